From an optimization exercise on the open Yosys and OpenROAD flow, aimed at small area, a short achievable clock period and few clock cycles; shortcuts taken in it are not production practice.
RTL that was checked went through simulation tests only; none was proved equivalent to the original.
The runs stand in the order in which they began. Some may have run side by side, so a run need not build on the results above it, and the first need not be the original design.
Some runs may be left out. An edit can pass the tests and still lose a function that they never use.
For runs 2 to 5, only the layout was checked, not whether the RTL still works.
No activity file was given, so power comes from the tool's default toggle rates.

<file path="config.mk">
export PLATFORM = sky130hd
export DESIGN_NAME = mips_core
export DESIGN_NICKNAME = mips_core
export VERILOG_FILES = /design/flow/design.v
export SDC_FILE = /design/flow/constraint.sdc
export NUM_CORES = 4
export LEC_CHECK = 0
export CAP_MARGIN = 20
export CORE_MARGIN = 2
export CORE_UTILIZATION = 40
export SLEW_MARGIN = 20
</file>
<file path="constraint.sdc">
create_clock -name core_clock -period 6.0 [get_ports {clk}]
set_input_delay 1.2000 -clock core_clock [delete_from_list [all_inputs] [get_ports {clk}]]
set_output_delay 1.2000 -clock core_clock [all_outputs]
set_load 0.01 [all_outputs]
</file>
<file path="design.v">
`timescale 1ns / 1ps
localparam
	PC_NEXT    = 0,
	PC_JUMP    = 1,
	PC_JR      = 2,
	PC_BEQ     = 4,
	PC_BNE     = 5;
localparam
	EXE_A_RS     = 0,
	EXE_A_LINK   = 2,
	EXE_A_BRANCH = 3;
localparam
	EXE_B_RT     = 0,
	EXE_B_IMM    = 1,
	EXE_B_LINK   = 2,
	EXE_B_BRANCH = 3;
localparam
	EXE_ALU_ADD    = 0,
	EXE_ALU_SUB    = 1,
	EXE_ALU_SLT    = 2,
	EXE_ALU_AND    = 4,
	EXE_ALU_OR     = 5;
localparam
	WB_ADDR_RD    = 0,
	WB_ADDR_RT    = 1,
	WB_ADDR_LINK  = 2;
localparam
	WB_DATA_ALU   = 0,
	WB_DATA_MEM   = 1;
localparam
	PC_RESET  = 32'h0000_0000;
localparam   
	INST_R          = 6'b000000,   
	R_FUNC_JR       = 6'b001000,
	R_FUNC_ADD      = 6'b100000,
	R_FUNC_SUB      = 6'b100010,
	R_FUNC_AND      = 6'b100100,
	R_FUNC_OR       = 6'b100101,
	R_FUNC_SLT      = 6'b101010,
	INST_J          = 6'b000010,
	INST_JAL        = 6'b000011,
	INST_BEQ        = 6'b000100,
	INST_BNE        = 6'b000101,
	INST_ADDI       = 6'b001000,
	INST_ANDI       = 6'b001100,
	INST_ORI        = 6'b001101,
	INST_LW         = 6'b100011,
	INST_SW         = 6'b101011;
localparam
	GPR_ZERO = 0,
	GPR_AT = 1,
	GPR_V0 = 2,
	GPR_V1 = 3,
	GPR_A0 = 4,
	GPR_A1 = 5,
	GPR_A2 = 6,
	GPR_A3 = 7,
	GPR_T0 = 8,
	GPR_T1 = 9,
	GPR_T2 = 10,
	GPR_T3 = 11,
	GPR_T4 = 12,
	GPR_T5 = 13,
	GPR_T6 = 14,
	GPR_T7 = 15,
	GPR_S0 = 16,
	GPR_S1 = 17,
	GPR_S2 = 18,
	GPR_S3 = 19,
	GPR_S4 = 20,
	GPR_S5 = 21,
	GPR_S6 = 22,
	GPR_S7 = 23,
	GPR_T8 = 24,
	GPR_T9 = 25,
	GPR_K0 = 26,
	GPR_K1 = 27,
	GPR_GP = 28,
	GPR_SP = 29,
	GPR_FP = 30,
	GPR_RA = 31;
 `timescale 1ns / 1ps
module alu (
	input wire [31:0] a, b,   
	input wire [3:0] oper,   
	output reg [31:0] result   
	);
localparam
	PC_NEXT    = 0,
	PC_JUMP    = 1,
	PC_JR      = 2,
	PC_BEQ     = 4,
	PC_BNE     = 5;
localparam
	EXE_A_RS     = 0,
	EXE_A_LINK   = 2,
	EXE_A_BRANCH = 3;
localparam
	EXE_B_RT     = 0,
	EXE_B_IMM    = 1,
	EXE_B_LINK   = 2,
	EXE_B_BRANCH = 3;
localparam
	EXE_ALU_ADD    = 0,
	EXE_ALU_SUB    = 1,
	EXE_ALU_SLT    = 2,
	EXE_ALU_AND    = 4,
	EXE_ALU_OR     = 5;
localparam
	WB_ADDR_RD    = 0,
	WB_ADDR_RT    = 1,
	WB_ADDR_LINK  = 2;
localparam
	WB_DATA_ALU   = 0,
	WB_DATA_MEM   = 1;
localparam
	PC_RESET  = 32'h0000_0000;
localparam   
	INST_R          = 6'b000000,   
	R_FUNC_JR       = 6'b001000,
	R_FUNC_ADD      = 6'b100000,
	R_FUNC_SUB      = 6'b100010,
	R_FUNC_AND      = 6'b100100,
	R_FUNC_OR       = 6'b100101,
	R_FUNC_SLT      = 6'b101010,
	INST_J          = 6'b000010,
	INST_JAL        = 6'b000011,
	INST_BEQ        = 6'b000100,
	INST_BNE        = 6'b000101,
	INST_ADDI       = 6'b001000,
	INST_ANDI       = 6'b001100,
	INST_ORI        = 6'b001101,
	INST_LW         = 6'b100011,
	INST_SW         = 6'b101011;
localparam
	GPR_ZERO = 0,
	GPR_AT = 1,
	GPR_V0 = 2,
	GPR_V1 = 3,
	GPR_A0 = 4,
	GPR_A1 = 5,
	GPR_A2 = 6,
	GPR_A3 = 7,
	GPR_T0 = 8,
	GPR_T1 = 9,
	GPR_T2 = 10,
	GPR_T3 = 11,
	GPR_T4 = 12,
	GPR_T5 = 13,
	GPR_T6 = 14,
	GPR_T7 = 15,
	GPR_S0 = 16,
	GPR_S1 = 17,
	GPR_S2 = 18,
	GPR_S3 = 19,
	GPR_S4 = 20,
	GPR_S5 = 21,
	GPR_S6 = 22,
	GPR_S7 = 23,
	GPR_T8 = 24,
	GPR_T9 = 25,
	GPR_K0 = 26,
	GPR_K1 = 27,
	GPR_GP = 28,
	GPR_SP = 29,
	GPR_FP = 30,
	GPR_RA = 31;
	always @(*) begin
		result = 0;
		case (oper)
			EXE_ALU_ADD: begin
				result = a + b;
			end
			EXE_ALU_SUB: begin
				result = a - b;
			end
			EXE_ALU_SLT: begin
				result = $signed(a) < $signed(b);
			end
			EXE_ALU_AND: begin
				result = a & b;
			end
			EXE_ALU_OR: begin
				result = a | b;
			end
		endcase
	end
endmodule
 `timescale 1ns / 1ps
module regfile (
	input wire clk,   
	input wire [4:0] addr_a,
	output wire [31:0] data_a,
	input wire [4:0] addr_b,
	output wire [31:0] data_b,
	input wire en_w,
	input wire [4:0] addr_w,
	input wire [31:0] data_w
	);
	reg [31:0] regfile [1:31];   
	always @(posedge clk) begin
		if (en_w && addr_w != 0)
			regfile[addr_w] <= data_w;
	end
	assign data_a = (addr_a == 0) ? 0 : (en_w && addr_w == addr_a) ? data_w : regfile[addr_a];
	assign data_b = (addr_b == 0) ? 0 : (en_w && addr_w == addr_b) ? data_w : regfile[addr_b];
endmodule
 `timescale 1ns / 1ps
module controller ( 
	input wire clk,   
	input wire rst,   
	input wire [31:0] inst,   
	input wire is_branch_exe,   
	input wire [4:0] regw_addr_exe,   
	input wire wb_wen_exe,   
	input wire is_branch_mem,   
	input wire [4:0] regw_addr_mem,   
	input wire wb_wen_mem,   
	output reg [2:0] pc_src,   
	output reg imm_ext,   
	output reg [1:0] exe_a_src,   
	output reg [1:0] exe_b_src,   
	output reg [3:0] exe_alu_oper,   
	output reg mem_ren,   
	output reg mem_wen,   
	output reg [1:0] wb_addr_src,   
	output reg wb_data_src,   
	output reg wb_wen,   
	output reg unrecognized,   
	output reg if_rst,   
	output reg if_en,   
	input wire if_valid,   
	output reg id_rst,
	output reg id_en,
	input wire id_valid,
	output reg exe_rst,
	output reg exe_en,
	input wire exe_valid,
	output reg mem_rst,
	output reg mem_en,
	input wire mem_valid,
	output reg wb_rst,
	output reg wb_en,
	input wire wb_valid
	);
localparam
	PC_NEXT    = 0,
	PC_JUMP    = 1,
	PC_JR      = 2,
	PC_BEQ     = 4,
	PC_BNE     = 5;
localparam
	EXE_A_RS     = 0,
	EXE_A_LINK   = 2,
	EXE_A_BRANCH = 3;
localparam
	EXE_B_RT     = 0,
	EXE_B_IMM    = 1,
	EXE_B_LINK   = 2,
	EXE_B_BRANCH = 3;
localparam
	EXE_ALU_ADD    = 0,
	EXE_ALU_SUB    = 1,
	EXE_ALU_SLT    = 2,
	EXE_ALU_AND    = 4,
	EXE_ALU_OR     = 5;
localparam
	WB_ADDR_RD    = 0,
	WB_ADDR_RT    = 1,
	WB_ADDR_LINK  = 2;
localparam
	WB_DATA_ALU   = 0,
	WB_DATA_MEM   = 1;
localparam
	PC_RESET  = 32'h0000_0000;
localparam   
	INST_R          = 6'b000000,   
	R_FUNC_JR       = 6'b001000,
	R_FUNC_ADD      = 6'b100000,
	R_FUNC_SUB      = 6'b100010,
	R_FUNC_AND      = 6'b100100,
	R_FUNC_OR       = 6'b100101,
	R_FUNC_SLT      = 6'b101010,
	INST_J          = 6'b000010,
	INST_JAL        = 6'b000011,
	INST_BEQ        = 6'b000100,
	INST_BNE        = 6'b000101,
	INST_ADDI       = 6'b001000,
	INST_ANDI       = 6'b001100,
	INST_ORI        = 6'b001101,
	INST_LW         = 6'b100011,
	INST_SW         = 6'b101011;
localparam
	GPR_ZERO = 0,
	GPR_AT = 1,
	GPR_V0 = 2,
	GPR_V1 = 3,
	GPR_A0 = 4,
	GPR_A1 = 5,
	GPR_A2 = 6,
	GPR_A3 = 7,
	GPR_T0 = 8,
	GPR_T1 = 9,
	GPR_T2 = 10,
	GPR_T3 = 11,
	GPR_T4 = 12,
	GPR_T5 = 13,
	GPR_T6 = 14,
	GPR_T7 = 15,
	GPR_S0 = 16,
	GPR_S1 = 17,
	GPR_S2 = 18,
	GPR_S3 = 19,
	GPR_S4 = 20,
	GPR_S5 = 21,
	GPR_S6 = 22,
	GPR_S7 = 23,
	GPR_T8 = 24,
	GPR_T9 = 25,
	GPR_K0 = 26,
	GPR_K1 = 27,
	GPR_GP = 28,
	GPR_SP = 29,
	GPR_FP = 30,
	GPR_RA = 31;
	reg rs_used, rt_used;
	always @(*) begin
		pc_src = PC_NEXT;
		imm_ext = 0;
		exe_a_src = EXE_A_RS;
		exe_b_src = EXE_B_RT;
		exe_alu_oper = EXE_ALU_ADD;
		mem_ren = 0;
		mem_wen = 0;
		wb_addr_src = WB_ADDR_RD;
		wb_data_src = WB_DATA_ALU;
		wb_wen = 0;
		rs_used = 0;
		rt_used = 0;
		unrecognized = 0;
		case (inst[31:26])
			INST_R: begin
				case (inst[5:0])
					R_FUNC_JR: begin
						pc_src = PC_JR;
						rs_used = 1;
					end
					R_FUNC_ADD: begin
						exe_alu_oper = EXE_ALU_ADD;
						wb_addr_src = WB_ADDR_RD;
						wb_data_src = WB_DATA_ALU;
						wb_wen = 1;
						rs_used = 1;
						rt_used = 1;
					end
					R_FUNC_SUB: begin
						exe_alu_oper = EXE_ALU_SUB;
						wb_addr_src = WB_ADDR_RD;
						wb_data_src = WB_DATA_ALU;
						wb_wen = 1;
						rs_used = 1;
						rt_used = 1;
					end
					R_FUNC_AND: begin
						exe_alu_oper = EXE_ALU_AND;
						wb_addr_src = WB_ADDR_RD;
						wb_data_src = WB_DATA_ALU;
						wb_wen = 1;
						rs_used = 1;
						rt_used = 1;
					end
					R_FUNC_OR: begin
						exe_alu_oper = EXE_ALU_OR;
						wb_addr_src = WB_ADDR_RD;
						wb_data_src = WB_DATA_ALU;
						wb_wen = 1;
						rs_used = 1;
						rt_used = 1;
					end
					R_FUNC_SLT: begin
						exe_alu_oper = EXE_ALU_SLT;
						wb_addr_src = WB_ADDR_RD;
						wb_data_src = WB_DATA_ALU;
						wb_wen = 1;
						rs_used = 1;
						rt_used = 1;
					end
					default: begin
						unrecognized = 1;
					end
				endcase
			end
			INST_J: begin
				pc_src = PC_JUMP;
			end
			INST_JAL: begin
				pc_src = PC_JUMP;
				exe_a_src = EXE_A_LINK;
				exe_b_src = EXE_B_LINK;
				exe_alu_oper = EXE_ALU_ADD;
				wb_addr_src = WB_ADDR_LINK;
				wb_data_src = WB_DATA_ALU;
				wb_wen = 1;
			end
			INST_BEQ: begin  
				pc_src = PC_BEQ;
				exe_a_src = EXE_A_BRANCH;
				exe_b_src = EXE_B_BRANCH;
				exe_alu_oper = EXE_ALU_ADD;
				imm_ext = 1;
				rs_used = 1;
				rt_used = 1;
			end
			INST_BNE: begin
				pc_src = PC_BNE;
				exe_a_src = EXE_A_BRANCH;
				exe_b_src = EXE_B_BRANCH;
				exe_alu_oper = EXE_ALU_ADD;
				imm_ext = 1;
				rs_used = 1;
				rt_used = 1;
			end
			INST_ADDI: begin
				imm_ext = 1;
				exe_b_src = EXE_B_IMM;
				exe_alu_oper = EXE_ALU_ADD;
				wb_addr_src = WB_ADDR_RT;
				wb_data_src = WB_DATA_ALU;
				wb_wen = 1;
				rs_used = 1;
			end
			INST_ANDI: begin
				imm_ext = 0;
				exe_b_src = EXE_B_IMM;
				exe_alu_oper = EXE_ALU_AND;
				wb_addr_src = WB_ADDR_RT;
				wb_data_src = WB_DATA_ALU;
				wb_wen = 1;
				rs_used = 1;
			end
			INST_ORI: begin
				imm_ext = 0;
				exe_b_src = EXE_B_IMM;
				exe_alu_oper = EXE_ALU_OR;
				wb_addr_src = WB_ADDR_RT;
				wb_data_src = WB_DATA_ALU;
				wb_wen = 1;
				rs_used = 1;
			end
			INST_LW: begin
				imm_ext = 1;
				exe_b_src = EXE_B_IMM;
				exe_alu_oper = EXE_ALU_ADD;
				mem_ren = 1;
				wb_addr_src = WB_ADDR_RT;
				wb_data_src = WB_DATA_MEM;
				wb_wen = 1;
				rs_used = 1;
			end
			INST_SW: begin
				imm_ext = 1;
				exe_b_src = EXE_B_IMM;
				exe_alu_oper = EXE_ALU_ADD;
				mem_wen = 1;
				rs_used = 1;
				rt_used = 1;
			end
			default: begin
				unrecognized = 1;
			end
		endcase
	end
	reg reg_stall;
	reg branch_stall;
	wire [4:0] addr_rs, addr_rt;
	assign
		addr_rs = inst[25:21],
		addr_rt = inst[20:16];
	always @(*) begin
		reg_stall = 0;
		if (rs_used && addr_rs != 0) begin
			if (regw_addr_exe == addr_rs && wb_wen_exe) begin
				reg_stall = 1;
			end
			else if (regw_addr_mem == addr_rs && wb_wen_mem) begin
				reg_stall = 1;
			end
		end
		if (rt_used && addr_rt != 0) begin
			if (regw_addr_exe == addr_rt && wb_wen_exe) begin
				reg_stall = 1;
			end
			else if (regw_addr_mem == addr_rt && wb_wen_mem) begin
				reg_stall = 1;
			end
		end
	end
	always @(*) begin
		branch_stall = 0;
		if (pc_src != PC_NEXT || is_branch_exe || is_branch_mem)
			branch_stall = 1;
	end
	always @(*) begin
		if_rst = 0;
		if_en = 1;
		id_rst = 0;
		id_en = 1;
		exe_rst = 0;
		exe_en = 1;
		mem_rst = 0;
		mem_en = 1;
		wb_rst = 0;
		wb_en = 1;
		if (rst) begin
			if_rst = 1;
			id_rst = 1;
			exe_rst = 1;
			mem_rst = 1;
			wb_rst = 1;
		end
		else if (reg_stall) begin
			if_en = 0;
			id_en = 0;
			exe_rst = 1;
		end
		else if (branch_stall) begin
			id_rst = 1;
		end
	end
endmodule
 `timescale 1ns / 1ps
module datapath (
	input wire clk,   
	output reg [31:0] inst_data_id,   
	output reg is_branch_exe,   
	output reg [4:0] regw_addr_exe,   
	output reg wb_wen_exe,   
	output reg is_branch_mem,   
	output reg [4:0] regw_addr_mem,   
	output reg wb_wen_mem,   
	input wire [2:0] pc_src_ctrl,   
	input wire imm_ext_ctrl,   
	input wire [1:0] exe_a_src_ctrl,   
	input wire [1:0] exe_b_src_ctrl,   
	input wire [3:0] exe_alu_oper_ctrl,   
	input wire mem_ren_ctrl,   
	input wire mem_wen_ctrl,   
	input wire [1:0] wb_addr_src_ctrl,   
	input wire wb_data_src_ctrl,   
	input wire wb_wen_ctrl,   
	input wire if_rst,   
	input wire if_en,   
	output reg if_valid,   
	output reg inst_ren,   
	output reg [31:0] inst_addr,   
	input wire [31:0] inst_data,   
	input wire id_rst,
	input wire id_en,
	output reg id_valid,
	input wire exe_rst,
	input wire exe_en,
	output reg exe_valid,
	input wire mem_rst,
	input wire mem_en,
	output reg mem_valid,
	output wire mem_ren,   
	output wire mem_wen,   
	output wire [31:0] mem_addr,   
	output wire [31:0] mem_dout,   
	input wire [31:0] mem_din,   
	input wire wb_rst,
	input wire wb_en,
	output reg wb_valid
	);
localparam
	PC_NEXT    = 0,
	PC_JUMP    = 1,
	PC_JR      = 2,
	PC_BEQ     = 4,
	PC_BNE     = 5;
localparam
	EXE_A_RS     = 0,
	EXE_A_LINK   = 2,
	EXE_A_BRANCH = 3;
localparam
	EXE_B_RT     = 0,
	EXE_B_IMM    = 1,
	EXE_B_LINK   = 2,
	EXE_B_BRANCH = 3;
localparam
	EXE_ALU_ADD    = 0,
	EXE_ALU_SUB    = 1,
	EXE_ALU_SLT    = 2,
	EXE_ALU_AND    = 4,
	EXE_ALU_OR     = 5;
localparam
	WB_ADDR_RD    = 0,
	WB_ADDR_RT    = 1,
	WB_ADDR_LINK  = 2;
localparam
	WB_DATA_ALU   = 0,
	WB_DATA_MEM   = 1;
localparam
	PC_RESET  = 32'h0000_0000;
localparam   
	INST_R          = 6'b000000,   
	R_FUNC_JR       = 6'b001000,
	R_FUNC_ADD      = 6'b100000,
	R_FUNC_SUB      = 6'b100010,
	R_FUNC_AND      = 6'b100100,
	R_FUNC_OR       = 6'b100101,
	R_FUNC_SLT      = 6'b101010,
	INST_J          = 6'b000010,
	INST_JAL        = 6'b000011,
	INST_BEQ        = 6'b000100,
	INST_BNE        = 6'b000101,
	INST_ADDI       = 6'b001000,
	INST_ANDI       = 6'b001100,
	INST_ORI        = 6'b001101,
	INST_LW         = 6'b100011,
	INST_SW         = 6'b101011;
localparam
	GPR_ZERO = 0,
	GPR_AT = 1,
	GPR_V0 = 2,
	GPR_V1 = 3,
	GPR_A0 = 4,
	GPR_A1 = 5,
	GPR_A2 = 6,
	GPR_A3 = 7,
	GPR_T0 = 8,
	GPR_T1 = 9,
	GPR_T2 = 10,
	GPR_T3 = 11,
	GPR_T4 = 12,
	GPR_T5 = 13,
	GPR_T6 = 14,
	GPR_T7 = 15,
	GPR_S0 = 16,
	GPR_S1 = 17,
	GPR_S2 = 18,
	GPR_S3 = 19,
	GPR_S4 = 20,
	GPR_S5 = 21,
	GPR_S6 = 22,
	GPR_S7 = 23,
	GPR_T8 = 24,
	GPR_T9 = 25,
	GPR_K0 = 26,
	GPR_K1 = 27,
	GPR_GP = 28,
	GPR_SP = 29,
	GPR_FP = 30,
	GPR_RA = 31;
	reg [2:0] pc_src_exe, pc_src_mem;
	reg [1:0] exe_a_src_exe, exe_b_src_exe;
	reg [3:0] exe_alu_oper_exe;
	reg mem_ren_exe, mem_ren_mem;
	reg mem_wen_exe, mem_wen_mem;
	reg wb_data_src_exe, wb_data_src_mem, wb_data_src_wb;
	wire [31:0] inst_addr_next;
	reg [31:0] inst_addr_id;
	reg [31:0] inst_addr_next_id;
	reg [4:0] regw_addr_id;
	wire [4:0] addr_rs, addr_rt, addr_rd;
	wire [31:0] data_rs, data_rt, data_imm;
	reg [31:0] inst_addr_exe;
	reg [31:0] inst_addr_next_exe;
	reg [31:0] inst_data_exe;
	reg [31:0] data_rs_exe, data_rt_exe, data_imm_exe;
	reg [31:0] opa_exe, opb_exe;
	wire [31:0] alu_out_exe;
	wire rs_rt_equal_exe;
	reg [31:0] inst_addr_mem;
	reg [31:0] inst_addr_next_mem;
	reg [31:0] inst_data_mem;
	reg [31:0] data_rs_mem;
	reg [31:0] data_rt_mem;
	reg [31:0] alu_out_mem;
	reg [31:0] branch_target_mem;
	reg rs_rt_equal_mem;
	reg wb_wen_wb;
	reg [31:0] alu_out_wb;
	reg [31:0] mem_din_wb;
	reg [4:0] regw_addr_wb;
	reg [31:0] regw_data_wb;
	assign
		inst_addr_next = inst_addr + 4;
	always @(*) begin
		if_valid = ~if_rst & if_en;
		inst_ren = ~if_rst;
	end
	always @(posedge clk) begin
		if (if_rst) begin
			inst_addr <= 0;
		end
		else if (if_en) begin
			if (is_branch_mem)
				inst_addr <= branch_target_mem;
			else
				inst_addr <= inst_addr_next;
		end
	end
	always @(posedge clk) begin
		if (id_rst) begin
			id_valid <= 0;
			inst_addr_id <= 0;
			inst_data_id <= 0;
			inst_addr_next_id <= 0;
		end
		else if (id_en) begin
			id_valid <= if_valid;
			inst_addr_id <= inst_addr;
			inst_data_id <= inst_data;
			inst_addr_next_id <= inst_addr_next;
		end
	end
	assign
		addr_rs = inst_data_id[25:21],
		addr_rt = inst_data_id[20:16],
		addr_rd = inst_data_id[15:11],
		data_imm = imm_ext_ctrl ? {{16{inst_data_id[15]}}, inst_data_id[15:0]} : {16'b0, inst_data_id[15:0]};
	always @(*) begin
		regw_addr_id = inst_data_id[15:11];  
		case (wb_addr_src_ctrl)
			WB_ADDR_RD: regw_addr_id = inst_data_id[15:11];
			WB_ADDR_RT: regw_addr_id = inst_data_id[20:16];
			WB_ADDR_LINK: regw_addr_id = GPR_RA;
		endcase
	end
	regfile REGFILE (
		.clk(clk),
		.addr_a(addr_rs),
		.data_a(data_rs),
		.addr_b(addr_rt),
		.data_b(data_rt),
		.en_w(wb_wen_wb),
		.addr_w(regw_addr_wb),
		.data_w(regw_data_wb)
		);
	always @(posedge clk) begin
		if (exe_rst) begin
			exe_valid <= 0;
			inst_addr_exe <= 0;
			inst_data_exe <= 0;
			inst_addr_next_exe <= 0;
			regw_addr_exe <= 0;
			pc_src_exe <= 0;
			exe_a_src_exe <= 0;
			exe_b_src_exe <= 0;
			data_rs_exe <= 0;
			data_rt_exe <= 0;
			data_imm_exe <= 0;
			exe_alu_oper_exe <= 0;
			mem_ren_exe <= 0;
			mem_wen_exe <= 0;
			wb_data_src_exe <= 0;
			wb_wen_exe <= 0;
		end
		else if (exe_en) begin
			exe_valid <= id_valid;
			inst_addr_exe <= inst_addr_id;
			inst_data_exe <= inst_data_id;
			inst_addr_next_exe <= inst_addr_next_id;
			regw_addr_exe <= regw_addr_id;
			pc_src_exe <= pc_src_ctrl;
			exe_a_src_exe <= exe_a_src_ctrl;
			exe_b_src_exe <= exe_b_src_ctrl;
			data_rs_exe <= data_rs;
			data_rt_exe <= data_rt;
			data_imm_exe <= data_imm;
			exe_alu_oper_exe <= exe_alu_oper_ctrl;
			mem_ren_exe <= mem_ren_ctrl;
			mem_wen_exe <= mem_wen_ctrl;
			wb_data_src_exe <= wb_data_src_ctrl;
			wb_wen_exe <= wb_wen_ctrl;
		end
	end
	always @(*) begin
		is_branch_exe <= (pc_src_exe != PC_NEXT);
	end
	assign
		rs_rt_equal_exe = (data_rs_exe == data_rt_exe);
	always @(*) begin
		opa_exe = data_rs_exe;
		opb_exe = data_rt_exe;
		case (exe_a_src_exe)
			EXE_A_RS: opa_exe = data_rs_exe;
			EXE_A_LINK: opa_exe = inst_addr_exe;
			EXE_A_BRANCH: opa_exe = inst_addr_next_exe;
		endcase
		case (exe_b_src_exe)
			EXE_B_RT: opb_exe = data_rt_exe;
			EXE_B_IMM: opb_exe = data_imm_exe;
			EXE_B_LINK: opb_exe = 4;   
			EXE_B_BRANCH: opb_exe = {data_imm_exe[29:0], 2'b0};
		endcase
	end
	alu ALU (
		.a(opa_exe),
		.b(opb_exe),
		.oper(exe_alu_oper_exe),
		.result(alu_out_exe)
		);
	always @(posedge clk) begin
		if (mem_rst) begin
			mem_valid <= 0;
			pc_src_mem <= 0;
			inst_addr_mem <= 0;
			inst_data_mem <= 0;
			inst_addr_next_mem <= 0;
			regw_addr_mem <= 0;
			data_rs_mem <= 0;
			data_rt_mem <= 0;
			alu_out_mem <= 0;
			mem_ren_mem <= 0;
			mem_wen_mem <= 0;
			wb_data_src_mem <= 0;
			wb_wen_mem <= 0;
			rs_rt_equal_mem <= 0;
		end
		else if (mem_en) begin
			mem_valid <= exe_valid;
			pc_src_mem <= pc_src_exe;
			inst_addr_mem <= inst_addr_exe;
			inst_data_mem <= inst_data_exe;
			inst_addr_next_mem <= inst_addr_next_exe;
			regw_addr_mem <= regw_addr_exe;
			data_rs_mem <= data_rs_exe;
			data_rt_mem <= data_rt_exe;
			alu_out_mem <= alu_out_exe;
			mem_ren_mem <= mem_ren_exe;
			mem_wen_mem <= mem_wen_exe;
			wb_data_src_mem <= wb_data_src_exe;
			wb_wen_mem <= wb_wen_exe;
			rs_rt_equal_mem <= rs_rt_equal_exe;
		end
	end
	always @(*) begin
		is_branch_mem <= (pc_src_mem != PC_NEXT);
	end
	always @(*) begin
		case (pc_src_mem)
			PC_JUMP: branch_target_mem <= {inst_addr_mem[31:28], inst_data_mem[25:0], 2'b0};
			PC_JR: branch_target_mem <= data_rs_mem;
			PC_BEQ: branch_target_mem <= rs_rt_equal_mem ? alu_out_mem : inst_addr_next_mem;
			PC_BNE: branch_target_mem <= rs_rt_equal_mem ? inst_addr_next_mem : alu_out_mem;
			default: branch_target_mem <= inst_addr_next_mem;
		endcase
	end
	assign
		mem_ren = mem_ren_mem,
		mem_wen = mem_wen_mem,
		mem_addr = alu_out_mem,
		mem_dout = data_rt_mem;
	always @(posedge clk) begin
		if (wb_rst) begin
			wb_valid <= 0;
			wb_wen_wb <= 0;
			wb_data_src_wb <= 0;
			regw_addr_wb <= 0;
			alu_out_wb <= 0;
			mem_din_wb <= 0;
		end
		else if (wb_en) begin
			wb_valid <= mem_valid;
			wb_wen_wb <= wb_wen_mem;
			wb_data_src_wb <= wb_data_src_mem;
			regw_addr_wb <= regw_addr_mem;
			alu_out_wb <= alu_out_mem;
			mem_din_wb <= mem_din;
		end
	end
	always @(*) begin
		regw_data_wb = alu_out_wb;
		case (wb_data_src_wb)
			WB_DATA_ALU: regw_data_wb = alu_out_wb;
			WB_DATA_MEM: regw_data_wb = mem_din_wb;
		endcase
	end
endmodule
 `timescale 1ns / 1ps
module mips_core (
	input wire clk,   
	input wire rst,   
	output wire [31:0] inst_addr,   
	input wire [31:0] inst_data,   
	output wire mem_wen,   
	output wire [31:0] mem_addr,   
	output wire [31:0] mem_dout,   
	input wire [31:0] mem_din   
	);
	wire [31:0] inst_data_ctrl;
	wire [2:0] pc_src_ctrl;
	wire imm_ext_ctrl;
	wire [1:0] exe_a_src_ctrl, exe_b_src_ctrl;
	wire [3:0] exe_alu_oper_ctrl;
	wire mem_ren_ctrl;
	wire mem_wen_ctrl;
	wire [1:0] wb_addr_src_ctrl;
	wire wb_data_src_ctrl;
	wire wb_wen_ctrl;
	wire is_branch_exe, is_branch_mem;
	wire [4:0] regw_addr_exe, regw_addr_mem;
	wire wb_wen_exe, wb_wen_mem;
	wire if_rst, if_en, if_valid;
	wire id_rst, id_en, id_valid;
	wire exe_rst, exe_en, exe_valid;
	wire mem_rst, mem_en, mem_valid;
	wire wb_rst, wb_en, wb_valid;
	controller CONTROLLER (
		.clk(clk),
		.rst(rst),
		.inst(inst_data_ctrl),
		.is_branch_exe(is_branch_exe),
		.regw_addr_exe(regw_addr_exe),
		.wb_wen_exe(wb_wen_exe),
		.is_branch_mem(is_branch_mem),
		.regw_addr_mem(regw_addr_mem),
		.wb_wen_mem(wb_wen_mem),
		.pc_src(pc_src_ctrl),
		.imm_ext(imm_ext_ctrl),
		.exe_a_src(exe_a_src_ctrl),
		.exe_b_src(exe_b_src_ctrl),
		.exe_alu_oper(exe_alu_oper_ctrl),
		.mem_ren(mem_ren_ctrl),
		.mem_wen(mem_wen_ctrl),
		.wb_addr_src(wb_addr_src_ctrl),
		.wb_data_src(wb_data_src_ctrl),
		.wb_wen(wb_wen_ctrl),
		.unrecognized(),
		.if_rst(if_rst),
		.if_en(if_en),
		.if_valid(if_valid),
		.id_rst(id_rst),
		.id_en(id_en),
		.id_valid(id_valid),
		.exe_rst(exe_rst),
		.exe_en(exe_en),
		.exe_valid(exe_valid),
		.mem_rst(mem_rst),
		.mem_en(mem_en),
		.mem_valid(mem_valid),
		.wb_rst(wb_rst),
		.wb_en(wb_en),
		.wb_valid(wb_valid)
	);
	datapath DATAPATH (
		.clk(clk),
		.inst_data_id(inst_data_ctrl),
		.is_branch_exe(is_branch_exe),
		.regw_addr_exe(regw_addr_exe),
		.wb_wen_exe(wb_wen_exe),
		.is_branch_mem(is_branch_mem),
		.regw_addr_mem(regw_addr_mem),
		.wb_wen_mem(wb_wen_mem),
		.pc_src_ctrl(pc_src_ctrl),
		.imm_ext_ctrl(imm_ext_ctrl),
		.exe_a_src_ctrl(exe_a_src_ctrl),
		.exe_b_src_ctrl(exe_b_src_ctrl),
		.exe_alu_oper_ctrl(exe_alu_oper_ctrl),
		.mem_ren_ctrl(mem_ren_ctrl),
		.mem_wen_ctrl(mem_wen_ctrl),
		.wb_addr_src_ctrl(wb_addr_src_ctrl),
		.wb_data_src_ctrl(wb_data_src_ctrl),
		.wb_wen_ctrl(wb_wen_ctrl),
		.if_rst(if_rst),
		.if_en(if_en),
		.if_valid(if_valid),
		.inst_ren(),
		.inst_addr(inst_addr),
		.inst_data(inst_data),
		.id_rst(id_rst),
		.id_en(id_en),
		.id_valid(id_valid),
		.exe_rst(exe_rst),
		.exe_en(exe_en),
		.exe_valid(exe_valid),
		.mem_rst(mem_rst),
		.mem_en(mem_en),
		.mem_valid(mem_valid),
		.mem_ren(),
		.mem_wen(mem_wen),
		.mem_addr(mem_addr),
		.mem_dout(mem_dout),
		.mem_din(mem_din),
		.wb_rst(wb_rst),
		.wb_en(wb_en),
		.wb_valid(wb_valid)
	);
endmodule
</file>
<file path="run.sh">
#!/bin/bash
# synth_recipe.tcl (not shown) runs the flow's synth.tcl, then flattens the netlist and writes it again
# the make line also repeats each setting of config.mk as NAME=value (left out here)
make -C /OpenROAD-flow-scripts/flow DESIGN_CONFIG=/design/flow/config.mk WORK_HOME=/design/flow/orfs CLKGATE_MAP_FILE= SYNTH_SCRIPT=/design/flow/synth_recipe.tcl finish
</file>
==> key figures, run 1 <==
Run status
  • Outcome: finished clean

Synthesis
  • Prevailing post-synth register cell: edfxtp_1
  • YS warnings: 4
  • Mux cell area share after synthesis: 0.208
  • Mapped Nets: 5210
  • Synth cell types: 78
  • Syn Area/Cell: 14.0 µm²
  • Synth Area in Adders: 0.0194
  • Synth Area in Simple Gates: 0.0792
  • Async SR Flop Fraction: 0
  • Largest family of logic cells by synthesized area: multiplexers
  • Post-synthesis cell count: 5036
  • Share of the synthesized area in compound gates (AO/OA/AOI/OAI): 0.0757
  • Register area share after synthesis: 0.574
  • Mapped cell area: 70600 µm²
  • EDFF count, synth: 992
  • #FFs+latches synth: around 1500
  • Xor and xnor area share after synthesis: 0.0145

Power
  • Clk pwr share: 0.345
  • Total chip power: ~29 mW
  • Switching Share: 0.305
  • PwrDens: roughly 360 nW/µm²
  • Net load switching power: 8.82 mW
  • P_leak: 26.3 nW
  • Combinational share of power: 0.213
  • Internal power: 20.1 mW
  • Reg power frac: 0.442
  • Worst ir drop on vdd: 0.316 mV

Drt
  • DR iter-0 viols: 4946
  • Pre-antenna DRT Iters: 7
  • Post-route ant nets: 0
  • Post-Route WL: 230 mm
  • Wire per inst: approximately 30 µm
  • Vias: 45006
  • Drt drc: 0
  • Via/cell ratio: 5.95

STA
  • Relative slew slack: 0.242
  • Worst-margin pin slew: 1.13 ns
  • Final Max Slew Viols: 0
  • Final worst-path cycle share: 0.811
  • Worst Setup Slack, final: around 1.1 ns
  • Final hold vios: 0
  • Unrepaired setup endpoints after global routing: no
  • Highest Clock Rate: 0.206 GHz
  • Setup violators final: 0
  • Worst Skew: 0.0472 ns
  • Fin crit period: 4.87 ns
  • Setup_tns: 0 ns

Critical path
  • Cell Chain, Critical Path: buf_4 -> mux2i_1 -> nor2_1 -> ha_1 -> fa_1 -> or2_1 -> a221oi_1 -> nor2_1 -> o31a_1 -> o31a_1 -> o31ai_2 -> a21oi_1 -> xor2_1 -> a221oi_1 -> nor2_1
  • R2R setup slack: roughly 1.1 ns
  • Critical path class: flip-flop to flip-flop
  • Crit-path max FO: 19
  • Nature of the critical path startpoint: flip-flop
  • Crit path buf inv count: 1
  • WP data required: 6.65 ns
  • Worst endpoint data arrival time: 5.51 ns
  • Crit path max-delay family: compound AO/OA/AOI/OAI gates
  • CP max stage delay: 0.77 ns
  • RR Startpoint: DATAPATH.exe_b_src_exe[0]
  • Most used cell, CP: nor2_1
  • CP max stage cell: dfxtp_1
  • Capturing point of the worst reg2reg path: DATAPATH.alu_out_mem[16]
  • Crit. End Element: flip-flop
  • R2R depth: 15

CTS
  • Post-CTS Hold Buffers: 0
  • # H-tree levels: 4
  • Num CTS Buffers: 164
  • Clk latency of the worst-skew pair: 0.83 ns
  • Root Buffer: clkbuf_16
  • Clock Sinks: 1529
  • CTS tree: done
  • CTS clk-pin slew, worst paths: about 0.060 ns
  • PostCTS Resize Cnt: 0
  • Post-CTS Setup Bufs: 0
  • Clock buffer depth: 3

Cells and area
  • Max reg flops: 992
  • Area delta synth->final: 13.7%
  • Final Cell Area: 80200 µm²
  • Share of cells above drive strength 1: 0.194
  • Most flops, register: DATAPATH.REGFILE.regfile
  • Most frequent cells in the layout: 992 x edfxtp_1, 550 x mux4_2, 522 x dfxtp_1, 356 x nor2_1, 266 x a21oi_1
  • Most common cell after layout, fill and taps aside: edfxtp_1
  • Final Non-Filler Cells: 7559
  • Total Nets Final: 5260

Floorplan
  • Top Ports: between 150 and 200
  • Die Wd: around 420 µm
  • Die H: roughly 420 µm
  • Core area: between 150000 and 200000 µm²
  • Starting density of the core: 0.402
  • Die Area: 180000 µm²
  • Cell Rows: 154

Run
  • Maxcap violations: 0

Hold path
  • Hold Path Depth: 1
  • Hold WC Path Type: flip-flop to flip-flop
  • Hold EP: DATAPATH.inst_addr_exe[28]
  • Hold path start: DATAPATH.inst_addr_id[28]

Place
  • Post-DP Area: 75000 µm²
  • Dpl ws: 1.22 ns
  • GPL Wtd Cong: roughly 0.91
  • Placed cells: 7260
  • HPWL after DPL: 150 mm
  • IO Port Bufs: 162

Global route
  • Largest net degree at the start of global routing: 136
  • Antenna violations before repair: 10
  • Global-route wire length before repair: 327 mm
  • Total gr overflow: 0
  • Vias in the first global route: 44719
  • Tot GR Track Use: 0.253
==> worst register-to-register path: cells and delay by family (launching register included) <==
family	cells	cell delay, ns
multiplexers	1	0.22
adder cells (fa/ha/maj)	2	0.72
AND/OR/NAND/NOR	4	0.59
flip-flops	1	0.77
XOR/XNOR	1	0.16
buffers and inverters	1	0.39
AO/OA/AOI/OAI	6	1.87
==> metrics by stage <==
step                       util  hold slack (ns)
after floorplan               -            0.414
after global routing      0.457            0.451
after detailed placement  0.427            0.422
final                     0.457            0.433
after global placement    0.426            0.417
after CTS                 0.457            0.427
==> layout make-up <==
| type | instances | area, µm² |
|---|---|---|
| inverter | 128 | 480 |
| multi-input combinational | 2998 | 28300 |
| sequential | 1529 | 40600 |
| tap | 2340 | 2930 |
| timing repair buffer | 265 | 2640 |
| clock inverter | 70 | 694 |
| fill | 15552 | 95500 |
| clock buffer | 226 | 4570 |
| antenna | 3 | 7.51 |
==> cells by family (layout without fill, tap and decap cells) <==
logic type	after synthesis	after routing
flops	1529	1529
simple gates	1167	1167
compound gates	828	828
mux	778	778
buf+inv	509	689
xor+xnor	117	117
fa+ha+maj	108	108
other cells	0	3
==> worst max-delay path by stage <==
stage / to / cells after the start / from
global route: DATAPATH.alu_out_mem[16] / 15 / DATAPATH.exe_b_src_exe[0]
detailed placement: DATAPATH.alu_out_mem[16] / 15 / DATAPATH.exe_b_src_exe[0]
floorplan: DATAPATH.alu_out_mem[16] / 16 / DATAPATH.exe_b_src_exe[0]
finish: DATAPATH.alu_out_mem[16] / 15 / DATAPATH.exe_b_src_exe[0]
global placement: DATAPATH.alu_out_mem[16] / 15 / DATAPATH.exe_b_src_exe[0]
CTS: DATAPATH.alu_out_mem[16] / 15 / DATAPATH.exe_b_src_exe[0]
==> power by group through the flow <==
stage	Combinational [mW]	Clock, mW	Sequential [mW]
final	6.16	9.97	12.8
after global routing	6.58	10.5	12.8
after CTS	6.14	10.1	12.8
after detailed placement	6.11	0	13.0
after global placement	6.10	0	13.0
after floorplan	4.26	0	12.3
==> synth_stat cells (9+ instances only) <==
cell        n  area share
mux2_2     38      0.0061
a221oi_1   46      0.0057
dfxtp_1   537        0.15
nand4_1    14      0.0012
mux4_2    550        0.18
o21bai_1   12      0.0013
and2_1     87      0.0077
clkbuf_1  256       0.014
o22ai_1    17      0.0015
xnor2_1    58      0.0072
nand3_1    49      0.0035
buf_1      56      0.0030
buf_2      64      0.0045
o21ai_1    18      0.0013
a22oi_1    12      0.0013
nand2_1   266       0.014
o31ai_1    40      0.0043
mux2i_1   190       0.027
a21o_1     33      0.0035
nor2b_1   224       0.020
nor4_1     16      0.0014
a211oi_1  157       0.017
ha_1      106       0.019
or3_1      12      0.0011
a31oi_1    13      0.0012
edfxtp_1  992        0.42
o31a_1      9      0.0011
nand2b_1   15      0.0013
xor2_1     59      0.0073
a21oi_1   266       0.019
inv_1     126      0.0067
nor3_1     50      0.0035
o21ai_0   127      0.0090
nor2_1    389       0.021
==> metal layers <==
metal | wire (µm) | track usage | vias to the layer above
met3 | 15300 | 0.0384 | 454
met2 | 115000 | 0.431 | 1872
li1 | - | - | 19399
met1 | 88000 | 0.317 | 23279
met5 | 13 | 0 | -
met4 | 11600 | 0.119 | 2
Testbench counts, summed over its fixed seeds: cycles 46,787.
==> inputs of run 2 (changes only) <==
==> design.v (replaced) <==
`timescale 1ns / 1ps
localparam
	PC_NEXT    = 0,
	PC_JUMP    = 1,
	PC_JR      = 2,
	PC_BEQ     = 4,
	PC_BNE     = 5;
localparam
	EXE_A_RS     = 0,
	EXE_A_LINK   = 2,
	EXE_A_BRANCH = 3;
localparam
	EXE_B_RT     = 0,
	EXE_B_IMM    = 1,
	EXE_B_LINK   = 2,
	EXE_B_BRANCH = 3;
localparam
	EXE_ALU_ADD    = 0,
	EXE_ALU_SUB    = 1,
	EXE_ALU_SLT    = 2,
	EXE_ALU_AND    = 4,
	EXE_ALU_OR     = 5;
localparam
	WB_ADDR_RD    = 0,
	WB_ADDR_RT    = 1,
	WB_ADDR_LINK  = 2;
localparam
	WB_DATA_ALU   = 0,
	WB_DATA_MEM   = 1;
localparam
	PC_RESET  = 32'h0000_0000;
localparam   
	INST_R          = 6'b000000,   
	R_FUNC_JR       = 6'b001000,
	R_FUNC_ADD      = 6'b100000,
	R_FUNC_SUB      = 6'b100010,
	R_FUNC_AND      = 6'b100100,
	R_FUNC_OR       = 6'b100101,
	R_FUNC_SLT      = 6'b101010,
	INST_J          = 6'b000010,
	INST_JAL        = 6'b000011,
	INST_BEQ        = 6'b000100,
	INST_BNE        = 6'b000101,
	INST_ADDI       = 6'b001000,
	INST_ANDI       = 6'b001100,
	INST_ORI        = 6'b001101,
	INST_LW         = 6'b100011,
	INST_SW         = 6'b101011;
localparam
	GPR_ZERO = 0,
	GPR_AT = 1,
	GPR_V0 = 2,
	GPR_V1 = 3,
	GPR_A0 = 4,
	GPR_A1 = 5,
	GPR_A2 = 6,
	GPR_A3 = 7,
	GPR_T0 = 8,
	GPR_T1 = 9,
	GPR_T2 = 10,
	GPR_T3 = 11,
	GPR_T4 = 12,
	GPR_T5 = 13,
	GPR_T6 = 14,
	GPR_T7 = 15,
	GPR_S0 = 16,
	GPR_S1 = 17,
	GPR_S2 = 18,
	GPR_S3 = 19,
	GPR_S4 = 20,
	GPR_S5 = 21,
	GPR_S6 = 22,
	GPR_S7 = 23,
	GPR_T8 = 24,
	GPR_T9 = 25,
	GPR_K0 = 26,
	GPR_K1 = 27,
	GPR_GP = 28,
	GPR_SP = 29,
	GPR_FP = 30,
	GPR_RA = 31;
 `timescale 1ns / 1ps
module alu (
	input wire [31:0] a, b,   
	input wire sub,   
	input wire op_and,   
	input wire op_or,   
	input wire op_slt,   
	output wire [31:0] result   
	);
	wire [31:0] sum = a + (sub ? ~b : b) + {31'b0, sub};
	wire lt = (a[31] != b[31]) ? a[31] : sum[31];
	assign result = op_and ? (a & b) : op_or ? (a | b) : op_slt ? {31'b0, lt} : sum;
endmodule
 `timescale 1ns / 1ps
module regfile (
	input wire clk,   
	input wire [4:0] addr_a,
	output wire [31:0] data_a,
	input wire [4:0] addr_b,
	output wire [31:0] data_b,
	input wire en_w,
	input wire [4:0] addr_w,
	input wire [31:0] data_w
	);
	reg [31:0] regfile [1:31];   
	always @(posedge clk) begin
		if (en_w && addr_w != 0)
			regfile[addr_w] <= data_w;
	end
	assign data_a = (addr_a == 0) ? 32'b0 : regfile[addr_a];
	assign data_b = (addr_b == 0) ? 32'b0 : regfile[addr_b];
endmodule
 `timescale 1ns / 1ps
module mips_core (
	input wire clk,   
	input wire rst,   
	output wire [31:0] inst_addr,   
	input wire [31:0] inst_data,   
	output wire mem_wen,   
	output wire [31:0] mem_addr,   
	output wire [31:0] mem_dout,   
	input wire [31:0] mem_din   
	);
localparam
	PC_NEXT    = 0,
	PC_JUMP    = 1,
	PC_JR      = 2,
	PC_BEQ     = 4,
	PC_BNE     = 5;
localparam
	EXE_A_RS     = 0,
	EXE_A_LINK   = 2,
	EXE_A_BRANCH = 3;
localparam
	EXE_B_RT     = 0,
	EXE_B_IMM    = 1,
	EXE_B_LINK   = 2,
	EXE_B_BRANCH = 3;
localparam
	EXE_ALU_ADD    = 0,
	EXE_ALU_SUB    = 1,
	EXE_ALU_SLT    = 2,
	EXE_ALU_AND    = 4,
	EXE_ALU_OR     = 5;
localparam
	WB_ADDR_RD    = 0,
	WB_ADDR_RT    = 1,
	WB_ADDR_LINK  = 2;
localparam
	WB_DATA_ALU   = 0,
	WB_DATA_MEM   = 1;
localparam
	PC_RESET  = 32'h0000_0000;
localparam   
	INST_R          = 6'b000000,   
	R_FUNC_JR       = 6'b001000,
	R_FUNC_ADD      = 6'b100000,
	R_FUNC_SUB      = 6'b100010,
	R_FUNC_AND      = 6'b100100,
	R_FUNC_OR       = 6'b100101,
	R_FUNC_SLT      = 6'b101010,
	INST_J          = 6'b000010,
	INST_JAL        = 6'b000011,
	INST_BEQ        = 6'b000100,
	INST_BNE        = 6'b000101,
	INST_ADDI       = 6'b001000,
	INST_ANDI       = 6'b001100,
	INST_ORI        = 6'b001101,
	INST_LW         = 6'b100011,
	INST_SW         = 6'b101011;
localparam
	GPR_ZERO = 0,
	GPR_AT = 1,
	GPR_V0 = 2,
	GPR_V1 = 3,
	GPR_A0 = 4,
	GPR_A1 = 5,
	GPR_A2 = 6,
	GPR_A3 = 7,
	GPR_T0 = 8,
	GPR_T1 = 9,
	GPR_T2 = 10,
	GPR_T3 = 11,
	GPR_T4 = 12,
	GPR_T5 = 13,
	GPR_T6 = 14,
	GPR_T7 = 15,
	GPR_S0 = 16,
	GPR_S1 = 17,
	GPR_S2 = 18,
	GPR_S3 = 19,
	GPR_S4 = 20,
	GPR_S5 = 21,
	GPR_S6 = 22,
	GPR_S7 = 23,
	GPR_T8 = 24,
	GPR_T9 = 25,
	GPR_K0 = 26,
	GPR_K1 = 27,
	GPR_GP = 28,
	GPR_SP = 29,
	GPR_FP = 30,
	GPR_RA = 31;
	reg [31:0] pc;
	wire [31:0] inst = inst_data;
	wire [5:0] op = inst[31:26];
	wire [5:0] fn = inst[5:0];
	wire [4:0] rs = inst[25:21];
	wire [4:0] rt = inst[20:16];
	wire [4:0] rd = inst[15:11];
	wire [15:0] imm = inst[15:0];
	wire f_rtype = (op == INST_R);
	wire f_alur = f_rtype & ((fn == R_FUNC_ADD) | (fn == R_FUNC_SUB) | (fn == R_FUNC_AND) | (fn == R_FUNC_OR) | (fn == R_FUNC_SLT));
	wire f_jr = f_rtype & (fn == R_FUNC_JR);
	wire f_j = (op == INST_J);
	wire f_jal = (op == INST_JAL);
	wire f_beq = (op == INST_BEQ);
	wire f_bne = (op == INST_BNE);
	wire f_addi = (op == INST_ADDI);
	wire f_andi = (op == INST_ANDI);
	wire f_ori = (op == INST_ORI);
	wire f_lw = (op == INST_LW);
	wire f_sw = (op == INST_SW);
	wire f_use_rs = f_alur | f_jr | f_beq | f_bne | f_addi | f_andi | f_ori | f_lw | f_sw;
	wire f_use_rt = f_alur | f_beq | f_bne | f_sw;
	wire f_imm = f_addi | f_andi | f_ori | f_lw | f_sw;
	wire f_sext = f_addi | f_lw | f_sw;
	wire [4:0] f_dest = f_alur ? rd : f_jal ? 5'd31 : rt;
	wire f_wen = (f_alur | f_jal | f_addi | f_andi | f_ori | f_lw) & (f_dest != 5'd0);
	wire f_sub = f_alur & ((fn == R_FUNC_SUB) | (fn == R_FUNC_SLT));
	wire f_and = (f_alur & (fn == R_FUNC_AND)) | f_andi;
	wire f_or = (f_alur & (fn == R_FUNC_OR)) | f_ori;
	wire f_slt = f_alur & (fn == R_FUNC_SLT);
	wire [31:0] pc4 = pc + 32'd4;
	wire [31:0] f_target = pc4 + {{14{imm[15]}}, imm, 2'b00};
	reg [31:0] x_a, x_b, x_t;
	reg [4:0] x_dest;
	reg x_wen, x_lw, x_sw, x_beq, x_bne, x_jr;
	reg x_sub, x_and, x_or, x_slt;
	wire [31:0] x_result;
	wire x_redirect;
	wire [31:0] x_redirect_pc;
	reg [31:0] m_result, m_dout;
	reg [4:0] m_dest;
	reg m_wen, m_lw, m_sw;
	wire [31:0] m_value = m_lw ? mem_din : m_result;
	wire [31:0] rf_a, rf_b;
	regfile REGFILE (
		.clk(clk),
		.addr_a(rs),
		.data_a(rf_a),
		.addr_b(rt),
		.data_b(rf_b),
		.en_w(m_wen),
		.addr_w(m_dest),
		.data_w(m_value)
	);
	wire a_hit_x = x_wen & (x_dest == rs);
	wire a_hit_m = m_wen & (m_dest == rs);
	wire b_hit_x = x_wen & (x_dest == rt);
	wire b_hit_m = m_wen & (m_dest == rt);
	wire [31:0] a_old = f_jal ? pc4 : a_hit_m ? m_value : rf_a;
	wire [31:0] b_old = b_hit_m ? m_value : rf_b;
	wire [31:0] rs_val = (a_hit_x & ~f_jal) ? x_result : a_old;
	wire [31:0] rt_val = b_hit_x ? x_result : b_old;
	wire [31:0] imm_val = {{16{f_sext & imm[15]}}, imm};
	wire stall = x_lw & ((f_use_rs & a_hit_x) | (f_use_rt & b_hit_x));
	wire kill = rst | x_redirect | stall;
	always @(posedge clk) begin
		if (rst)
			pc <= PC_RESET;
		else if (x_redirect)
			pc <= x_redirect_pc;
		else if (stall)
			pc <= pc;
		else if (f_j | f_jal)
			pc <= {pc[31:28], inst[25:0], 2'b00};
		else
			pc <= pc4;
	end
	assign inst_addr = pc;
	always @(posedge clk) begin
		x_a <= rs_val;
		x_b <= f_imm ? imm_val : rt_val;
		x_t <= (f_beq | f_bne) ? f_target : rt_val;
		x_dest <= f_dest;
		x_sub <= f_sub;
		x_and <= f_and;
		x_or <= f_or;
		x_slt <= f_slt;
		if (kill) begin
			x_wen <= 0;
			x_lw <= 0;
			x_sw <= 0;
			x_beq <= 0;
			x_bne <= 0;
			x_jr <= 0;
		end
		else begin
			x_wen <= f_wen;
			x_lw <= f_lw;
			x_sw <= f_sw;
			x_beq <= f_beq;
			x_bne <= f_bne;
			x_jr <= f_jr;
		end
	end
	alu ALU (
		.a(x_a),
		.b(x_b),
		.sub(x_sub),
		.op_and(x_and),
		.op_or(x_or),
		.op_slt(x_slt),
		.result(x_result)
	);
	wire x_eq = (x_a == x_b);
	assign x_redirect = x_jr | (x_beq & x_eq) | (x_bne & ~x_eq);
	assign x_redirect_pc = x_jr ? x_a : x_t;
	always @(posedge clk) begin
		m_result <= x_result;
		m_dout <= x_t;
		m_dest <= x_dest;
		if (rst) begin
			m_wen <= 0;
			m_lw <= 0;
			m_sw <= 0;
		end
		else begin
			m_wen <= x_wen;
			m_lw <= x_lw;
			m_sw <= x_sw;
		end
	end
	assign mem_wen = m_sw;
	assign mem_addr = m_result;
	assign mem_dout = m_dout;
endmodule
--- a/config.mk
+++ b/config.mk
@@ -6,6 +6,8 @@
 export NUM_CORES = 4
 export LEC_CHECK = 0
+export ABC_CLOCK_PERIOD_IN_PS = 2500
 export CAP_MARGIN = 20
 export CORE_MARGIN = 2
 export CORE_UTILIZATION = 40
+export SETUP_SLACK_MARGIN = 3.5
 export SLEW_MARGIN = 20
==> run 2 against run 1 <==
Against the previous run:
- still clean
- sequential share of layout area is 6.8 points lower
- die area is 14% lower
- non-clock buffer count is 439 higher
- first-iteration DRC count is 25% higher
- sequential cell count is 322 lower
- via count is 2.7% lower
- critical path type unchanged
- critical endpoint is now x_t[31]
==> key figures, run 2 <==
Floorplan
  • Die H: 392 µm
  • Starting density of the core: 0.403
  • Top Ports: ~160
  • Core area: 150000 µm²
  • Cell Rows: 142
  • Die Area: 154000 µm²
  • Die Wd: slightly below 400 µm

Hold path
  • Hold WC Path Type: flip-flop to flip-flop
  • Hold EP: m_dout[3]
  • Hold Path Depth: 0
  • Hold path start: x_t[3]

Synthesis
  • Register area share after synthesis: 0.565
  • #FFs+latches synth: 1207
  • Syn Area/Cell: around 15 µm²
  • Post-synthesis cell count: 4029
  • Mapped cell area: 60400 µm²
  • Synth cell types: 77
  • Synth area leader: edfxtp_1
  • Synth top area share: 0.493
  • Commonest cells in the netlist: 992 x edfxtp_1, 502 x mux4_2, 246 x nor2_1
  • Mapped Nets: 4221
  • Async SR Flop Fraction: 0
  • Top post-synthesis cells by area: edfxtp_1 49%, mux4_2 19%, dfxtp_1 7.1%
  • EDFF count, synth: ~990
  • YS warnings: 2
  • Prevailing post-synth register cell: edfxtp_1
  • Count leader, synth: edfxtp_1

Critical path
  • R2R depth: 12
  • WP data required: 6.67 ns
  • Critical Path Start: pc[2]
  • Critical path class: flip-flop to flip-flop
  • Crit path max-delay family: XOR/XNOR gates
  • Cell Chain, Critical Path: ha_4 -> and4_4 -> nand2_8 -> buf_4 -> nor4_1 -> xor2_1 -> ha_1 -> nand2_1 -> o31ai_2 -> a21oi_1 -> xnor2_1 -> mux2i_1
  • Crit-path max FO: 5
  • CP max stage delay: 0.80 ns
  • CP max stage cell: xor2_1
  • Crit path buf inv count: 1
  • R2R setup slack: 2.46 ns
  • RR Startpoint: pc[2]
  • Worst endpoint data arrival time: 4.21 ns
  • Capturing point of the worst reg2reg path: x_t[31]
  • Nature of the critical path startpoint: flip-flop
  • Crit. End Element: flip-flop

Drt
  • Post-route ant nets: 0
  • DR iter-0 viols: 6173
  • Wire per inst: 36.0 µm
  • Pre-antenna DRT Iters: 5
  • Post-Route WL: 242 mm
  • Vias: 43777
  • Drt drc: 0
  • Via/cell ratio: 6.51

Power
  • Internal power: between 15 and 20 mW
  • Reg power frac: 0.424
  • Clk pwr share: 0.338
  • Worst ir drop on vdd: 0.281 mV
  • P_leak: 27.3 nW
  • Net load switching power: 7.42 mW
  • PwrDens: around 320 nW/µm²
  • Combinational share of power: 0.237
  • Switching Share: 0.297

Run status
  • Outcome: finished clean

Place
  • GPL Wtd Cong: roughly 0.97
  • Post-DP Area: about 65000 µm²
  • HPWL after DPL: 141 mm
  • IO Port Bufs: about 160

STA
  • Worst-margin pin slew: 0.975 ns
  • Unrepaired setup endpoints after global routing: yes
  • Worst hold slack: 0.346 ns
  • Setup violators final: 0
  • Final worst-path cycle share: 0.590
  • Highest Clock Rate: 0.282 GHz
  • Setup_tns: 0 ns
  • Fin crit period: 3.54 ns
  • Worst Skew: between 0.05 and 0.06 ns
  • Final Max Slew Viols: 0
  • Final hold vios: 0
  • Relative slew slack: 0.349

Cells and area
  • Finished Core Util: 0.524
  • Final Cell Area: 78500 µm²
  • Share of cells above drive strength 1: 0.447
  • Most frequent cells in the layout: 992 x edfxtp_1, 502 x mux4_2, 349 x buf_4, 184 x nor2_1, 173 x a21oi_1
  • Most flops, register: REGFILE.regfile
  • Area delta synth->final: 30.0%
  • Most common cell after layout, fill and taps aside: edfxtp_1
  • Max reg flops: between 900 and 1000
  • Total Nets Final: 4786

Global route
  • Largest net degree at the start of global routing: 53
  • Vias in the first global route: 42445
  • Global-route wire length before repair: 332 mm
  • Tot GR Track Use: 0.310
  • Total gr overflow: 0
  • Antenna violations before repair: 10

CTS
  • # H-tree levels: 4
  • Clk latency of the worst-skew pair: 0.81 ns
  • Clock buffer depth: 3
  • CTS clk-pin slew, worst paths: 0.06 ns
  • Root Buffer: clkbuf_16
  • Num CTS Buffers: 135
  • Clock Sinks: 1207
  • CTS tree: done
  • Post-CTS Hold Buffers: 0

Run
  • Maxcap violations: 0
## run 2: cell count changes in the layout (fill, tap and decap cells not counted), sizes merged, moves of 45 or more
cell	before	now
clkdlybuf4s50	161	42
buf	104	625
mux4	550	502
nor2	389	246
nand2	266	190
a211oi	158	83
a21oi	266	221
nor2b	224	18
and2	87	10
dfxtp	537	215
## run 2: cell type report
class	instances	area [µm²]
repair inverters	6	45.0
clock buffers	178	3660
flip-flops and latches	1207	34300
diodes	7	17.5
multi-input cells	2424	28900
clock inverters	66	757
well taps	2016	2520
fillers	11990	71300
inverters	116	467
repair buffers	704	7820
## run 2: kinds of logic after synthesis
group | share of synthesized area
flip-flops | 0.565
buffers and inverters | 0.0304
multiplexers | 0.228
AO/OA/AOI/OAI | 0.0820
adder cells (fa/ha/maj) | 0.0264
XOR/XNOR | 0.0184
AND/OR/NAND/NOR | 0.0496
## run 2: worst max-delay path by stage
stage                   end  depth (start not counted)
global placement    x_a[24]                         10
CTS                 x_t[24]                         13
finish              x_t[31]                         12
detailed placement  x_a[24]                         10
floorplan           x_t[30]                         11
global route        x_t[31]                         16
## run 2: power by group through the flow
stage / logic [mW] / clock network [mW] / registers (mW)
3_3_place_gp: 4.25 / 0 / 10.7
5_1_grt: 6.20 / 8.83 / 10.6
2_1_floorplan: 2.42 / 0 / 10.7
4_1_cts: 5.37 / 8.50 / 10.6
3_5_place_dp: 4.27 / 0 / 10.7
6_report: 5.94 / 8.46 / 10.6
## run 2: metal layers
layer / up-vias / share of wire / track usage
met5: - / 0.000099 / 0
met4: 4 / 0.064 / 0.168
met3: 714 / 0.12 / 0.0775
met2: 2931 / 0.46 / 0.480
met1: 22750 / 0.36 / 0.401
li1: 17378 / - / -
## run 2: what timing repair did
action	4_1_cts	5_1_grt
setup buffers	230	137
resized for setup	1248	264
cloned	49	5
endpoints found under the setup margin	1378	531
hold endpoints to repair	0	0
pin swaps	177	152
## run 2: stage by stage
stage / worst slack [ns] / std cells / total power, mW
6_report: 2.46 / 6724 / 25.0
3_5_place_dp: 1.02 / 6052 / 15.0
3_3_place_gp: 0.819 / 6052 / 15.0
2_1_floorplan: 2.56 / 4029 / 13.1
4_1_cts: 2.61 / 6575 / 24.5
5_1_grt: 2.39 / 6719 / 25.7
==> inputs of run 3 (changes only) <==
--- a/design.v
+++ b/design.v
@@ -234,12 +234,11 @@
 	wire f_slt = f_alur & (fn == R_FUNC_SLT);
 	wire [31:0] pc4 = pc + 32'd4;
-	wire [31:0] f_target = pc4 + {{14{imm[15]}}, imm, 2'b00};
 	reg [31:0] x_a, x_b, x_t;
+	reg [15:0] x_off;
 	reg [4:0] x_dest;
-	reg x_wen, x_lw, x_sw, x_beq, x_bne, x_jr;
+	reg x_wen, x_lw, x_sw, x_beq, x_bne;
 	reg x_sub, x_and, x_or, x_slt;
 	wire [31:0] x_result;
 	wire x_redirect;
-	wire [31:0] x_redirect_pc;
 	reg [31:0] m_result, m_dout;
 	reg [4:0] m_dest;
@@ -272,9 +271,11 @@
 			pc <= PC_RESET;
 		else if (x_redirect)
-			pc <= x_redirect_pc;
+			pc <= x_target;
 		else if (stall)
 			pc <= pc;
 		else if (f_j | f_jal)
 			pc <= {pc[31:28], inst[25:0], 2'b00};
+		else if (f_jr)
+			pc <= rs_val;
 		else
 			pc <= pc4;
@@ -284,5 +285,6 @@
 		x_a <= rs_val;
 		x_b <= f_imm ? imm_val : rt_val;
-		x_t <= (f_beq | f_bne) ? f_target : rt_val;
+		x_t <= (f_beq | f_bne) ? pc4 : rt_val;
+		x_off <= imm;
 		x_dest <= f_dest;
 		x_sub <= f_sub;
@@ -296,5 +298,4 @@
 			x_beq <= 0;
 			x_bne <= 0;
-			x_jr <= 0;
 		end
 		else begin
@@ -304,5 +305,4 @@
 			x_beq <= f_beq;
 			x_bne <= f_bne;
-			x_jr <= f_jr;
 		end
 	end
@@ -317,6 +317,6 @@
 	);
 	wire x_eq = (x_a == x_b);
-	assign x_redirect = x_jr | (x_beq & x_eq) | (x_bne & ~x_eq);
-	assign x_redirect_pc = x_jr ? x_a : x_t;
+	wire [31:0] x_target = x_t + {{14{x_off[15]}}, x_off, 2'b00};
+	assign x_redirect = (x_beq & x_eq) | (x_bne & ~x_eq);
 	always @(posedge clk) begin
 		m_result <= x_result;
==> run 3 against run 2 <==
Against the previous run:
- wire length rose by 2.1%
- critical path type unchanged
- still clean
- combinational power increased by 7.7%
- first-iteration DRC count increased by 9.1%
- clock skew is 0.0023 ns lower
- sequential cell count rose by 15
- worst setup slack improved by 0.13 ns
- non-clock buffer count is 69 lower
- global-route usage decreased by 0.20 points
- cell count increased by 1.4%
- area after synthesis grew 1.7%
- sequential power is essentially flat
==> key figures, run 3 <==
Run status
  • Outcome: finished clean

STA
  • Relative slew slack: 0.195
  • Setup_tns: 0 ns
  • Worst-margin pin slew: 1.20 ns
  • Worst hold slack: 0.358 ns
  • Final hold vios: 0
  • Setup violators final: 0
  • Final worst-path cycle share: 0.568
  • Highest Clock Rate: ~0.29 GHz
  • Final Max Slew Viols: 0
  • Fin crit period: 3.41 ns
  • Worst Skew: 0.0498 ns
  • Unrepaired setup endpoints after global routing: yes

Place
  • Placed cells: just over 6000
  • IO Port Bufs: 162
  • GPL Wtd Cong: 1.00
  • HPWL after DPL: 146 mm

Power
  • Total chip power: 25.8 mW
  • P_leak: ~27 nW
  • PwrDens: 331 nW/µm²
  • Worst ir drop on vdd: about 0.25 mV

Hold path
  • Hold WC Path Type: flip-flop to flip-flop
  • Hold path start: x_t[20]

CTS
  • Root Buffer: clkbuf_16
  • Clock buffer depth: 3
  • CTS clk-pin slew, worst paths: around 0.060 ns
  • Num CTS Buffers: 135
  • CTS tree: done
  • Post-CTS Hold Buffers: 0
  • # H-tree levels: 4
  • Clk latency of the worst-skew pair: 0.81 ns
  • Clock Sinks: 1222

Global route
  • Vias in the first global route: 42686
  • Global-route wire length before repair: between 300 and 400 mm
  • Tot GR Track Use: 0.308
  • Largest net degree at the start of global routing: 54
  • Antenna violations before repair: 7
  • Total gr overflow: 0

Floorplan
  • Core area: 152000 µm²
  • Starting density of the core: 0.403
  • Cell Rows: 143
  • Die H: roughly 400 µm
  • Die Area: 157000 µm²
  • Die Wd: 396 µm
  • Top Ports: 163

Critical path
  • Nature of the critical path startpoint: flip-flop
  • Critical path class: flip-flop to flip-flop
  • CP max stage delay: 0.42 ns
  • Crit-path max FO: 8
  • CP max stage cell: dfxtp_4
  • Critical Path Start: x_sub
  • Worst endpoint data arrival time: a little over 4 ns
  • Cell Chain, Critical Path: buf_6 -> mux2i_4 -> inv_2 -> fa_2 -> a21o_1 -> nand4_1 -> buf_6 -> buf_6 -> a21oi_4 -> or3_4 -> nand2_4 -> xnor2_4 -> o221ai_4 -> a21oi_2 -> mux2i_2
  • WP data required: 6.66 ns
  • Most used cell, CP: buf_6
  • RR Startpoint: x_sub
  • Crit. End Element: flip-flop

Drt
  • Wire per inst: 36.2 µm
  • Via/cell ratio: ~6.6
  • M1 WL: 89.3 mm
  • Routed wl met2: around 110 mm
  • DR iter-0 viols: just under 7000
  • Post-route ant nets: 0
  • Post-Route WL: 247 mm
  • Metal3 WL: 30.1 mm
  • Vias: 45040
  • Drt drc: 0
  • Highest metal used: met4
  • Pre-antenna DRT Iters: 8

Cells and area
  • Area delta synth->final: 26.5%
  • Most common cell after layout, fill and taps aside: edfxtp_1
  • Most flops, register: REGFILE.regfile
  • Most frequent cells in the layout: 992 x edfxtp_1, 443 x mux4_2, 295 x buf_4, 214 x mux2i_1, 187 x a21oi_1
  • Total Nets Final: 4871
  • Max reg flops: 992
  • Share of cells above drive strength 1: 0.395
  • Final Non-Filler Cells: around 6800
  • FILL cells: 12481

Synthesis
  • Synth area leader: edfxtp_1
  • YS warnings: 2
  • Prevailing post-synth register cell: edfxtp_1
  • Register area share after synthesis: 0.560
  • Synth cell types: 96
  • Mapped cell area: 61400 µm²
  • Mapped Nets: about 4400
  • Syn Area/Cell: 14.7 µm²
  • Synth top area share: 0.485
  • Async SR Flop Fraction: 0
  • Post-synthesis cell count: ~4200
  • Count leader, synth: edfxtp_1
  • Top post-synthesis cells by area: edfxtp_1 49%, mux4_2 15%, dfxtp_1 7.5%
  • #FFs+latches synth: 1222
  • Commonest cells in the netlist: 992 x edfxtp_1, 420 x mux4_2, 247 x mux2i_1
  • EDFF count, synth: 992

Run
  • Maxcap violations: 0
[run 3: what timing repair did]
item / in CTS / in global routing
endpoints found under the setup margin: 919 / 530
resized for setup: 1126 / 328
pin swaps: 157 / 102
buffers inserted: 210 / 89
cloned: 35 / 10
[run 3: logic make-up after synthesis]
| logic type | Yosys count | synth area share |
|---|---|---|
| fa+ha+maj | 126 | 0.0259 |
| xor+xnor | 119 | 0.0170 |
| buf+inv | 407 | 0.0335 |
| flops | 1222 | 0.560 |
| compound gates | 865 | 0.0927 |
| mux | 740 | 0.217 |
| simple gates | 711 | 0.0539 |
[run 3: area by class of cell]
type / count / area (µm²) / share of cell area
Inverter: 111 / 483 / 0.00621
Timing Repair inverter: 10 / 66.3 / 0.000853
Sequential cell: 1222 / 34700 / 0.446
Clock inverter: 74 / 843 / 0.0109
Clock buffer: 169 / 3680 / 0.0474
Antenna cell: 3 / 7.51 / 0.0000966
Timing Repair Buffer: 635 / 6860 / 0.0883
Multi-Input combinational cell: 2564 / 28600 / 0.368
Tap cell: 2030 / 2540 / 0.0327
[run 3: layer usage]
layer / GRT usage / up-vias
met5: 0 / -
met4: 0.171 / 0
met3: 0.0785 / 811
met2: 0.471 / 3353
met1: 0.401 / 23007
li1: - / 17869
[run 3: critical path, delay by kind of cell (launching register included)]
family | cells | cell delay (ns)
xor gates and xnor gates | 1 | 0.10
and+or+nand+nor | 3 | 0.61
adders and majority gates | 1 | 0.35
muxes | 2 | 0.55
AOI/OAI and AO/OA | 4 | 0.72
buffers and inverters | 4 | 0.50
DFF | 1 | 0.42
[run 3: report_power, final]
group	internal (mW)	switching (mW)
clock network	5.06	3.57
registers	10.4	0.295
logic	2.36	4.04
total	17.8	7.91
[run 3: path summary, 6_finish.rpt]
path / end / slack [ns] / cells after the start
setup reg to reg: x_t[18] / 2.59 / 15
hold reg to reg: m_dout[20] / 0.36 / 0
hold / removal: m_dout[20] / 0.36 / 0
setup / recovery: x_t[18] / 2.59 / 15
[run 3: stage by stage]
stage	cell area [µm²]	utilization	setup slack [ns]
3_5_place_dp	65700	0.431	1.15
5_1_grt	77700	0.510	2.58
2_1_floorplan	62400	-	2.58
6_report	77700	0.510	2.59
3_3_place_gp	65700	0.431	1.11
4_1_cts	75600	0.497	2.73
==> inputs of run 4 (changes only) <==
--- a/design.v
+++ b/design.v
@@ -89,6 +89,6 @@
 	output wire [31:0] result   
 	);
-	wire [31:0] sum = a + (sub ? ~b : b) + {31'b0, sub};
-	wire lt = (a[31] != b[31]) ? a[31] : sum[31];
+	wire [31:0] sum = a + b + {31'b0, sub};
+	wire lt = (a[31] == b[31]) ? a[31] : sum[31];   
 	assign result = op_and ? (a & b) : op_or ? (a | b) : op_slt ? {31'b0, lt} : sum;
 endmodule
@@ -104,11 +104,30 @@
 	input wire [31:0] data_w
 	);
-	reg [31:0] regfile [1:31];   
-	always @(posedge clk) begin
-		if (en_w && addr_w != 0)
-			regfile[addr_w] <= data_w;
-	end
-	assign data_a = (addr_a == 0) ? 32'b0 : regfile[addr_a];
-	assign data_b = (addr_b == 0) ? 32'b0 : regfile[addr_b];
+	wire [31:0] sel_a = 32'b1 << addr_a;
+	wire [31:0] sel_b = 32'b1 << addr_b;
+	wire [31:0] and_a [0:31];
+	wire [31:0] and_b [0:31];
+	wire [31:0] or_a [0:31];
+	wire [31:0] or_b [0:31];
+	assign and_a[0] = 32'b0;
+	assign and_b[0] = 32'b0;
+	assign or_a[0] = 32'b0;
+	assign or_b[0] = 32'b0;
+	genvar i;
+	generate
+		for (i = 1; i < 32; i = i + 1) begin : r
+			reg [31:0] q;   
+			always @(posedge clk) begin
+				if (en_w && addr_w == i)
+					q <= data_w;
+			end
+			assign and_a[i] = {32{sel_a[i]}} & q;
+			assign and_b[i] = {32{sel_b[i]}} & q;
+			assign or_a[i] = or_a[i - 1] | and_a[i];
+			assign or_b[i] = or_b[i - 1] | and_b[i];
+		end
+	endgenerate
+	assign data_a = or_a[31];
+	assign data_b = or_b[31];
 endmodule
  `timescale 1ns / 1ps
@@ -284,5 +303,5 @@
 	always @(posedge clk) begin
 		x_a <= rs_val;
-		x_b <= f_imm ? imm_val : rt_val;
+		x_b <= f_imm ? imm_val : f_sub ? ~rt_val : rt_val;   
 		x_t <= (f_beq | f_bne) ? pc4 : rt_val;
 		x_off <= imm;
==> run 4 against run 3 <==
Against the previous run:
- critical path type is now primary input to flip-flop
- wire length increased by 34%
- total power decreased by 1.6%
- cell area decreased by 1.0%
- global-route usage increased by 14 points
- clock skew decreased by 0.015 ns
- combinational power decreased by 3%
- cell count increased by 11%
- first-iteration DRC count increased by 88%
==> key figures, run 4 <==
Run status
  • Outcome: finished clean

Floorplan
  • Die H: 379 µm
  • Die Wd: about 380 µm
  • Top Ports: 163
  • Core area: 140000 µm²
  • Die Area: 144000 µm²
  • Starting density of the core: 0.403
  • Cell Rows: 137

Synthesis
  • YS warnings: 2
  • Prevailing post-synth register cell: edfxtp_1
  • Synth top area share: 0.529
  • Commonest cells in the netlist: 992 x edfxtp_1, 787 x a22oi_1, 348 x nand2_1
  • Synth cell types: 93
  • Synth area leader: edfxtp_1
  • Register area share after synthesis: 0.611
  • #FFs+latches synth: approximately 1200
  • Top post-synthesis cells by area: edfxtp_1 53%, a22oi_1 10%, dfxtp_1 8.2%
  • EDFF count, synth: 992
  • Post-synthesis cell count: around 4700
  • Mapped cell area: 56300 µm²
  • Count leader, synth: edfxtp_1
  • Syn Area/Cell: 12.0 µm²
  • Async SR Flop Fraction: 0
  • Mapped Nets: 4858

Global route
  • Largest net degree at the start of global routing: 42
  • Global-route wire length before repair: between 400 and 500 mm
  • Antenna violations before repair: 26
  • Vias in the first global route: 51114
  • Tot GR Track Use: 0.449
  • Total gr overflow: 0

STA
  • Unrepaired setup endpoints after global routing: yes
  • Worst Setup Slack, final: 2.45 ns
  • Highest Clock Rate: ~0.28 GHz
  • Final worst-path cycle share: 0.591
  • Setup_tns: 0 ns
  • Relative slew slack: 0.256
  • Worst hold slack: 0.355 ns
  • Final hold vios: 0
  • Worst Skew: 0.0346 ns
  • Setup violators final: 0
  • Fin crit period: roughly 3.5 ns
  • Final Max Slew Viols: 0
  • Worst-margin pin slew: 1.12 ns

Critical path
  • WP data required: 6.66 ns
  • Worst endpoint data arrival time: 4.21 ns
  • Crit-path max FO: 5
  • R2R setup slack: 2.47 ns
  • CP max stage delay: 0.64 ns
  • Most used cell, CP: buf_12
  • Cell Chain, Critical Path: buf_12 -> buf_12 -> buf_6 -> nand2b_4 -> nor2_4 -> buf_12 -> a22oi_1 -> nand2_1 -> or3_4 -> nor3_4 -> buf_4 -> o22a_4 -> o221ai_2 -> a31oi_2 -> o32ai_1
  • Crit. End Element: flip-flop
  • Critical path class: primary input to flip-flop
  • CP max stage cell: nor3_4
  • R2R depth: 13
  • Capturing point of the worst reg2reg path: pc[12]
  • RR Startpoint: x_sub
  • Nature of the critical path startpoint: primary input

Drt
  • Post-route ant nets: 0
  • M1 WL: 105 mm
  • DR iter-0 viols: 12665
  • Routed wl met2: roughly 130 mm
  • Vias: about 56000
  • Drt drc: 0
  • Highest metal used: met5
  • Via/cell ratio: 7.37
  • Metal3 WL: 60.0 mm
  • Post-Route WL: 331 mm
  • Pre-antenna DRT Iters: 13
  • Wire per inst: around 44 µm

CTS
  • CTS tree: done
  • # H-tree levels: 4
  • Clock Sinks: ~1200
  • CTS clk-pin slew, worst paths: 0.06 ns
  • Clk latency of the worst-skew pair: 0.83 ns
  • Clock buffer depth: 3
  • Root Buffer: clkbuf_16
  • Num CTS Buffers: between 100 and 150

Hold path
  • Hold WC Path Type: flip-flop to flip-flop
  • Hold EP: m_dout[18]
  • Hold path start: x_t[18]
  • Hold Path Depth: 0

Place
  • IO Port Bufs: 162
  • Dpl ws: 0.555 ns
  • GPL Wtd Cong: 1.13
  • HPWL after DPL: 200 mm

Cells and area
  • FILL cells: 11484
  • Total Nets Final: 5707
  • Max reg flops: between 900 and 1000
  • Share of cells above drive strength 1: 0.332
  • Most frequent cells in the layout: 992 x edfxtp_1, 735 x a22oi_1, 516 x buf_4, 320 x nand2_1, 215 x buf_6
  • Area delta synth->final: 36.7%
  • Most common cell after layout, fill and taps aside: edfxtp_1
  • Most flops, register: REGFILE.r.q

Power
  • Reg power frac: 0.423
  • Switching Share: 0.313
  • PwrDens: 329 nW/µm²
  • P_leak: 28.0 nW
  • Combinational share of power: 0.246
  • Internal power: 17.4 mW
  • Clk pwr share: 0.331
  • Worst ir drop on vdd: 0.367 mV
  • Net load switching power: about 7.9 mW

Run
  • Maxcap violations: 0
==> run 4: worst max-delay path, delay by kind of cell <==
kind,cells,cell delay (ns)
AND/OR/NAND/NOR,5,1.38
AO/OA/AOI/OAI,5,0.78
buffers and inverters,5,0.80
==> run 4: layer usage <==
metal,track usage,vias up
met5,0.0103,-
li1,-,20443
met1,0.519,26431
met3,0.235,2288
met4,0.376,32
met2,0.607,6450
==> run 4: kinds of logic after synthesis <==
kind of cell             share of synthesized area
flip-flops                                   0.611
AO/OA/AOI/OAI                                0.197
XOR/XNOR                                    0.0152
AND/OR/NAND/NOR                              0.110
multiplexers                                0.0130
buffers and inverters                       0.0319
adder cells (fa/ha/maj)                     0.0220
==> run 4: final cells by class <==
type	count	area [µm²]	area share
multi-input combinational	3044	24200	0.315
clock buffer	172	3630	0.0472
antenna	23	57.6	0.000748
timing repair inverter	2	15.0	0.000195
sequential	1222	34600	0.449
clock inverter	68	698	0.00908
tap	1876	2350	0.0305
timing repair buffer	1036	11000	0.142
inverter	105	414	0.00538
==> run 4: worst max-delay path by stage <==
stage	from	end	slack (ns)
floorplan	inst_data[16]	x_b[0]	2.64
global placement	inst_data[22]	pc[31]	0.05
detailed placement	inst_data[22]	pc[31]	0.55
CTS	x_a[0]	pc[12]	2.60
global route	x_a[0]	pc[27]	2.40
finish	inst_data[21]	pc[31]	2.45
==> run 4: power groups by stage <==
stage | clock network, mW | registers [mW] | logic (mW)
floorplan | 0 | 10.8 | 2.19
global placement | 0 | 10.9 | 4.48
detailed placement | 0 | 10.9 | 4.49
CTS | 8.34 | 10.7 | 5.55
global route | 8.67 | 10.7 | 6.37
finish | 8.39 | 10.7 | 6.24
==> run 4: timing repair <==
item / CTS / global route
setup endpoints to repair: 765 / 474
setup buffers: 462 / 92
pin swaps: 307 / 145
hold buffers: 0 / 0
cloned: 20 / 3
gates resized for setup: 1348 / 215
==> run 4: stage by stage <==
stage / cell area, µm² / utilization / instances / total power [mW]
after global routing: 76900 / 0.551 / 7530 / 25.8
after CTS: 75100 / 0.538 / 7430 / 24.6
after global placement: 62600 / 0.449 / 6704 / 15.3
after floorplan: 57400 / - / 4695 / 13.0
final: 76900 / 0.551 / 7548 / 25.3
after detailed placement: 62700 / 0.449 / 6708 / 15.4
==> inputs of run 5 (changes only) <==
--- a/config.mk
+++ b/config.mk
@@ -12,2 +12,3 @@
 export SETUP_SLACK_MARGIN = 3.5
 export SLEW_MARGIN = 20
+export TNS_END_PERCENT = 5
==> run 5 against run 4 <==
Against the previous run:
- worst setup slack better by 0.10 ns
- non-clock buffer count is 89 lower
- fmax is 3.0% higher
- sequential power hardly changed
- global-route usage is 0.36 points lower
- sequential share of layout area is 0.60 points higher
- clock-buffer cell count is 4 lower
- core utilization is 0.89 points lower
- largest cell class unchanged
==> key figures, run 5 <==
Hold path
  • Hold WC Path Type: flip-flop to flip-flop

STA
  • Worst Skew: 0.0329 ns
  • Setup violators final: 0
  • Highest Clock Rate: 0.290 GHz
  • Final Max Slew Viols: 0
  • Final worst-path cycle share: 0.574
  • Unrepaired setup endpoints after global routing: yes
  • Final hold vios: 0
  • Fin crit period: ~3.4 ns
  • Relative slew slack: 0.151
  • Setup_tns: 0 ns
  • Worst-margin pin slew: 1.27 ns

Drt
  • Post-route ant nets: 0
  • Vias: around 56000
  • Drt drc: 0
  • Pre-antenna DRT Iters: 13
  • Wire per inst: 44.9 µm
  • Via/cell ratio: 7.46
  • Post-Route WL: between 300 and 400 mm
  • DR iter-0 viols: 11811

Power
  • P_leak: 27.3 nW
  • PwrDens: roughly 340 nW/µm²
  • Worst ir drop on vdd: 0.315 mV
  • Total chip power: 25.5 mW

Cells and area
  • FILL cells: 11647
  • Most frequent cells in the layout: 992 x edfxtp_1, 763 x a22oi_1, 544 x buf_4, 334 x nand2_1, 201 x dfxtp_1
  • Total Nets Final: 5627
  • Most flops, register: REGFILE.r.q
  • Max reg flops: 992
  • Most common cell after layout, fill and taps aside: edfxtp_1
  • Area delta synth->final: 34.4%
  • Final Cell Area: 75700 µm²
  • Share of cells above drive strength 1: 0.293

Critical path
  • Cell Chain, Critical Path: inv_2 -> fa_2 -> fa_2 -> nor2b_4 -> o31ai_4 -> a21o_1 -> a32oi_2 -> xnor2_1 -> o22ai_1 -> mux2_4 -> buf_4 -> buf_6 -> mux2_4 -> o311ai_2
  • Crit path buf inv count: 3
  • Crit path max-delay family: compound AO/OA/AOI/OAI gates
  • WP data required: 6.72 ns
  • Crit. End Element: flip-flop
  • Crit-path max FO: 3
  • CP max stage delay: 0.42 ns
  • Nature of the critical path startpoint: flip-flop
  • Critical path class: flip-flop to flip-flop
  • R2R setup slack: 2.56 ns
  • CP max stage cell: fa_2
  • Worst endpoint data arrival time: 4.16 ns

Synthesis
  • Top post-synthesis cells by area: edfxtp_1 53%, a22oi_1 10%, dfxtp_1 8.2%
  • Async SR Flop Fraction: 0
  • Largest family of logic cells by synthesized area: compound AO/OA/AOI/OAI gates
  • Syn Area/Cell: between 10 and 15 µm²
  • Mapped Nets: approximately 4900
  • YS warnings: 2
  • EDFF count, synth: around 990
  • Synth cell types: 93
  • Synth Area in Adders: 0.0220
  • Post-synthesis cell count: 4695
  • #FFs+latches synth: 1222
  • Count leader, synth: edfxtp_1
  • Register area share after synthesis: 0.611
  • Mapped cell area: between 50000 and 60000 µm²
  • Synth Area in Simple Gates: 0.110
  • Mux cell area share after synthesis: 0.0130
  • Prevailing post-synth register cell: edfxtp_1
  • Synth top area share: 0.529
  • Synth area leader: edfxtp_1
  • Xor and xnor area share after synthesis: 0.0152
  • Commonest cells in the netlist: 992 x edfxtp_1, 787 x a22oi_1, 348 x nand2_1
  • Share of the synthesized area in compound gates (AO/OA/AOI/OAI): 0.197

Floorplan
  • Die Area: between 100000 and 150000 µm²
  • Cell Rows: 137
  • Core area: approximately 140000 µm²
  • Die Wd: between 300 and 400 µm
  • Top Ports: 163
  • Starting density of the core: 0.403
  • Die H: between 300 and 400 µm

Global route
  • Largest net degree at the start of global routing: 42
  • Vias in the first global route: 50064
  • Total gr overflow: 0
  • Global-route wire length before repair: 432 mm
  • Antenna violations before repair: 23
  • Tot GR Track Use: 0.445

Place
  • IO Port Bufs: 162
  • HPWL after DPL: between 200 and 250 mm
  • GPL Wtd Cong: 1.04
  • Post-DP Area: 62400 µm²

CTS
  • CTS clk-pin slew, worst paths: 0.06 ns
  • Clk latency of the worst-skew pair: roughly 0.82 ns
  • Num CTS Buffers: 135
  • Clock buffer depth: 3
  • # H-tree levels: 4
  • Clock Sinks: ~1200
  • CTS tree: done
  • Root Buffer: clkbuf_16

Run
  • Maxcap violations: 0

Run status
  • Outcome: finished clean
[run 5: cell counts after synthesis]
Identical to the previous run, type by type.
[run 5: cell families after synthesis]
kind of cell | after synthesis
fa+ha+maj | 97
flops | 1222
compound gates | 1516
xor+xnor | 98
buf+inv | 432
simple gates | 1261
mux | 69
[run 5: per-stage QoR]
step	hold slack (ns)	worst slack, ns	util	std cells
CTS	0.364	2.59	0.518	7237
finish	0.363	2.56	0.542	7473
detailed placement	0.350	0.470	0.447	6689
floorplan	0.331	2.64	-	4695
global route	0.376	2.49	0.542	7448
global placement	0.344	0.493	0.447	6685
[run 5: worst reg2reg max path, cell delays in order, from the launching register on]
cell      delay [ns]
dfxtp_2         0.34
inv_2           0.05
fa_2            0.38
fa_2            0.42
nor2b_4         0.18
o31ai_4         0.12
a21o_1          0.24
a32oi_2         0.29
xnor2_1         0.18
o22ai_1         0.10
mux2_4          0.32
buf_4           0.15
buf_6           0.11
mux2_4          0.29
o311ai_2        0.21
[run 5: layout make-up]
cell class | instances | area (µm²) | share of cell area
timing repair inverter | 1 | 5.00 | 0.0000661
multi-input combinational | 3052 | 24000 | 0.318
timing repair buffer | 947 | 9790 | 0.129
tap | 1876 | 2350 | 0.0310
clock buffer | 168 | 3780 | 0.0499
inverter | 105 | 398 | 0.00526
antenna | 25 | 62.6 | 0.000827
clock inverter | 77 | 801 | 0.0106
sequential | 1222 | 34500 | 0.455
[run 5: what timing repair did]
action / CTS / global route
gates cloned: 9 / 9
gates resized for setup: 564 / 333
buffers inserted: 294 / 200
setup endpoints to repair: 928 / 1216
pin swaps: 162 / 137
hold buffers: 0 / 0
[run 5: final timing paths]
check / from / endpoint / cells past startpoint
min: x_t[18] / m_dout[18] / 0
max reg2reg: x_b[0] / x_b[12] / 14
min reg2reg: x_t[18] / m_dout[18] / 0
max: x_b[0] / x_b[12] / 14
[run 5: power by group]
part           internal [mW]  switching [mW]  total [mW]
sequential              10.5           0.272        10.7
combinational           2.00            3.96        5.96
clock                   5.08            3.71        8.80
[run 5: layer usage]
metal / track usage / wire (µm) / up-vias
li1: - / - / 20290
met1: 0.534 / 110000 / 26771
met2: 0.613 / 130000 / 6495
met3: 0.209 / 58900 / 2159
met4: 0.344 / 36200 / 28
met5: 0.00480 / 506 / -
==> inputs of run 6 (changes only) <==
--- a/design.v
+++ b/design.v
@@ -87,9 +87,38 @@
 	input wire op_or,   
 	input wire op_slt,   
-	output wire [31:0] result   
+	input wire inv,   
+	output wire [31:0] result,   
+	output wire [31:0] result_x   
 	);
-	wire [31:0] sum = a + b + {31'b0, sub};
-	wire lt = (a[31] == b[31]) ? a[31] : sum[31];   
-	assign result = op_and ? (a & b) : op_or ? (a | b) : op_slt ? {31'b0, lt} : sum;
+	wire [31:0] p = a ^ b;
+	wire [31:0] g = a & b;
+	wire [31:0] gg [0:5];
+	wire [31:0] pp [0:5];
+	assign gg[0] = g;
+	assign pp[0] = p;
+	genvar k, i;
+	generate
+		for (k = 0; k < 5; k = k + 1) begin : level
+			for (i = 0; i < 32; i = i + 1) begin : bits
+				if (i >= (1 << k)) begin : merge
+					assign gg[k + 1][i] = gg[k][i] | (pp[k][i] & gg[k][i - (1 << k)]);
+					assign pp[k + 1][i] = pp[k][i] & pp[k][i - (1 << k)];
+				end
+				else begin : pass
+					assign gg[k + 1][i] = gg[k][i];
+					assign pp[k + 1][i] = pp[k][i];
+				end
+			end
+		end
+	endgenerate
+	wire [31:0] c = {gg[5][30:0], 1'b0};   
+	wire [31:0] ps = p ^ {32{sub}};
+	wire [31:0] sum = ps ^ c;   
+	wire lt = (a[31] == b[31]) ? ~a[31] : sum[31];
+	wire arith = ~(op_and | op_or | op_slt);
+	wire [31:0] logic_res = op_and ? (a & b) : op_or ? (a | b) : {31'b0, lt};
+	wire [31:0] psk = ps ^ {32{inv}};
+	assign result = arith ? sum : logic_res;
+	assign result_x = arith ? (psk ^ c) : (logic_res ^ {32{inv}});
 endmodule
  `timescale 1ns / 1ps
@@ -258,5 +287,5 @@
 	reg x_wen, x_lw, x_sw, x_beq, x_bne;
 	reg x_sub, x_and, x_or, x_slt;
-	wire [31:0] x_result;
+	wire [31:0] x_result, x_result_x;
 	wire x_redirect;
 	reg [31:0] m_result, m_dout;
@@ -282,4 +311,5 @@
 	wire [31:0] b_old = b_hit_m ? m_value : rf_b;
 	wire [31:0] rs_val = (a_hit_x & ~f_jal) ? x_result : a_old;
+	wire [31:0] a_next = (a_hit_x & ~f_jal) ? x_result_x : f_sub ? ~a_old : a_old;
 	wire [31:0] rt_val = b_hit_x ? x_result : b_old;
 	wire [31:0] imm_val = {{16{f_sext & imm[15]}}, imm};
@@ -302,6 +332,6 @@
 	assign inst_addr = pc;
 	always @(posedge clk) begin
-		x_a <= rs_val;
-		x_b <= f_imm ? imm_val : f_sub ? ~rt_val : rt_val;   
+		x_a <= a_next;
+		x_b <= f_imm ? imm_val : rt_val;
 		x_t <= (f_beq | f_bne) ? pc4 : rt_val;
 		x_off <= imm;
@@ -333,5 +363,7 @@
 		.op_or(x_or),
 		.op_slt(x_slt),
-		.result(x_result)
+		.inv(f_sub),
+		.result(x_result),
+		.result_x(x_result_x)
 	);
 	wire x_eq = (x_a == x_b);
==> run 6 against run 5 <==
Against the previous run:
- synthesized cell count grew 0.77%
- non-clock buffer count shrank 81
- via count shrank 0.64%
- first-iteration DRC count shrank 4.2%
- sequential cell count is the same
- clock power is essentially flat
- cell count shrank 0.31%
- sequential power is essentially flat
- core utilization shrank 0.77 points
- total power shrank 1.2%
- critical path type is now primary input to flip-flop
- critical endpoint is now pc[19]
- largest cell class unchanged
==> key figures, run 6 <==
STA
  • Final hold vios: 0
  • Setup_tns: 0 ns
  • Worst hold slack: 0.350 ns
  • Setup violators final: 0
  • Unrepaired setup endpoints after global routing: yes
  • Relative slew slack: 0.167
  • Worst-margin pin slew: 1.25 ns
  • Final worst-path cycle share: 0.549
  • Fin crit period: about 3.3 ns
  • Highest Clock Rate: 0.304 GHz
  • Final Max Slew Viols: 0
  • Worst Skew: 0.0417 ns

Critical path
  • Crit-path max FO: 8
  • Crit path buf inv count: 5
  • WP data required: about 6.7 ns
  • CP max stage cell: o211ai_1
  • WP depth: 14
  • Crit path max-delay family: simple AND/OR/NAND/NOR gates
  • Cell Chain, Critical Path: buf_12 -> buf_12 -> buf_4 -> nand2b_4 -> nor2_4 -> buf_12 -> buf_4 -> a22oi_1 -> nand2_1 -> nor4_1 -> nand3_1 -> o211ai_1 -> o221ai_2 -> o21a_1
  • CP max stage delay: around 0.38 ns
  • Most used cell, CP: buf_12
  • Capturing point of the worst reg2reg path: pc[0]
  • R2R setup slack: 2.83 ns
  • Critical Path Start: inst_data[22]
  • RR Startpoint: x_a[12]
  • Critical path class: primary input to flip-flop
  • Critical Path End: pc[19]
  • Crit. End Element: flip-flop
  • R2R depth: 11
  • Worst endpoint data arrival time: approximately 4.0 ns
  • Nature of the critical path startpoint: primary input

CTS
  • Num CTS Buffers: 137
  • Clk latency of the worst-skew pair: 0.84 ns
  • CTS tree: done
  • Clock buffer depth: 3
  • # H-tree levels: 4
  • CTS clk-pin slew, worst paths: 0.06 ns
  • Post-CTS Hold Buffers: 0
  • Clock Sinks: 1222
  • Root Buffer: clkbuf_16

Floorplan
  • Die H: 380 µm
  • Die Area: 145000 µm²
  • Core area: approximately 140000 µm²
  • Cell Rows: about 140
  • Die Wd: around 380 µm
  • Starting density of the core: 0.402
  • Top Ports: 163

Cells and area
  • Most flops, register: REGFILE.r.q
  • Max reg flops: ~990
  • Area delta synth->final: 33.1%
  • FILL cells: 11792
  • Total Nets Final: 5582
  • Most common cell after layout, fill and taps aside: edfxtp_1
  • Share of cells above drive strength 1: 0.288
  • Most frequent cells in the layout: 992 x edfxtp_1, 749 x a22oi_1, 483 x buf_4, 424 x nand2_1, 182 x dfxtp_1

Synthesis
  • Async SR Flop Fraction: 0
  • Post-synthesis cell count: 4731
  • #FFs+latches synth: between 1000 and 1500
  • EDFF count, synth: 992
  • YS warnings: 3
  • Synth cell types: 100
  • Commonest cells in the netlist: 992 x edfxtp_1, 815 x a22oi_1, 439 x nand2_1
  • Top post-synthesis cells by area: edfxtp_1 53%, a22oi_1 11%, dfxtp_1 8.1%
  • Mapped Nets: 4892
  • Count leader, synth: edfxtp_1
  • Synth area leader: edfxtp_1
  • Mapped cell area: around 57000 µm²
  • Syn Area/Cell: 12.0 µm²
  • Register area share after synthesis: 0.607
  • Prevailing post-synth register cell: edfxtp_1
  • Synth top area share: 0.526

Drt
  • Post-Route WL: roughly 340 mm
  • Wire per inst: 45.0 µm
  • Drt drc: 0
  • Vias: roughly 55000
  • DR iter-0 viols: 11310
  • Pre-antenna DRT Iters: 13
  • Post-route ant nets: 0
  • Via/cell ratio: 7.43

Run
  • Maxcap violations: 0

Run status
  • Outcome: finished clean

Hold path
  • Hold Path Depth: 0
  • Hold WC Path Type: flip-flop to flip-flop

Place
  • HPWL after DPL: 195 mm
  • IO Port Bufs: 162
  • GPL Wtd Cong: 0.998

Power
  • P_leak: 27.5 nW
  • PwrDens: 334 nW/µm²
  • Total chip power: 25.2 mW
  • Worst ir drop on vdd: slightly below 0.3 mV

Global route
  • Vias in the first global route: 50908
  • Tot GR Track Use: 0.447
  • Global-route wire length before repair: 441 mm
  • Total gr overflow: 0
  • Antenna violations before repair: 22
  • Largest net degree at the start of global routing: 40
run 6: cell families after synthesis:
family	share of synthesized area
adder cells (fa/ha/maj)	0.0211
AND/OR/NAND/NOR	0.106
AO/OA/AOI/OAI	0.193
flip-flops	0.607
buffers and inverters	0.0329
XOR/XNOR	0.0239
multiplexers	0.0156
run 6: worst min-delay path by stage:
stage	start	end	slack, ns
after detailed placement	x_t[29]	m_dout[29]	0.35
after global routing	x_t[15]	m_dout[15]	0.36
final	x_t[4]	m_dout[4]	0.35
after floorplan	x_t[1]	m_dout[1]	0.33
after CTS	x_t[4]	m_dout[4]	0.35
after global placement	x_t[19]	m_dout[19]	0.34
run 6: report_power, final:
| part | switching, mW | leakage, nW | total, mW | internal (mW) |
|---|---|---|---|---|
| Sequential | 0.235 | 10.9 | 10.7 | 10.5 |
| Combinational | 3.79 | 14.4 | 5.63 | 1.84 |
| Clock | 3.77 | 2.24 | 8.82 | 5.05 |
| Total | 7.80 | 27.5 | 25.2 | 17.4 |
run 6: metrics by stage:
stage	util	setup WS (ns)	instance area [µm²]	std cells
floorplan	-	2.77	57800	4731
global placement	0.442	0.519	62400	6697
detailed placement	0.443	0.352	62500	6703
CTS	0.522	2.84	73700	7332
global route	0.534	2.78	75400	7429
finish	0.535	2.71	75400	7450
run 6: layer usage:
layer,GRT usage,wire length [µm],share of wire,vias up
met5,0.0235,800,0.0024,-
met4,0.361,39000,0.12,39
met3,0.235,57500,0.17,2312
met2,0.619,131000,0.39,6540
met1,0.508,107000,0.32,26350
li1,-,-,-,20145
run 6: layout make-up:
| class | count | area [µm²] | share of cell area |
|---|---|---|---|
| Antenna cell | 26 | 65.1 | 0.000863 |
| Clock buffer | 163 | 3590 | 0.0476 |
| Clock inverter | 89 | 997 | 0.0132 |
| Inverter | 105 | 400 | 0.00531 |
| Multi-Input combinational cell | 3089 | 24300 | 0.322 |
| Sequential cell | 1222 | 34500 | 0.457 |
| Tap cell | 1890 | 2360 | 0.0313 |
| Timing Repair Buffer | 866 | 9230 | 0.122 |
run 6: what timing repair did:
action                                  CTS  global route
buffers inserted                        343            89
endpoints found under the setup margin  781          1177
gates cloned                             34             2
pin swaps                               235           123
gates resized for setup                 759           176
run 6: worst register-to-register path: cells and delay by family, from the launching register on:
| family | cells | cell delay (ns) |
|---|---|---|
| fa+ha+maj | 1 | 0.30 |
| compound gates | 5 | 1.39 |
| buf+inv | 2 | 0.15 |
| flops | 1 | 0.34 |
| simple gates | 3 | 0.89 |
Testbench counts for the RTL of run 6, summed over its fixed seeds: cycles 24,702.
==> inputs of run 7 (changes only) <==
--- a/design.v
+++ b/design.v
@@ -272,5 +272,5 @@
 	wire f_sw = (op == INST_SW);
 	wire f_use_rs = f_alur | f_jr | f_beq | f_bne | f_addi | f_andi | f_ori | f_lw | f_sw;
-	wire f_use_rt = f_alur | f_beq | f_bne | f_sw;
+	wire f_use_rt = f_alur | f_beq | f_bne;   
 	wire f_imm = f_addi | f_andi | f_ori | f_lw | f_sw;
 	wire f_sext = f_addi | f_lw | f_sw;
@@ -287,4 +287,5 @@
 	reg x_wen, x_lw, x_sw, x_beq, x_bne;
 	reg x_sub, x_and, x_or, x_slt;
+	reg x_tfwd;   
 	wire [31:0] x_result, x_result_x;
 	wire x_redirect;
@@ -334,5 +335,6 @@
 		x_a <= a_next;
 		x_b <= f_imm ? imm_val : rt_val;
-		x_t <= (f_beq | f_bne) ? pc4 : rt_val;
+		x_t <= (f_beq | f_bne) ? pc4 : b_old;
+		x_tfwd <= b_hit_x;
 		x_off <= imm;
 		x_dest <= f_dest;
@@ -372,5 +374,5 @@
 	always @(posedge clk) begin
 		m_result <= x_result;
-		m_dout <= x_t;
+		m_dout <= x_tfwd ? m_value : x_t;
 		m_dest <= x_dest;
 		if (rst) begin
--- a/config.mk
+++ b/config.mk
@@ -6,8 +6,8 @@
 export NUM_CORES = 4
 export LEC_CHECK = 0
-export ABC_CLOCK_PERIOD_IN_PS = 2500
 export CAP_MARGIN = 20
 export CORE_MARGIN = 2
 export CORE_UTILIZATION = 40
+export CTS_BUF_LIST = sky130_fd_sc_hd__clkbuf_8
 export SETUP_SLACK_MARGIN = 3.5
 export SLEW_MARGIN = 20
==> run 7 against run 6 <==
Against the previous run:
- sequential power is essentially flat
- non-clock buffer count shrank 35
- die area shrank 1.6%
- area after synthesis shrank 1.6%
- wire length shrank 5.7%
- hold slack gained 0.076 ns
- sequential cell count grew 1
- clock skew grew 0.060 ns
- clock power shrank 17%
- first-iteration DRC count grew 1.2%
- via count shrank 3.0%
- largest cell class unchanged
- highest routed layer unchanged
==> key figures, run 7 <==
Run status
  • Outcome: finished clean

Synthesis
  • Async SR Flop Fraction: 0
  • Top post-synthesis cells by area: edfxtp_1 53%, a22oi_1 12%, dfxtp_1 8.3%
  • Mapped cell area: 55800 µm²
  • Prevailing post-synth register cell: edfxtp_1
  • YS warnings: 3
  • Mapped Nets: around 4800
  • Syn Area/Cell: 12.1 µm²
  • Count leader, synth: edfxtp_1
  • EDFF count, synth: a little under 1000
  • #FFs+latches synth: 1223
  • Synth cell types: 81
  • Synth area leader: edfxtp_1
  • Register area share after synthesis: 0.617
  • Synth top area share: 0.534
  • Post-synthesis cell count: 4608
  • Commonest cells in the netlist: 992 x edfxtp_1, 857 x a22oi_1, 358 x nand2_1

Power
  • Internal power: 16.0 mW
  • Reg power frac: 0.455
  • Combinational share of power: 0.236
  • P_leak: approximately 26 nW
  • Worst ir drop on vdd: 0.375 mV
  • PwrDens: 325 nW/µm²
  • Net load switching power: 7.58 mW
  • Switching Share: 0.321
  • Clk pwr share: 0.309

Drt
  • Drt drc: 0
  • Post-Route WL: 316 mm
  • Pre-antenna DRT Iters: 14
  • Vias: 53699
  • Wire per inst: 42.7 µm
  • Post-route ant nets: 0
  • DR iter-0 viols: around 11000
  • Via/cell ratio: 7.25

Critical path
  • Crit-path max FO: 7
  • CP max stage delay: 0.59 ns
  • Crit path max-delay family: buffers and inverters
  • Crit path buf inv count: 1
  • Cell Chain, Critical Path: clkdlybuf4s50_1
  • Worst endpoint data arrival time: 2.09 ns
  • Nature of the critical path startpoint: flip-flop
  • CP max stage cell: clkdlybuf4s50_1
  • WP data required: 4.80 ns
  • Crit. End Element: primary output
  • Critical path class: flip-flop to primary output

STA
  • Highest Clock Rate: 0.304 GHz
  • Final Max Slew Viols: 0
  • Final hold vios: 0
  • Worst Skew: 0.102 ns
  • Setup violators final: 0
  • Worst-margin pin slew: 1.22 ns
  • Setup_tns: 0 ns
  • Unrepaired setup endpoints after global routing: yes
  • Final worst-path cycle share: 0.548
  • Relative slew slack: 0.180
  • Fin crit period: approximately 3.3 ns
  • Worst hold slack: 0.425 ns

CTS
  • CTS clk-pin slew, worst paths: 0.06 ns
  • CTS tree: done
  • Num CTS Buffers: 202
  • Clock Sinks: 1223
  • # H-tree levels: 4
  • Clock buffer depth: 3
  • Root Buffer: clkbuf_8
  • Clk latency of the worst-skew pair: 1.05 ns
  • Post-CTS Hold Buffers: 0

Cells and area
  • Most frequent cells in the layout: 992 x edfxtp_1, 823 x a22oi_1, 500 x buf_4, 345 x nand2_1, 216 x clkbuf_8
  • Max reg flops: roughly 990
  • Area delta synth->final: 30.1%
  • Most common cell after layout, fill and taps aside: edfxtp_1
  • Total Nets Final: 5505
  • Share of cells above drive strength 1: 0.276
  • Most flops, register: REGFILE.r.q

Floorplan
  • Die Wd: 377 µm
  • Core area: 139000 µm²
  • Die H: 377 µm
  • Top Ports: 163
  • Cell Rows: 137
  • Die Area: 142000 µm²
  • Starting density of the core: 0.401

Place
  • HPWL after DPL: 194 mm
  • GPL Wtd Cong: 1.03
  • IO Port Bufs: 162

Global route
  • Tot GR Track Use: 0.430
  • Global-route wire length before repair: 416 mm
  • Largest net degree at the start of global routing: 44
  • Antenna violations before repair: 25
  • Total gr overflow: 0
  • Vias in the first global route: 49921

Run
  • Maxcap violations: 0

Hold path
  • Hold WC Path Type: flip-flop to flip-flop
==> run 7: changes by cell type in the layout (fill, tap and decap cells not counted), moves of 38 or more <==
cell,before,now
clkbuf_8,3,216
a22oi_1,749,823
clkbuf_16,141,3
nand2_1,424,345
nor3_1,46,86
nor2_1,138,176
inv_1,94,158
and3_1,74,34
==> run 7: final cells by class <==
class                           instances  area [µm²]
Antenna cell                           20        50.0
Clock inverter                        153         872
Sequential cell                      1223       34500
Clock buffer                          216        2970
Tap cell                             1876        2350
Timing Repair Buffer                  831        8340
Inverter                              100         379
Fill cell                           11726       66400
Multi-Input combinational cell       2986       23100
==> run 7: logic make-up after synthesis <==
family                   count (synthesis)  share of synthesized area
buffers and inverters                  404                     0.0282
AND/OR/NAND/NOR                       1146                     0.0962
adder cells (fa/ha/maj)                 95                     0.0214
multiplexers                           105                     0.0203
XOR/XNOR                               159                     0.0250
flip-flops                            1223                      0.617
AO/OA/AOI/OAI                         1476                      0.192
==> run 7: metal layers <==
metal	vias to the layer above	track usage	routed length [µm]
li1	19825	-	-
met1	25400	0.493	100000
met2	6304	0.590	123000
met3	2150	0.210	55900
met4	20	0.378	36800
met5	-	0.0106	433
==> run 7: timing repair <==
item,in CTS,in global routing
gates resized for setup,492,201
setup buffers,267,84
setup endpoints to repair,794,1133
endpoints found under the hold margin,0,0
cloned,9,3
pin swaps,170,105
==> run 7: final timing paths <==
kind	slack (ns)	startpoint	cells after the start	to
setup / recovery	2.71	pc[18]	1	inst_addr[18]
hold / removal	0.43	x_dest[0]	0	m_dest[0]
setup reg to reg	2.74	x_a[1]	16	pc[15]
hold reg to reg	0.43	x_dest[0]	0	m_dest[0]
==> run 7: per-stage QoR <==
step           instance area [µm²]  cells  total power, mW  setup WS, ns  utilization
2_1_floorplan                57100   4608             13.0          2.85            -
3_3_place_gp                 62200   6644             15.1         0.338        0.448
3_5_place_dp                 62400   6652             15.2         0.523        0.449
4_1_cts                      70900   7297             22.9          2.72        0.510
5_1_grt                      72500   7392             24.1          2.71        0.522
6_report                     72600   7405             23.6          2.71        0.522
==> run 7: power groups by stage <==
| stage | Sequential [mW] | Clock, mW | Combinational (mW) |
|---|---|---|---|
| final | 10.7 | 7.29 | 5.58 |
| after CTS | 10.7 | 7.23 | 4.96 |
| after global routing | 10.7 | 7.60 | 5.71 |
| after detailed placement | 10.9 | 0 | 4.28 |
| after global placement | 10.9 | 0 | 4.25 |
| after floorplan | 10.8 | 0 | 2.15 |
Testbench counts for the RTL of run 7, summed over its fixed seeds: cycles 24,582.
==> inputs of run 8 (changes only) <==
--- a/design.v
+++ b/design.v
@@ -272,5 +272,5 @@
 	wire f_sw = (op == INST_SW);
 	wire f_use_rs = f_alur | f_jr | f_beq | f_bne | f_addi | f_andi | f_ori | f_lw | f_sw;
-	wire f_use_rt = f_alur | f_beq | f_bne;   
+	wire f_use_rt = f_alur | f_beq | f_bne | f_sw;
 	wire f_imm = f_addi | f_andi | f_ori | f_lw | f_sw;
 	wire f_sext = f_addi | f_lw | f_sw;
@@ -287,5 +287,4 @@
 	reg x_wen, x_lw, x_sw, x_beq, x_bne;
 	reg x_sub, x_and, x_or, x_slt;
-	reg x_tfwd;   
 	wire [31:0] x_result, x_result_x;
 	wire x_redirect;
@@ -335,6 +334,5 @@
 		x_a <= a_next;
 		x_b <= f_imm ? imm_val : rt_val;
-		x_t <= (f_beq | f_bne) ? pc4 : b_old;
-		x_tfwd <= b_hit_x;
+		x_t <= (f_beq | f_bne) ? pc4 : rt_val;
 		x_off <= imm;
 		x_dest <= f_dest;
@@ -374,5 +372,5 @@
 	always @(posedge clk) begin
 		m_result <= x_result;
-		m_dout <= x_tfwd ? m_value : x_t;
+		m_dout <= x_t;
 		m_dest <= x_dest;
 		if (rst) begin
==> run 8 against run 7 <==
Against the previous run:
- still clean
- clock-buffer cell count decreased by 2
- cell count rose by 0.90%
- core utilization down 0.33 points
- first-iteration DRC count shrank 2.4%
- largest cell class unchanged
==> key figures, run 8 <==
Global route
  • Tot GR Track Use: 0.439
  • Vias in the first global route: 50785
  • Antenna violations before repair: 27
  • Total gr overflow: 0
  • Global-route wire length before repair: roughly 430 mm
  • Largest net degree at the start of global routing: 40

CTS
  • Clock buffer depth: 3
  • Root Buffer: clkbuf_8
  • Num CTS Buffers: around 200
  • # H-tree levels: 4
  • Clock Sinks: roughly 1200
  • Post-CTS Hold Buffers: 0
  • CTS tree: done
  • Clk latency of the worst-skew pair: 1.05 ns
  • CTS clk-pin slew, worst paths: approximately 0.060 ns

Drt
  • Via/cell ratio: between 7 and 8
  • Vias: 54500
  • Wire per inst: 44.0 µm
  • DR iter-0 viols: 11180
  • Post-route ant nets: 0
  • Post-Route WL: 329 mm
  • Drt drc: 0
  • Pre-antenna DRT Iters: 15

Power
  • PwrDens: 328 nW/µm²
  • Combinational share of power: 0.231
  • P_leak: 27.3 nW
  • Net load switching power: 7.77 mW
  • Switching Share: 0.324
  • Worst ir drop on vdd: about 0.25 mV
  • Reg power frac: 0.447
  • Clk pwr share: 0.323
  • Internal power: 16.2 mW

Floorplan
  • Cell Rows: 138
  • Starting density of the core: 0.402
  • Die H: 380 µm
  • Die Wd: around 380 µm
  • Core area: around 140000 µm²
  • Die Area: 145000 µm²
  • Top Ports: ~160

Critical path
  • Most used cell, CP: nor2_4
  • RR Startpoint: x_a[10]
  • Critical path class: flip-flop to flip-flop
  • Nature of the critical path startpoint: flip-flop
  • Critical Path Start: x_a[10]
  • Worst endpoint data arrival time: 4.08 ns
  • Crit-path max FO: 6
  • CP max stage cell: mux2_4
  • Cell Chain, Critical Path: inv_2 -> ha_4 -> nor4_4 -> nand4_1 -> nor2_4 -> buf_6 -> mux2_4 -> nor2_4 -> buf_12 -> nand3_1 -> o211ai_1 -> nor4_1
  • Crit. End Element: flip-flop
  • R2R depth: 12
  • WP data required: 6.87 ns
  • CP max stage delay: about 0.44 ns

Synthesis
  • Synth area leader: edfxtp_1
  • Synth Area in Adders: 0.0211
  • Xor and xnor area share after synthesis: 0.0239
  • Post-synthesis cell count: 4731
  • Synth top area share: 0.526
  • Async SR Flop Fraction: 0
  • Commonest cells in the netlist: 992 x edfxtp_1, 815 x a22oi_1, 439 x nand2_1
  • Prevailing post-synth register cell: edfxtp_1
  • #FFs+latches synth: 1222
  • Largest family of logic cells by synthesized area: compound AO/OA/AOI/OAI gates
  • Top post-synthesis cells by area: edfxtp_1 53%, a22oi_1 11%, dfxtp_1 8.1%
  • YS warnings: 3
  • Register area share after synthesis: 0.607
  • Synth cell types: 100
  • Synth Area in Simple Gates: 0.106
  • EDFF count, synth: 992
  • Share of the synthesized area in compound gates (AO/OA/AOI/OAI): 0.193
  • Count leader, synth: edfxtp_1
  • Mux cell area share after synthesis: 0.0156
  • Mapped cell area: 56700 µm²
  • Syn Area/Cell: 12.0 µm²
  • Mapped Nets: 4892

Hold path
  • Hold path start: x_t[29]
  • Hold WC Path Type: flip-flop to flip-flop
  • Hold Path Depth: 0

Cells and area
  • Share of cells above drive strength 1: 0.273
  • Total Nets Final: 5542
  • Most common cell after layout, fill and taps aside: edfxtp_1
  • Max reg flops: 992
  • Most flops, register: REGFILE.r.q
  • Area delta synth->final: 29.1%
  • Most frequent cells in the layout: 992 x edfxtp_1, 768 x a22oi_1, 443 x buf_4, 425 x nand2_1, 214 x clkbuf_8
  • Final Cell Area: ~73000 µm²

STA
  • Relative slew slack: 0.200
  • Fin crit period: 3.21 ns
  • Worst Skew: 0.0898 ns
  • Final Max Slew Viols: 0
  • Final worst-path cycle share: 0.535
  • Highest Clock Rate: 0.311 GHz
  • Setup violators final: 0
  • Worst-margin pin slew: 1.20 ns
  • Unrepaired setup endpoints after global routing: yes
  • Final hold vios: 0
  • Worst hold slack: 0.358 ns
  • Setup_tns: 0 ns

Place
  • HPWL after DPL: 195 mm
  • Post-DP Area: roughly 63000 µm²
  • IO Port Bufs: between 150 and 200
  • GPL Wtd Cong: 0.998

Run
  • Maxcap violations: 0

Run status
  • Outcome: finished clean
## run 8: cell count changes after synthesis, moves of 34 or more
| cell | change |
|---|---|
| nor3_1 | -34 |
| a22oi_1 | -42 |
| nand2_1 | +81 |
| buf_2 | +68 |
| clkbuf_1 | -39 |
| nor2_1 | -78 |
| and3_1 | +50 |
## run 8: kinds of logic after synthesis
group | count (synthesis)
compound gates | 1503
flops | 1222
xor+xnor | 155
mux | 83
simple gates | 1232
fa+ha+maj | 95
buf+inv | 441
## run 8: worst paths after layout
check        slack, ns          to
max               2.79      pc[30]
min               0.36  m_dout[29]
min reg2reg       0.36  m_dout[29]
max reg2reg       2.79      pc[30]
## run 8: worst max-delay path: cells and delay by family, from the launching register on
family,cells,cell delay [ns]
AND/OR/NAND/NOR,6,1.55
multiplexers,1,0.44
buffers and inverters,3,0.36
flip-flops,1,0.35
adder cells (fa/ha/maj),1,0.25
AO/OA/AOI/OAI,1,0.11
## run 8: area by class of cell
| cell class | instances | area, µm² |
|---|---|---|
| fill | 12202 | 67900 |
| sequential | 1222 | 34500 |
| multi-input combinational | 3086 | 23900 |
| timing repair buffer | 762 | 7830 |
| clock buffer | 214 | 2950 |
| tap | 1890 | 2360 |
| clock inverter | 165 | 1180 |
| inverter | 105 | 398 |
| antenna | 28 | 70.1 |
## run 8: what timing repair did
action | 4_1_cts | 5_1_grt
gates cloned | 25 | 1
pin swaps | 149 | 58
resized for setup | 684 | 168
endpoints found under the hold margin | 0 | 0
buffers inserted | 266 | 70
endpoints found under the setup margin | 793 | 1208
## run 8: per-layer routing
layer | wire, µm | vias to the layer above | GRT usage
met3 | 54500 | 2089 | 0.214
met5 | 738 | - | 0.0241
li1 | - | 20099 | -
met1 | 106000 | 25993 | 0.508
met2 | 131000 | 6289 | 0.609
met4 | 35800 | 30 | 0.358
## run 8: power by group through the flow
stage / Sequential [mW] / Clock (mW) / Combinational [mW]
after floorplan: 10.8 / 0 / 2.23
after global placement: 10.9 / 0 / 4.40
after detailed placement: 10.9 / 0 / 4.44
after CTS: 10.7 / 7.69 / 5.07
after global routing: 10.7 / 8.06 / 5.68
final: 10.7 / 7.75 / 5.54
## run 8: metrics by stage
stage	utilization	setup slack, ns	total power [mW]	instances
after floorplan	-	2.77	13.1	4731
after global placement	0.442	0.519	15.3	6697
after detailed placement	0.443	0.352	15.3	6703
after CTS	0.509	2.83	23.5	7373
after global routing	0.518	2.83	24.5	7453
final	0.519	2.79	24.0	7472
Testbench counts for the RTL of run 8, summed over its fixed seeds: cycles 24,702.
==> inputs of run 9 (changes only) <==
--- a/design.v
+++ b/design.v
@@ -272,5 +272,5 @@
 	wire f_sw = (op == INST_SW);
 	wire f_use_rs = f_alur | f_jr | f_beq | f_bne | f_addi | f_andi | f_ori | f_lw | f_sw;
-	wire f_use_rt = f_alur | f_beq | f_bne | f_sw;
+	wire f_use_rt = f_alur | f_beq | f_bne;   
 	wire f_imm = f_addi | f_andi | f_ori | f_lw | f_sw;
 	wire f_sext = f_addi | f_lw | f_sw;
@@ -287,4 +287,5 @@
 	reg x_wen, x_lw, x_sw, x_beq, x_bne;
 	reg x_sub, x_and, x_or, x_slt;
+	reg x_tfwd;   
 	wire [31:0] x_result, x_result_x;
 	wire x_redirect;
@@ -334,5 +335,6 @@
 		x_a <= a_next;
 		x_b <= f_imm ? imm_val : rt_val;
-		x_t <= (f_beq | f_bne) ? pc4 : rt_val;
+		x_t <= (f_beq | f_bne) ? pc4 : b_old;
+		x_tfwd <= b_hit_x;
 		x_off <= imm;
 		x_dest <= f_dest;
@@ -372,5 +374,5 @@
 	always @(posedge clk) begin
 		m_result <= x_result;
-		m_dout <= x_t;
+		m_dout <= x_tfwd ? m_value : x_t;
 		m_dest <= x_dest;
 		if (rst) begin
--- a/config.mk
+++ b/config.mk
@@ -10,5 +10,5 @@
 export CORE_UTILIZATION = 40
 export CTS_BUF_LIST = sky130_fd_sc_hd__clkbuf_8
-export SETUP_SLACK_MARGIN = 3.5
+export SETUP_SLACK_MARGIN = 3.25
 export SLEW_MARGIN = 20
 export TNS_END_PERCENT = 5
==> run 9 against run 8 <==
Against the previous run:
- global-route usage decreased by 2.0 points
- critical path depth decreased by 8
- total power decreased by 2.5%
- fmax decreased by 7.1%
- via count decreased by 2.9%
- still clean on timing, DRC and antenna
- area after synthesis decreased by 1.6%
- largest cell class unchanged
- first-iteration DRC count increased by 4.5%
- clock skew decreased by 0.00091 ns
==> key figures, run 9 <==
CTS
  • Root Buffer: clkbuf_8
  • # H-tree levels: 4
  • Num CTS Buffers: 196
  • Clock Sinks: 1223
  • Clk latency of the worst-skew pair: 1.03 ns
  • Post-CTS Hold Buffers: 0
  • Clock buffer depth: 3
  • CTS clk-pin slew, worst paths: 0.07 ns
  • CTS tree: done

STA
  • Highest Clock Rate: slightly below 0.3 GHz
  • Setup_tns: 0 ns
  • Worst hold slack: just over 0.4 ns
  • Relative slew slack: 0.144
  • Setup violators final: 0
  • Final Max Slew Viols: 0
  • Final worst-path cycle share: 0.576
  • Worst Setup Slack, final: 2.54 ns
  • Worst-margin pin slew: between 1 and 1.5 ns
  • Fin crit period: 3.46 ns
  • Final hold vios: 0
  • Unrepaired setup endpoints after global routing: yes
  • Worst Skew: 0.0889 ns

Global route
  • Tot GR Track Use: 0.419
  • Antenna violations before repair: 38
  • Total gr overflow: 0
  • Global-route wire length before repair: around 410 mm
  • Largest net degree at the start of global routing: between 40 and 50
  • Vias in the first global route: around 50000

Place
  • Dpl ws: about 0.47 ns
  • HPWL after DPL: between 150 and 200 mm
  • GPL Wtd Cong: 1.06
  • Post-DP Area: 61800 µm²
  • IO Port Bufs: 162
  • Placed cells: 6613

Cells and area
  • Max reg flops: 992
  • Most flops, register: REGFILE.r.q
  • Finished Core Util: 0.505
  • Share of cells above drive strength 1: 0.236
  • Final Cell Area: between 70000 and 80000 µm²
  • Most frequent cells in the layout: 992 x edfxtp_1, 852 x a22oi_1, 427 x buf_4, 346 x nand2_1, 212 x clkbuf_8
  • Final Non-Filler Cells: just over 7000
  • Area delta synth->final: 25.9%
  • Total Nets Final: 5369
  • Most common cell after layout, fill and taps aside: edfxtp_1

Critical path
  • Worst endpoint data arrival time: 4.06 ns
  • Cell Chain, Critical Path: nor2b_1 -> nand2_1 -> nor2_4 -> buf_4
  • CP max stage delay: between 1 and 1.5 ns
  • CP max stage cell: nor2_4
  • Critical path class: flip-flop to flip-flop
  • Crit. End Element: flip-flop
  • WP data required: 6.60 ns
  • Crit-path max FO: 17
  • Nature of the critical path startpoint: flip-flop

Synthesis
  • Prevailing post-synth register cell: edfxtp_1
  • Async SR Flop Fraction: 0
  • Register area share after synthesis: 0.617
  • Syn Area/Cell: between 10 and 15 µm²
  • EDFF count, synth: 992
  • Post-synthesis cell count: 4608
  • Synth cell types: 81
  • Commonest cells in the netlist: 992 x edfxtp_1, 857 x a22oi_1, 358 x nand2_1
  • Mapped Nets: 4769
  • #FFs+latches synth: approximately 1200
  • Synth area leader: edfxtp_1
  • Synth top area share: 0.534
  • Mapped cell area: around 56000 µm²
  • Top post-synthesis cells by area: edfxtp_1 53%, a22oi_1 12%, dfxtp_1 8.3%
  • Count leader, synth: edfxtp_1
  • YS warnings: 3

Floorplan
  • Cell Rows: 137
  • Top Ports: 163
  • Die H: about 380 µm
  • Die Area: around 140000 µm²
  • Starting density of the core: 0.401
  • Core area: ~140000 µm²
  • Die Wd: between 300 and 400 µm

Run status
  • Outcome: finished clean

Drt
  • Via/cell ratio: 7.28
  • Wire per inst: 42.5 µm
  • Post-Route WL: 309 mm
  • Post-route ant nets: 0
  • Pre-antenna DRT Iters: 30
  • DR iter-0 viols: 11685
  • Vias: 52915
  • Drt drc: 0

Run
  • Maxcap violations: 0

Power
  • PwrDens: 334 nW/µm²
  • Total chip power: 23.4 mW
  • P_leak: ~25 nW
  • Worst ir drop on vdd: a little over 0.3 mV

Hold path
  • Hold WC Path Type: flip-flop to flip-flop
[run 9: critical path, delay by kind of cell (launching register included)]
family                 cells  cell delay (ns)
buffers and inverters      1             0.64
flip-flops                 1             0.70
AND/OR/NAND/NOR            3             1.63
[run 9: cells by family after synthesis]
kind of cell               Yosys count  share of synthesized area
buffers and inverters              404                     0.0282
AOI/OAI and AO/OA                 1476                      0.192
and+or+nand+nor                   1146                     0.0962
muxes                              105                     0.0203
adders and majority gates           95                     0.0214
xor gates and xnor gates           159                     0.0250
DFF                               1223                      0.617
[run 9: final cells by class]
type | count | area [µm²]
timing repair buffer | 699 | 6800
multi-input combinational | 2987 | 22200
tap | 1876 | 2350
clock buffer | 212 | 2920
timing repair inverter | 1 | 5.00
antenna | 21 | 52.6
inverter | 100 | 382
fill | 11945 | 68800
sequential | 1223 | 34500
clock inverter | 154 | 1110
[run 9: power by group]
group | internal (mW) | switching, mW | total, mW
Sequential | 10.5 | 0.256 | 10.7
Clock | 3.93 | 3.68 | 7.61
Combinational | 1.62 | 3.45 | 5.07
Total | 16.0 | 7.38 | 23.4
[run 9: what timing repair did]
| action | CTS | global route |
|---|---|---|
| gates resized for setup | 438 | 56 |
| gates cloned | 8 | 2 |
| pin swaps | 154 | 18 |
| buffers inserted | 234 | 27 |
| setup endpoints to repair | 608 | 627 |
[run 9: worst paths after layout]
check	from	end	slack (ns)	cells past startpoint
worst min-delay path	x_dest[2]	m_dest[2]	0.40	0
worst max-delay path	m_wen	REGFILE.r[5].q[2]	2.54	4
worst min register to register	x_dest[2]	m_dest[2]	0.40	0
worst max register to register	m_wen	REGFILE.r[5].q[2]	2.54	4
[run 9: metal layers]
layer | wire [µm] | global-route usage | vias to the layer above
li1 | - | - | 19538
met1 | 98000 | 0.482 | 24935
met3 | 54800 | 0.210 | 2173
met5 | 805 | 0.0326 | -
met4 | 35200 | 0.344 | 28
met2 | 120000 | 0.580 | 6241
Testbench counts for the RTL of run 9, summed over its fixed seeds: cycles 24,582.
==> inputs of run 10 (changes only) <==
--- a/design.v
+++ b/design.v
@@ -272,5 +272,5 @@
 	wire f_sw = (op == INST_SW);
 	wire f_use_rs = f_alur | f_jr | f_beq | f_bne | f_addi | f_andi | f_ori | f_lw | f_sw;
-	wire f_use_rt = f_alur | f_beq | f_bne;   
+	wire f_use_rt = f_alur | f_beq | f_bne | f_sw;
 	wire f_imm = f_addi | f_andi | f_ori | f_lw | f_sw;
 	wire f_sext = f_addi | f_lw | f_sw;
@@ -287,5 +287,4 @@
 	reg x_wen, x_lw, x_sw, x_beq, x_bne;
 	reg x_sub, x_and, x_or, x_slt;
-	reg x_tfwd;   
 	wire [31:0] x_result, x_result_x;
 	wire x_redirect;
@@ -335,6 +334,5 @@
 		x_a <= a_next;
 		x_b <= f_imm ? imm_val : rt_val;
-		x_t <= (f_beq | f_bne) ? pc4 : b_old;
-		x_tfwd <= b_hit_x;
+		x_t <= (f_beq | f_bne) ? pc4 : rt_val;
 		x_off <= imm;
 		x_dest <= f_dest;
@@ -374,5 +372,5 @@
 	always @(posedge clk) begin
 		m_result <= x_result;
-		m_dout <= x_tfwd ? m_value : x_t;
+		m_dout <= x_t;
 		m_dest <= x_dest;
 		if (rst) begin
==> run 10 against run 9 <==
Against the previous run:
- first-iteration DRC count rose by 5.2%
- synthesized cell count rose by 2.7%
- die area rose by 1.6%
- critical path type is now flip-flop to primary output
- sequential power barely moved
- fmax rose by 2.9%
- total power fell by 0.55%
- still clean on timing, DRC and antenna
- cell area rose by 1.4%
- critical path depth fell by 3
- largest cell class unchanged
- global-route usage rose by 0.65 points
- clock skew fell by 0.028 ns
- non-clock buffer count rose by 13
==> key figures, run 10 <==
Run status
  • Outcome: finished clean

Cells and area
  • Share of cells above drive strength 1: 0.238
  • Area delta synth->final: 25.6%
  • Max reg flops: 992
  • Finished Core Util: 0.505
  • Most common cell after layout, fill and taps aside: edfxtp_1
  • Most flops, register: REGFILE.r.q
  • Most frequent cells in the layout: 992 x edfxtp_1, 801 x a22oi_1, 427 x buf_4, 424 x nand2_1, 202 x clkbuf_8
  • Total Nets Final: 5481

STA
  • Unrepaired setup endpoints after global routing: yes
  • Setup_tns: 0 ns
  • Worst Skew: 0.0606 ns
  • Final hold vios: 0
  • Highest Clock Rate: 0.298 GHz
  • Setup violators final: 0
  • Worst Setup Slack, final: 2.64 ns
  • Final Max Slew Viols: 0
  • Worst-margin pin slew: 1.38 ns
  • Fin crit period: around 3.4 ns
  • Final worst-path cycle share: 0.560
  • Relative slew slack: 0.0781

Power
  • P_leak: 26.0 nW
  • Total chip power: about 23 mW
  • Worst ir drop on vdd: 0.281 mV
  • PwrDens: 327 nW/µm²

Drt
  • Wire per inst: 43.0 µm
  • Post-Route WL: roughly 320 mm
  • Vias: 54482
  • Drt drc: 0
  • Pre-antenna DRT Iters: 17
  • Via/cell ratio: 7.36
  • DR iter-0 viols: 12296
  • Post-route ant nets: 0

Hold path
  • Hold path start: x_t[17]
  • Hold EP: m_dout[17]
  • Hold Path Depth: 0
  • Hold WC Path Type: flip-flop to flip-flop

CTS
  • Num CTS Buffers: 199
  • Clock Sinks: roughly 1200
  • CTS tree: done
  • Clock buffer depth: 3
  • Root Buffer: clkbuf_8
  • Clk latency of the worst-skew pair: 0.99 ns
  • # H-tree levels: 4
  • CTS clk-pin slew, worst paths: 0.06 ns

Floorplan
  • Die H: roughly 380 µm
  • Die Area: 145000 µm²
  • Core area: 141000 µm²
  • Cell Rows: 138
  • Starting density of the core: 0.402
  • Die Wd: 380 µm
  • Top Ports: 163

Critical path
  • CP max stage cell: clkdlybuf4s50_1
  • Worst endpoint data arrival time: 2.16 ns
  • Crit. End Element: primary output
  • Capturing point of the worst reg2reg path: pc[23]
  • Nature of the critical path startpoint: flip-flop
  • RR Startpoint: x_b[6]
  • WP data required: roughly 4.8 ns
  • R2R depth: 13
  • CP max stage delay: 0.62 ns
  • Cell Chain, Critical Path: clkdlybuf4s50_1
  • Crit path buf inv count: 1
  • WP depth: 1
  • Critical path class: flip-flop to primary output
  • R2R setup slack: 2.70 ns
  • Crit-path max FO: 6
  • Crit path max-delay family: buffers and inverters

Global route
  • Total gr overflow: 0
  • Antenna violations before repair: 33
  • Largest net degree at the start of global routing: 40
  • Global-route wire length before repair: 425 mm
  • Tot GR Track Use: 0.426
  • Vias in the first global route: 50865

Synthesis
  • Top post-synthesis cells by area: edfxtp_1 53%, a22oi_1 11%, dfxtp_1 8.1%
  • YS warnings: 3
  • EDFF count, synth: 992
  • Commonest cells in the netlist: 992 x edfxtp_1, 815 x a22oi_1, 439 x nand2_1
  • Synth area leader: edfxtp_1
  • Post-synthesis cell count: between 4000 and 5000
  • Synth top area share: 0.526
  • Syn Area/Cell: roughly 12 µm²
  • Prevailing post-synth register cell: edfxtp_1
  • Async SR Flop Fraction: 0
  • Count leader, synth: edfxtp_1
  • Mapped cell area: 56700 µm²
  • Mapped Nets: 4892
  • Register area share after synthesis: 0.607
  • #FFs+latches synth: 1222
  • Synth cell types: 100

Place
  • HPWL after DPL: 191 mm
  • Dpl ws: 0.612 ns
  • IO Port Bufs: 162
  • GPL Wtd Cong: ~1.1

Run
  • Maxcap violations: 0
-- run 10: cell count changes in the layout (fill, tap and decap cells not counted), sizes merged, moves of 27 or more --
cell / before / now
nand2: 361 / 440
nor2: 277 / 201
and3: 40 / 91
a22oi: 857 / 815
nor4: 42 / 77
nand4: 99 / 66
nor3: 98 / 65
and2: 31 / 58
-- run 10: power breakdown --
part / leakage, nW / total (mW) / internal [mW] / switching (mW)
logic: 13.0 / 5.14 / 1.64 / 3.50
clock network: 2.17 / 7.45 / 3.71 / 3.74
registers: 10.9 / 10.7 / 10.5 / 0.223
total: 26.0 / 23.3 / 15.8 / 7.46
-- run 10: metrics by stage --
stage | hold slack [ns] | instance area, µm² | instances
global route | 0.366 | 71100 | 7380
CTS | 0.351 | 70700 | 7352
global placement | 0.346 | 62200 | 6706
detailed placement | 0.349 | 62200 | 6708
floorplan | 0.331 | 57200 | 4731
finish | 0.350 | 71200 | 7404
-- run 10: repair_timing --
item,4_1_cts,5_1_grt
setup endpoints to repair,602,1042
pin swaps,148,18
gates cloned,13,0
resized for setup,540,33
setup buffers,264,22
hold buffers,0,0
hold endpoints to repair,0,0
-- run 10: how the worst max path moves through the flow --
| stage | start | to | slack, ns |
|---|---|---|---|
| after floorplan | inst_data[31] | pc[25] | 2.77 |
| after global placement | inst_data[25] | x_a[26] | 0.56 |
| after detailed placement | inst_data[25] | x_a[26] | 0.61 |
| after CTS | pc[26] | inst_addr[26] | 2.62 |
| after global routing | pc[8] | inst_addr[8] | 2.64 |
| final | pc[26] | inst_addr[26] | 2.64 |
-- run 10: metal layers --
| layer | wire, µm | part of all wire | track usage |
|---|---|---|---|
| met1 | 99600 | 0.31 | 0.480 |
| met2 | 125000 | 0.39 | 0.591 |
| met3 | 56700 | 0.18 | 0.224 |
| met4 | 36600 | 0.12 | 0.355 |
| met5 | 529 | 0.0017 | 0.0139 |
-- run 10: layout make-up --
cell class / count / area [µm²]
Clock inverter: 165 / 1150
Inverter: 105 / 394
Tap cell: 1890 / 2360
Clock buffer: 202 / 2780
Timing Repair Buffer: 712 / 7000
Multi-Input combinational cell: 3080 / 23000
Sequential cell: 1222 / 34400
Fill cell: 12283 / 69900
Antenna cell: 28 / 70.1
-- run 10: cell families (layout without fill, tap and decap cells) --
kind of cell    after synthesis  count (layout)  synth area share
flops                      1222            1222             0.607
other cells                   0              28                 0
fa+ha+maj                    95              95            0.0211
mux                          83              84            0.0156
xor+xnor                    155             155            0.0239
buf+inv                     441            1184            0.0329
compound gates             1503            1503             0.193
simple gates               1232            1243             0.106
Testbench counts for the RTL of run 10, summed over its fixed seeds: cycles 24,702.

-- port drivers added, routing unchanged --
No port has a modelled driver above. Below, the same layouts with a new extraction and two added sets of constraints.
Step 1 assumes that a clkbuf_16 drives the clock port and a buf_2 every other input.
Step 2 adds t to the input delays and takes it off the output delays; t is the mean of the earliest and latest rising clock arrival at the registers after step 1. Input paths then give back, and output paths get back, about the clock's delay inside the block.
Three values: ideal ports, drivers, drivers and shift; two values: the first two.
run	t, ns	slack for setup (ns)	hold slack, ns	worst setup path after step 2
run 1	0.898	1.134 / 1.134 / 1.134	0.433 / 0.433 / 0.433	register to register
run 2	0.874	2.458 / 2.458 / 1.611	0.346 / 0.346 / 0.346	input to register
run 3	0.863	2.592 / 2.434 / 1.571	0.358 / 0.358 / 0.358	input to register
run 4	0.887	2.453 / 2.377 / 1.490	0.355 / 0.355 / 0.355	input to register
run 5	0.883	2.555 / 2.555 / 1.728	0.363 / 0.363 / 0.363	input to register
run 6	0.891	2.709 / 2.662 / 1.771	0.350 / 0.350 / 0.350	input to register
run 7	1.071	2.710 / 2.639 / 1.610	0.425 / 0.425 / 0.425	input to register
run 8	1.086	2.788 / 2.784 / 1.698	0.358 / 0.358 / 0.358	input to register
run 9	1.069	2.545 / 2.545 / 1.655	0.404 / 0.404 / 0.404	input to register
run 10	1.046	2.641 / 2.565 / 1.623	0.350 / 0.350 / 0.350	input to register
After both steps every run listed still meets setup and hold. The setup slack of run 7, which loses most, moves by -0.071 ns with the drivers and by -1.100 ns with both steps.
